This is an optimization exercise on Yosys and OpenROAD, whose aim is small area, not a production implementation.
Where RTL was checked, it was by simulation tests only, not by an equivalence proof against the original.
Order is by start time. A run may have started before the one above it ended, and the first run may already hold edits.
Not every run is shown, and edits may drop behaviour that the tests do not exercise.
For run 2, only the layout was checked, not whether the RTL still works.
In runs 4 to 8 the design's own scripts or RTL, not TritonCTS, make the clock network.
The clock port is modelled as an ideal driver, which makes a skipped or thinned clock tree look cheaper than it is; a real chip needs a root buffer or a tree.
Power and IR drop assume default switching activity.

## design/flow/config.mk

```make
export PLATFORM = sky130hd
export DESIGN_NAME = cross_bar_top
export DESIGN_NICKNAME = cross_bar_top
export VERILOG_FILES = /design/flow/design.v
export SDC_FILE = /design/flow/constraint.sdc
export NUM_CORES = 4
export LEC_CHECK = 0
export CAP_MARGIN = 20
export CORE_MARGIN = 2
export CORE_UTILIZATION = 40
export SLEW_MARGIN = 20
```

## design/flow/constraint.sdc

```tcl
create_clock -name core_clock -period 7.0 [get_ports {clk_i}]
set_input_delay 1.4000 -clock core_clock [delete_from_list [all_inputs] [get_ports {clk_i}]]
set_output_delay 1.4000 -clock core_clock [all_outputs]
set_load 0.01 [all_outputs]
```

## design/flow/design.v

```verilog
module ch_rr (
  input  logic [4:0] entry_valid_i,
  input  logic [2:0] read_ptr_i,
  output logic [2:0] first_ptr_o
);
  logic [4:0] read_ptr_one_hot;
  logic [2:0] ptr_incr;
  logic [4:0] shift_entry_valid;
  logic [3:0] first_ptr_sum;
  assign read_ptr_one_hot[0] = read_ptr_i[2:0] == 3'd0;
  assign read_ptr_one_hot[1] = read_ptr_i[2:0] == 3'd1;
  assign read_ptr_one_hot[2] = read_ptr_i[2:0] == 3'd2;
  assign read_ptr_one_hot[3] = read_ptr_i[2:0] == 3'd3;
  assign read_ptr_one_hot[4] = read_ptr_i[2:0] == 3'd4;
  assign shift_entry_valid[4:0] = {5{read_ptr_one_hot[0]}} &  entry_valid_i[4:0]
                                | {5{read_ptr_one_hot[1]}} & {entry_valid_i[0],   entry_valid_i[4:1]}
                                | {5{read_ptr_one_hot[2]}} & {entry_valid_i[1:0], entry_valid_i[4:2]}
                                | {5{read_ptr_one_hot[3]}} & {entry_valid_i[2:0], entry_valid_i[4:3]}
                                | {5{read_ptr_one_hot[4]}} & {entry_valid_i[3:0], entry_valid_i[4]  };
  assign ptr_incr[2:0] = shift_entry_valid[0] ? 3'd0
                       : shift_entry_valid[1] ? 3'd1
                       : shift_entry_valid[2] ? 3'd2
                       : shift_entry_valid[3] ? 3'd3
                       : shift_entry_valid[4] ? 3'd4
                       :                        3'd0;
  assign first_ptr_sum[3:0] = {1'b0, read_ptr_i[2:0]} + {1'b0, ptr_incr[2:0]};
  assign first_ptr_o[2:0] = first_ptr_sum[3:0] > 4'd4 ? 3'(first_ptr_sum[3:0] - 4'd5)
                                                      : first_ptr_sum[2:0];
endmodule
module bank_ch_rr(
  input  logic       clk_i,
  input  logic       rstn_i,
  input  logic [2:0] ch_req_valid_i,
  output logic [1:0] ch_req_id_o
);
  logic [1:0] ch_bottom_ptr_incr;
  logic [2:0] ch_grant_sum;
  logic [1:0] ch_grant_id;
  logic [1:0] ch_bottom_ptr_In;
  logic [1:0] ch_bottom_ptr_Q;
  logic [2:0] ch_bottom_ptr_onehot;
  logic [2:0] shift_ch_req_valid;
  assign ch_bottom_ptr_onehot[0] = ch_bottom_ptr_Q == 2'd0;
  assign ch_bottom_ptr_onehot[1] = ch_bottom_ptr_Q == 2'd1;
  assign ch_bottom_ptr_onehot[2] = ch_bottom_ptr_Q == 2'd2;
  assign shift_ch_req_valid[2:0] = {3{ch_bottom_ptr_onehot[0]}} &  ch_req_valid_i[2:0]
                                 | {3{ch_bottom_ptr_onehot[1]}} & {ch_req_valid_i[0]  , ch_req_valid_i[2:1]}
                                 | {3{ch_bottom_ptr_onehot[2]}} & {ch_req_valid_i[1:0], ch_req_valid_i[2]};
  assign ch_bottom_ptr_incr[1:0] = shift_ch_req_valid[0] ? 2'd0
                                 : shift_ch_req_valid[1] ? 2'd1
                                 : shift_ch_req_valid[2] ? 2'd2
                                 :                         2'd0;
  assign ch_grant_sum[2:0] = {1'b0, ch_bottom_ptr_Q[1:0]} + {1'b0, ch_bottom_ptr_incr[1:0]};
  assign ch_grant_id[1:0] = ch_grant_sum[2:0] > 3'd2 ? 2'(ch_grant_sum[2:0] - 3'd3)
                                                     : ch_grant_sum[1:0];
  assign ch_bottom_ptr_In[1:0] = ~|ch_req_valid_i[2:0] ? ch_bottom_ptr_Q[1:0]
                               : ch_grant_id[1:0] == 2'd2 ? 2'd0
                               :                            ch_grant_id[1:0] + 2'd1;
  always_ff @(posedge clk_i or negedge rstn_i) begin
    if (~rstn_i) begin
      ch_bottom_ptr_Q[1:0] <= 2'd0;
    end
    else begin
      ch_bottom_ptr_Q[1:0] <= ch_bottom_ptr_In[1:0];
    end
  end
  assign ch_req_id_o[1:0] = ch_grant_id[1:0];
endmodule
module cross_bar_top #(
  parameter BUFFER_SIZE = 5,
  parameter AW          = 3
) (
  input  logic       clk_i,
  input  logic       rstn_i,
  input  logic       ch0_req_valid_i,
  output logic       ch0_req_allowIn_o,
  input  logic [1:0] ch0_req_addr_i,
  input  logic       ch1_req_valid_i,
  output logic       ch1_req_allowIn_o,
  input  logic [1:0] ch1_req_addr_i,
  input  logic       ch2_req_valid_i,
  output logic       ch2_req_allowIn_o,
  input  logic [1:0] ch2_req_addr_i,
  output logic [3:0] bank_grant_valid_o,
  output logic [7:0] bank_grant_ch_o
);
  logic [1:0] ch0_bank_map;
  logic [1:0] ch1_bank_map;
  logic [1:0] ch2_bank_map;
  logic          ch0_req_push;
  logic          ch0_req_pop;
  logic          ch0_buffer_has_valid_entry;
  logic          ch0_last_entry_already_pop;
  logic [AW-1:0] ch0_write_ptr_In;
  logic [AW-1:0] ch0_write_ptr_Q;
  logic [AW-1:0] ch0_read_ptr_In;
  logic [AW-1:0] ch0_read_ptr_Q;
  logic [AW:0]   ch0_buffer_cnt_In;
  logic [AW:0]   ch0_buffer_cnt_Q;
  logic [4:0]    ch0_bank0_req_array_valid_In;
  logic [4:0]    ch0_bank0_req_array_valid_Q;
  logic [4:0]    ch0_bank0_req_array_invalidate;
  logic [4:0]    ch0_bank1_req_array_valid_In;
  logic [4:0]    ch0_bank1_req_array_valid_Q;
  logic [4:0]    ch0_bank1_req_array_invalidate;
  logic [4:0]    ch0_bank2_req_array_valid_In;
  logic [4:0]    ch0_bank2_req_array_valid_Q;
  logic [4:0]    ch0_bank2_req_array_invalidate;
  logic [4:0]    ch0_bank3_req_array_valid_In;
  logic [4:0]    ch0_bank3_req_array_valid_Q;
  logic [4:0]    ch0_bank3_req_array_invalidate;
  logic          ch0_want_send_to_bank0;
  logic          ch0_want_send_to_bank1;
  logic          ch0_want_send_to_bank2;
  logic          ch0_want_send_to_bank3;
  logic [2:0]    ch0_entryId_want_send_to_bank0;
  logic [2:0]    ch0_entryId_want_send_to_bank1;
  logic [2:0]    ch0_entryId_want_send_to_bank2;
  logic [2:0]    ch0_entryId_want_send_to_bank3;
  logic          ch1_req_push;
  logic          ch1_req_pop;
  logic          ch1_buffer_has_valid_entry;
  logic          ch1_last_entry_already_pop;
  logic [AW-1:0] ch1_write_ptr_In;
  logic [AW-1:0] ch1_write_ptr_Q;
  logic [AW-1:0] ch1_read_ptr_In;
  logic [AW-1:0] ch1_read_ptr_Q;
  logic [AW:0]   ch1_buffer_cnt_In;
  logic [AW:0]   ch1_buffer_cnt_Q;
  logic [4:0]    ch1_bank0_req_array_valid_In;
  logic [4:0]    ch1_bank0_req_array_valid_Q;
  logic [4:0]    ch1_bank0_req_array_invalidate;
  logic [4:0]    ch1_bank1_req_array_valid_In;
  logic [4:0]    ch1_bank1_req_array_valid_Q;
  logic [4:0]    ch1_bank1_req_array_invalidate;
  logic [4:0]    ch1_bank2_req_array_valid_In;
  logic [4:0]    ch1_bank2_req_array_valid_Q;
  logic [4:0]    ch1_bank2_req_array_invalidate;
  logic [4:0]    ch1_bank3_req_array_valid_In;
  logic [4:0]    ch1_bank3_req_array_valid_Q;
  logic [4:0]    ch1_bank3_req_array_invalidate;
  logic          ch1_want_send_to_bank0;
  logic          ch1_want_send_to_bank1;
  logic          ch1_want_send_to_bank2;
  logic          ch1_want_send_to_bank3;
  logic [2:0]    ch1_entryId_want_send_to_bank0;
  logic [2:0]    ch1_entryId_want_send_to_bank1;
  logic [2:0]    ch1_entryId_want_send_to_bank2;
  logic [2:0]    ch1_entryId_want_send_to_bank3;
  logic          ch2_req_push;
  logic          ch2_req_pop;
  logic          ch2_buffer_has_valid_entry;
  logic          ch2_last_entry_already_pop;
  logic [AW-1:0] ch2_write_ptr_In;
  logic [AW-1:0] ch2_write_ptr_Q;
  logic [AW-1:0] ch2_read_ptr_In;
  logic [AW-1:0] ch2_read_ptr_Q;
  logic [AW:0]   ch2_buffer_cnt_In;
  logic [AW:0]   ch2_buffer_cnt_Q;
  logic [4:0]    ch2_bank0_req_array_valid_In;
  logic [4:0]    ch2_bank0_req_array_valid_Q;
  logic [4:0]    ch2_bank0_req_array_invalidate;
  logic [4:0]    ch2_bank1_req_array_valid_In;
  logic [4:0]    ch2_bank1_req_array_valid_Q;
  logic [4:0]    ch2_bank1_req_array_invalidate;
  logic [4:0]    ch2_bank2_req_array_valid_In;
  logic [4:0]    ch2_bank2_req_array_valid_Q;
  logic [4:0]    ch2_bank2_req_array_invalidate;
  logic [4:0]    ch2_bank3_req_array_valid_In;
  logic [4:0]    ch2_bank3_req_array_valid_Q;
  logic [4:0]    ch2_bank3_req_array_invalidate;
  logic          ch2_want_send_to_bank0;
  logic          ch2_want_send_to_bank1;
  logic          ch2_want_send_to_bank2;
  logic          ch2_want_send_to_bank3;
  logic [2:0]    ch2_entryId_want_send_to_bank0;
  logic [2:0]    ch2_entryId_want_send_to_bank1;
  logic [2:0]    ch2_entryId_want_send_to_bank2;
  logic [2:0]    ch2_entryId_want_send_to_bank3;
  logic [2:0] bank0_channel_req_array;
  logic [2:0] bank1_channel_req_array;
  logic [2:0] bank2_channel_req_array;
  logic [2:0] bank3_channel_req_array;
  logic [1:0] bank0_channel_req_id;
  logic [1:0] bank1_channel_req_id;
  logic [1:0] bank2_channel_req_id;
  logic [1:0] bank3_channel_req_id;
  assign ch0_bank_map[1:0] = ch0_req_addr_i[1:0];
  assign ch1_bank_map[1:0] = ch1_req_addr_i[1:0];
  assign ch2_bank_map[1:0] = ch2_req_addr_i[1:0];
  assign ch0_buffer_has_valid_entry = ch0_buffer_cnt_Q != 'd0;
  assign ch0_req_allowIn_o = ch0_buffer_cnt_Q != BUFFER_SIZE;
  assign ch0_req_push = ch0_req_valid_i & ch0_req_allowIn_o;
  assign ch0_last_entry_already_pop = ~(  ch0_bank0_req_array_valid_Q[ch0_read_ptr_Q]  
                                        | ch0_bank1_req_array_valid_Q[ch0_read_ptr_Q]  
                                        | ch0_bank2_req_array_valid_Q[ch0_read_ptr_Q]  
                                        | ch0_bank3_req_array_valid_Q[ch0_read_ptr_Q]  
                                       );
  assign ch0_req_pop = ch0_buffer_has_valid_entry & ch0_last_entry_already_pop;
  assign ch0_write_ptr_In = ch0_write_ptr_Q == BUFFER_SIZE - 1
                          ? 'd0
                          : ch0_write_ptr_Q + 'd1;
  assign ch0_read_ptr_In = ch0_read_ptr_Q == BUFFER_SIZE - 1
                         ? 'd0
                         : ch0_read_ptr_Q + 'd1;
  assign ch0_buffer_cnt_In =  ch0_req_push & ~ch0_req_pop ? ch0_buffer_cnt_Q + 'd1
                           : ~ch0_req_push &  ch0_req_pop ? ch0_buffer_cnt_Q - 'd1
                           :                                ch0_buffer_cnt_Q;
  always_ff @(posedge clk_i or negedge rstn_i) begin
    if (~rstn_i) begin
      ch0_write_ptr_Q <= 'd0;
    end
    else if(ch0_req_push) begin
      ch0_write_ptr_Q <= ch0_write_ptr_In;
    end
  end
  always_ff @(posedge clk_i or negedge rstn_i) begin
    if (~rstn_i) begin
      ch0_read_ptr_Q <= 'd0;
    end
    else if (ch0_req_pop) begin
      ch0_read_ptr_Q <= ch0_read_ptr_In;
    end
  end
  always_ff @(posedge clk_i or negedge rstn_i) begin
    if (~rstn_i) begin
      ch0_buffer_cnt_Q <= 'd0;
    end
    else begin
      ch0_buffer_cnt_Q <= ch0_buffer_cnt_In;
    end
  end
  always_comb begin
    ch0_bank0_req_array_invalidate = '0;
    ch0_bank1_req_array_invalidate = '0;
    ch0_bank2_req_array_invalidate = '0;
    ch0_bank3_req_array_invalidate = '0;
    ch0_bank0_req_array_invalidate[ch0_entryId_want_send_to_bank0] = (bank0_channel_req_id[1:0] == 2'd0)
                                                                   & ch0_want_send_to_bank0;
    ch0_bank1_req_array_invalidate[ch0_entryId_want_send_to_bank1] = (bank1_channel_req_id[1:0] == 2'd0)
                                                                   & ch0_want_send_to_bank1;
    ch0_bank2_req_array_invalidate[ch0_entryId_want_send_to_bank2] = (bank2_channel_req_id[1:0] == 2'd0)
                                                                   & ch0_want_send_to_bank2;
    ch0_bank3_req_array_invalidate[ch0_entryId_want_send_to_bank3] = (bank3_channel_req_id[1:0] == 2'd0)
                                                                   & ch0_want_send_to_bank3;
  end
  always_comb begin
    ch0_bank0_req_array_valid_In[4:0] = ch0_bank0_req_array_valid_Q[4:0] & ~ch0_bank0_req_array_invalidate[4:0];  
    ch0_bank1_req_array_valid_In[4:0] = ch0_bank1_req_array_valid_Q[4:0] & ~ch0_bank1_req_array_invalidate[4:0];  
    ch0_bank2_req_array_valid_In[4:0] = ch0_bank2_req_array_valid_Q[4:0] & ~ch0_bank2_req_array_invalidate[4:0];  
    ch0_bank3_req_array_valid_In[4:0] = ch0_bank3_req_array_valid_Q[4:0] & ~ch0_bank3_req_array_invalidate[4:0];  
    if (ch0_req_push) begin
      ch0_bank0_req_array_valid_In[ch0_write_ptr_Q] = ch0_bank_map[1:0] == 2'd0;
      ch0_bank1_req_array_valid_In[ch0_write_ptr_Q] = ch0_bank_map[1:0] == 2'd1;
      ch0_bank2_req_array_valid_In[ch0_write_ptr_Q] = ch0_bank_map[1:0] == 2'd2;
      ch0_bank3_req_array_valid_In[ch0_write_ptr_Q] = ch0_bank_map[1:0] == 2'd3;
    end
  end
  always_ff @(posedge clk_i or negedge rstn_i) begin
    if (~rstn_i) begin
      ch0_bank0_req_array_valid_Q[4:0] <= 5'd0;
      ch0_bank1_req_array_valid_Q[4:0] <= 5'd0;
      ch0_bank2_req_array_valid_Q[4:0] <= 5'd0;
      ch0_bank3_req_array_valid_Q[4:0] <= 5'd0;
    end
    else begin
      ch0_bank0_req_array_valid_Q[4:0] <= ch0_bank0_req_array_valid_In[4:0];
      ch0_bank1_req_array_valid_Q[4:0] <= ch0_bank1_req_array_valid_In[4:0];
      ch0_bank2_req_array_valid_Q[4:0] <= ch0_bank2_req_array_valid_In[4:0];
      ch0_bank3_req_array_valid_Q[4:0] <= ch0_bank3_req_array_valid_In[4:0];
    end
  end
  assign ch1_buffer_has_valid_entry = ch1_buffer_cnt_Q != 'd0;
  assign ch1_req_allowIn_o = ch1_buffer_cnt_Q != BUFFER_SIZE;
  assign ch1_req_push = ch1_req_valid_i & ch1_req_allowIn_o;
  assign ch1_last_entry_already_pop = ~(  ch1_bank0_req_array_valid_Q[ch1_read_ptr_Q]  
                                        | ch1_bank1_req_array_valid_Q[ch1_read_ptr_Q]  
                                        | ch1_bank2_req_array_valid_Q[ch1_read_ptr_Q]  
                                        | ch1_bank3_req_array_valid_Q[ch1_read_ptr_Q]  
                                       );
  assign ch1_req_pop = ch1_buffer_has_valid_entry & ch1_last_entry_already_pop;
  assign ch1_write_ptr_In = ch1_write_ptr_Q == BUFFER_SIZE - 1
                          ? 'd0
                          : ch1_write_ptr_Q + 'd1;
  assign ch1_read_ptr_In = ch1_read_ptr_Q == BUFFER_SIZE - 1
                         ? 'd0
                         : ch1_read_ptr_Q + 'd1;
  assign ch1_buffer_cnt_In =  ch1_req_push & ~ch1_req_pop ? ch1_buffer_cnt_Q + 'd1
                           : ~ch1_req_push &  ch1_req_pop ? ch1_buffer_cnt_Q - 'd1
                           :                                ch1_buffer_cnt_Q;
  always_ff @(posedge clk_i or negedge rstn_i) begin
    if (~rstn_i) begin
      ch1_write_ptr_Q <= 'd0;
    end
    else if(ch1_req_push) begin
      ch1_write_ptr_Q <= ch1_write_ptr_In;
    end
  end
  always_ff @(posedge clk_i or negedge rstn_i) begin
    if (~rstn_i) begin
      ch1_read_ptr_Q <= 'd0;
    end
    else if (ch1_req_pop) begin
      ch1_read_ptr_Q <= ch1_read_ptr_In;
    end
  end
  always_ff @(posedge clk_i or negedge rstn_i) begin
    if (~rstn_i) begin
      ch1_buffer_cnt_Q <= 'd0;
    end
    else begin
      ch1_buffer_cnt_Q <= ch1_buffer_cnt_In;
    end
  end
  always_comb begin
    ch1_bank0_req_array_invalidate = '0;
    ch1_bank1_req_array_invalidate = '0;
    ch1_bank2_req_array_invalidate = '0;
    ch1_bank3_req_array_invalidate = '0;
    ch1_bank0_req_array_invalidate[ch1_entryId_want_send_to_bank0] = (bank0_channel_req_id[1:0] == 2'd1)
                                                                   & ch1_want_send_to_bank0;
    ch1_bank1_req_array_invalidate[ch1_entryId_want_send_to_bank1] = (bank1_channel_req_id[1:0] == 2'd1)
                                                                   & ch1_want_send_to_bank1;
    ch1_bank2_req_array_invalidate[ch1_entryId_want_send_to_bank2] = (bank2_channel_req_id[1:0] == 2'd1)
                                                                   & ch1_want_send_to_bank2;
    ch1_bank3_req_array_invalidate[ch1_entryId_want_send_to_bank3] = (bank3_channel_req_id[1:0] == 2'd1)
                                                                   & ch1_want_send_to_bank3;
  end
  always_comb begin
    ch1_bank0_req_array_valid_In[4:0] = ch1_bank0_req_array_valid_Q[4:0] & ~ch1_bank0_req_array_invalidate[4:0];  
    ch1_bank1_req_array_valid_In[4:0] = ch1_bank1_req_array_valid_Q[4:0] & ~ch1_bank1_req_array_invalidate[4:0];  
    ch1_bank2_req_array_valid_In[4:0] = ch1_bank2_req_array_valid_Q[4:0] & ~ch1_bank2_req_array_invalidate[4:0];  
    ch1_bank3_req_array_valid_In[4:0] = ch1_bank3_req_array_valid_Q[4:0] & ~ch1_bank3_req_array_invalidate[4:0];  
    if (ch1_req_push) begin
      ch1_bank0_req_array_valid_In[ch1_write_ptr_Q] = ch1_bank_map[1:0] == 2'd0;
      ch1_bank1_req_array_valid_In[ch1_write_ptr_Q] = ch1_bank_map[1:0] == 2'd1;
      ch1_bank2_req_array_valid_In[ch1_write_ptr_Q] = ch1_bank_map[1:0] == 2'd2;
      ch1_bank3_req_array_valid_In[ch1_write_ptr_Q] = ch1_bank_map[1:0] == 2'd3;
    end
  end
  always_ff @(posedge clk_i or negedge rstn_i) begin
    if (~rstn_i) begin
      ch1_bank0_req_array_valid_Q[4:0] <= 5'd0;
      ch1_bank1_req_array_valid_Q[4:0] <= 5'd0;
      ch1_bank2_req_array_valid_Q[4:0] <= 5'd0;
      ch1_bank3_req_array_valid_Q[4:0] <= 5'd0;
    end
    else begin
      ch1_bank0_req_array_valid_Q[4:0] <= ch1_bank0_req_array_valid_In[4:0];
      ch1_bank1_req_array_valid_Q[4:0] <= ch1_bank1_req_array_valid_In[4:0];
      ch1_bank2_req_array_valid_Q[4:0] <= ch1_bank2_req_array_valid_In[4:0];
      ch1_bank3_req_array_valid_Q[4:0] <= ch1_bank3_req_array_valid_In[4:0];
    end
  end
  assign ch2_buffer_has_valid_entry = ch2_buffer_cnt_Q != 'd0;
  assign ch2_req_allowIn_o = ch2_buffer_cnt_Q != BUFFER_SIZE;
  assign ch2_req_push = ch2_req_valid_i & ch2_req_allowIn_o;
  assign ch2_last_entry_already_pop = ~(  ch2_bank0_req_array_valid_Q[ch2_read_ptr_Q]  
                                        | ch2_bank1_req_array_valid_Q[ch2_read_ptr_Q]  
                                        | ch2_bank2_req_array_valid_Q[ch2_read_ptr_Q]  
                                        | ch2_bank3_req_array_valid_Q[ch2_read_ptr_Q]  
                                       );
  assign ch2_req_pop = ch2_buffer_has_valid_entry & ch2_last_entry_already_pop;
  assign ch2_write_ptr_In = ch2_write_ptr_Q == BUFFER_SIZE - 1
                          ? 'd0
                          : ch2_write_ptr_Q + 'd1;
  assign ch2_read_ptr_In = ch2_read_ptr_Q == BUFFER_SIZE - 1
                         ? 'd0
                         : ch2_read_ptr_Q + 'd1;
  assign ch2_buffer_cnt_In =  ch2_req_push & ~ch2_req_pop ? ch2_buffer_cnt_Q + 'd1
                           : ~ch2_req_push &  ch2_req_pop ? ch2_buffer_cnt_Q - 'd1
                           :                                ch2_buffer_cnt_Q;
  always_ff @(posedge clk_i or negedge rstn_i) begin
    if (~rstn_i) begin
      ch2_write_ptr_Q <= 'd0;
    end
    else if(ch2_req_push) begin
      ch2_write_ptr_Q <= ch2_write_ptr_In;
    end
  end
  always_ff @(posedge clk_i or negedge rstn_i) begin
    if (~rstn_i) begin
      ch2_read_ptr_Q <= 'd0;
    end
    else if (ch2_req_pop) begin
      ch2_read_ptr_Q <= ch2_read_ptr_In;
    end
  end
  always_ff @(posedge clk_i or negedge rstn_i) begin
    if (~rstn_i) begin
      ch2_buffer_cnt_Q <= 'd0;
    end
    else begin
      ch2_buffer_cnt_Q <= ch2_buffer_cnt_In;
    end
  end
  always_comb begin
    ch2_bank0_req_array_invalidate = '0;
    ch2_bank1_req_array_invalidate = '0;
    ch2_bank2_req_array_invalidate = '0;
    ch2_bank3_req_array_invalidate = '0;
    ch2_bank0_req_array_invalidate[ch2_entryId_want_send_to_bank0] = (bank0_channel_req_id[1:0] == 2'd2)
                                                                   & ch2_want_send_to_bank0;
    ch2_bank1_req_array_invalidate[ch2_entryId_want_send_to_bank1] = (bank1_channel_req_id[1:0] == 2'd2)
                                                                   & ch2_want_send_to_bank1;
    ch2_bank2_req_array_invalidate[ch2_entryId_want_send_to_bank2] = (bank2_channel_req_id[1:0] == 2'd2)
                                                                   & ch2_want_send_to_bank2;
    ch2_bank3_req_array_invalidate[ch2_entryId_want_send_to_bank3] = (bank3_channel_req_id[1:0] == 2'd2)
                                                                   & ch2_want_send_to_bank3;
  end
  always_comb begin
    ch2_bank0_req_array_valid_In[4:0] = ch2_bank0_req_array_valid_Q[4:0] & ~ch2_bank0_req_array_invalidate[4:0];  
    ch2_bank1_req_array_valid_In[4:0] = ch2_bank1_req_array_valid_Q[4:0] & ~ch2_bank1_req_array_invalidate[4:0];  
    ch2_bank2_req_array_valid_In[4:0] = ch2_bank2_req_array_valid_Q[4:0] & ~ch2_bank2_req_array_invalidate[4:0];  
    ch2_bank3_req_array_valid_In[4:0] = ch2_bank3_req_array_valid_Q[4:0] & ~ch2_bank3_req_array_invalidate[4:0];  
    if (ch2_req_push) begin
      ch2_bank0_req_array_valid_In[ch2_write_ptr_Q] = ch2_bank_map[1:0] == 2'd0;
      ch2_bank1_req_array_valid_In[ch2_write_ptr_Q] = ch2_bank_map[1:0] == 2'd1;
      ch2_bank2_req_array_valid_In[ch2_write_ptr_Q] = ch2_bank_map[1:0] == 2'd2;
      ch2_bank3_req_array_valid_In[ch2_write_ptr_Q] = ch2_bank_map[1:0] == 2'd3;
    end
  end
  always_ff @(posedge clk_i or negedge rstn_i) begin
    if (~rstn_i) begin
      ch2_bank0_req_array_valid_Q[4:0] <= 5'd0;
      ch2_bank1_req_array_valid_Q[4:0] <= 5'd0;
      ch2_bank2_req_array_valid_Q[4:0] <= 5'd0;
      ch2_bank3_req_array_valid_Q[4:0] <= 5'd0;
    end
    else begin
      ch2_bank0_req_array_valid_Q[4:0] <= ch2_bank0_req_array_valid_In[4:0];
      ch2_bank1_req_array_valid_Q[4:0] <= ch2_bank1_req_array_valid_In[4:0];
      ch2_bank2_req_array_valid_Q[4:0] <= ch2_bank2_req_array_valid_In[4:0];
      ch2_bank3_req_array_valid_Q[4:0] <= ch2_bank3_req_array_valid_In[4:0];
    end
  end
  assign ch0_want_send_to_bank0 = |ch0_bank0_req_array_valid_Q[4:0];
  assign ch0_want_send_to_bank1 = |ch0_bank1_req_array_valid_Q[4:0];
  assign ch0_want_send_to_bank2 = |ch0_bank2_req_array_valid_Q[4:0];
  assign ch0_want_send_to_bank3 = |ch0_bank3_req_array_valid_Q[4:0];
  ch_rr
  ch0_bank0_rr(
    .entry_valid_i (ch0_bank0_req_array_valid_Q[4:0]),
    .read_ptr_i    (ch0_read_ptr_Q                  ),
    .first_ptr_o   (ch0_entryId_want_send_to_bank0  )
  );
  ch_rr
  ch0_bank1_rr(
    .entry_valid_i (ch0_bank1_req_array_valid_Q[4:0]),
    .read_ptr_i    (ch0_read_ptr_Q                  ),
    .first_ptr_o   (ch0_entryId_want_send_to_bank1  )
  );
  ch_rr
  ch0_bank2_rr(
    .entry_valid_i (ch0_bank2_req_array_valid_Q[4:0]),
    .read_ptr_i    (ch0_read_ptr_Q                  ),
    .first_ptr_o   (ch0_entryId_want_send_to_bank2  )
  );
  ch_rr
  ch0_bank3_rr(
    .entry_valid_i (ch0_bank3_req_array_valid_Q[4:0]),
    .read_ptr_i    (ch0_read_ptr_Q                  ),
    .first_ptr_o   (ch0_entryId_want_send_to_bank3  )
  );
  assign ch1_want_send_to_bank0 = |ch1_bank0_req_array_valid_Q[4:0];
  assign ch1_want_send_to_bank1 = |ch1_bank1_req_array_valid_Q[4:0];
  assign ch1_want_send_to_bank2 = |ch1_bank2_req_array_valid_Q[4:0];
  assign ch1_want_send_to_bank3 = |ch1_bank3_req_array_valid_Q[4:0];
  ch_rr
  ch1_bank0_rr(
    .entry_valid_i (ch1_bank0_req_array_valid_Q[4:0]),
    .read_ptr_i    (ch1_read_ptr_Q                  ),
    .first_ptr_o   (ch1_entryId_want_send_to_bank0  )
  );
  ch_rr
  ch1_bank1_rr(
    .entry_valid_i (ch1_bank1_req_array_valid_Q[4:0]),
    .read_ptr_i    (ch1_read_ptr_Q                  ),
    .first_ptr_o   (ch1_entryId_want_send_to_bank1  )
  );
  ch_rr
  ch1_bank2_rr(
    .entry_valid_i (ch1_bank2_req_array_valid_Q[4:0]),
    .read_ptr_i    (ch1_read_ptr_Q                  ),
    .first_ptr_o   (ch1_entryId_want_send_to_bank2  )
  );
  ch_rr
  ch1_bank3_rr(
    .entry_valid_i (ch1_bank3_req_array_valid_Q[4:0]),
    .read_ptr_i    (ch1_read_ptr_Q                  ),
    .first_ptr_o   (ch1_entryId_want_send_to_bank3  )
  );
  assign ch2_want_send_to_bank0 = |ch2_bank0_req_array_valid_Q[4:0];
  assign ch2_want_send_to_bank1 = |ch2_bank1_req_array_valid_Q[4:0];
  assign ch2_want_send_to_bank2 = |ch2_bank2_req_array_valid_Q[4:0];
  assign ch2_want_send_to_bank3 = |ch2_bank3_req_array_valid_Q[4:0];
  ch_rr
  ch2_bank0_rr(
    .entry_valid_i (ch2_bank0_req_array_valid_Q[4:0]),
    .read_ptr_i    (ch2_read_ptr_Q                  ),
    .first_ptr_o   (ch2_entryId_want_send_to_bank0  )
  );
  ch_rr
  ch2_bank1_rr(
    .entry_valid_i (ch2_bank1_req_array_valid_Q[4:0]),
    .read_ptr_i    (ch2_read_ptr_Q                  ),
    .first_ptr_o   (ch2_entryId_want_send_to_bank1  )
  );
  ch_rr
  ch2_bank2_rr(
    .entry_valid_i (ch2_bank2_req_array_valid_Q[4:0]),
    .read_ptr_i    (ch2_read_ptr_Q                  ),
    .first_ptr_o   (ch2_entryId_want_send_to_bank2  )
  );
  ch_rr
  ch2_bank3_rr(
    .entry_valid_i (ch2_bank3_req_array_valid_Q[4:0]),
    .read_ptr_i    (ch2_read_ptr_Q                  ),
    .first_ptr_o   (ch2_entryId_want_send_to_bank3  )
  );
  assign bank0_channel_req_array[2:0] = {ch2_want_send_to_bank0, 
                                         ch1_want_send_to_bank0,
                                         ch0_want_send_to_bank0};
  assign bank1_channel_req_array[2:0] = {ch2_want_send_to_bank1, 
                                         ch1_want_send_to_bank1,
                                         ch0_want_send_to_bank1};
  assign bank2_channel_req_array[2:0] = {ch2_want_send_to_bank2, 
                                         ch1_want_send_to_bank2,
                                         ch0_want_send_to_bank2};
  assign bank3_channel_req_array[2:0] = {ch2_want_send_to_bank3, 
                                         ch1_want_send_to_bank3,
                                         ch0_want_send_to_bank3};
  bank_ch_rr
  bank0_ch_rr(
    .clk_i          (clk_i                  ),
    .rstn_i         (rstn_i                 ),
    .ch_req_valid_i (bank0_channel_req_array),
    .ch_req_id_o    (bank0_channel_req_id   )
  );
  bank_ch_rr
  bank1_ch_rr(
    .clk_i          (clk_i                  ),
    .rstn_i         (rstn_i                 ),
    .ch_req_valid_i (bank1_channel_req_array),
    .ch_req_id_o    (bank1_channel_req_id   )
  );
  bank_ch_rr
  bank2_ch_rr(
    .clk_i          (clk_i                  ),
    .rstn_i         (rstn_i                 ),
    .ch_req_valid_i (bank2_channel_req_array),
    .ch_req_id_o    (bank2_channel_req_id   )
  );
  bank_ch_rr
  bank3_ch_rr(
    .clk_i          (clk_i                  ),
    .rstn_i         (rstn_i                 ),
    .ch_req_valid_i (bank3_channel_req_array),
    .ch_req_id_o    (bank3_channel_req_id   )
  );
  assign bank_grant_valid_o[3:0] = {|bank3_channel_req_array[2:0],
                                    |bank2_channel_req_array[2:0],
                                    |bank1_channel_req_array[2:0],
                                    |bank0_channel_req_array[2:0]};
  assign bank_grant_ch_o[7:0] = {bank3_channel_req_id[1:0],
                                 bank2_channel_req_id[1:0],
                                 bank1_channel_req_id[1:0],
                                 bank0_channel_req_id[1:0]};
endmodule
```

## design/flow/run.sh

```bash
#!/bin/bash
# synth_recipe.tcl (not shown) runs the flow's synth.tcl, then flattens the netlist and writes it again
# the make line also repeats each setting of config.mk as NAME=value (left out here)
make -C /OpenROAD-flow-scripts/flow DESIGN_CONFIG=/design/flow/config.mk WORK_HOME=/design/flow/orfs CLKGATE_MAP_FILE= SYNTH_SCRIPT=/design/flow/synth_recipe.tcl finish
```

==> impl_results.md, run 1 <==
* Area grow syn2layout at 5.33%
* Clock transition at path regs at 0.08 ns
* CTS H-tree lvls at 3
* Initial antenna violation count at 1
* Final Hold Fails at 0
* Crit Path Class: flop to flop
* Routed met2 length at ~15 mm
* Routed via count at 12100
* Synth top cells by count: 160 x nand2_1, 112 x nor2_1, 107 x ha_1, 98 x clkbuf_1, 98 x dfrtp_1
* Hold buffers post-CTS at 0
* Mean Syn Cell Area at 7.83 µm²
* Hold crit path type: flop to flop
* Wl on met1 at 16.1 mm
* Clock skew at 0.0148 ns
* Largest area contributor in the netlist: dfrtp_1
* RePlAce Congestion at 0.876
* Max Cap Viol at 0
* Initial Utilization at roughly two fifths
* Outcome: finished clean
* Post_cts resized at 0
* Adder-cell share of the synthesized area at around 14%
* Actual slew at the worst max-slew pin at 0.919 ns
* Simple-gate area share of the yosys netlist at 21.3%
* Largest family of logic cells by synthesized area: compound AO/OA/AOI/OAI gates
* Post-Syn Nets at between 1500 and 2000
* CTS root buf: clkbuf_16
* Maximum clock frequency at 163 MHz
* Port bufs at 25
* XOR/XNOR Fraction of Synth Area at 3.77%
* Min-Delay Path Depth at 1
* Post-synthesis compound-gate area fraction at 30.3%
* Crit path buffers/inverters at 3
* Core area at 30400 µm²
* Die height at approximately 180 µm
* CP startpoint kind: flop
* Vias/cell at 6.34
* Cell count along the critical path at 17
* Critical Path Sink: ch0_bank0_req_array_valid_Q[4]
* R2R Path Start: ch0_read_ptr_Q[1]
* Post-Synthesis Cells at 1573
* Num rows at 64
* Register area share after synthesis at 19.9%
* R2R Path End: ch0_bank0_req_array_valid_Q[4]
* Worst endpoint required time at 7.27 ns
* Hpwl dp at 24.3 mm
* WL met3 at approximately 1.7 mm
* CP Max Fanout at 14
* CP max stage cell: a2111oi_0
* Initial drt markers at 1337
* Setup bufs post-CTS at 0
* EDFF count, synth at 0
* Die boundary width at about 180 µm
* Period minus WS final at 6.13 ns
* Die ar. at 32200 µm²
* Crit path from: ch0_read_ptr_Q[1]
* Fin crit share at 87.6%
* R2r setup slk at 0.87 ns
* Async S/R FF share, synth at 100%
* Synth top area cells: dfrtp_1 20%, ha_1 11%, nand2_1 4.9%
* GRT Util Overall at 20.4%
* Top_reg_cell synth: dfrtp_1
* Most numerous cell in the Yosys netlist: nand2_1
* R2R depth at 17
* Pin count of the biggest net entering global routing at 63
* Final wirelength at 33.7 mm
* Layout cell share with drive strength beyond 1 at under 10%
* First-pass DRT Iterations at 10
* Fillers at 3032
* Yosys top cell area share at 19.9%
* Final #Nets at 1638
* CTS tree: done
* DR top layer: met4
* Slew Limit Fails at 0
* Antenna cells at 0
* Worst path cell trace: inv_1, ha_1, and2_0, or2_2, a2111oi_0, fa_1, inv_1, ha_1, inv_1, a221oi_1, mux2_2, ha_1, a311oi_1, nor2_1, a222oi_1, o211ai_1, o21ai_0
* Clock latency on the worst-skew pair at 0.36 ns
* Area of the multi-input gates at ~9100 µm²
* Max Root-Sink Buffers at 2
* Top Ports at 26
* Post-synth cell types at 81
* RSZ-0062 raised after global routing: false
* Sink Count at 98
* Avg WL per Cell at 17.7 µm
* Reg area at 2450 µm²
* Worst slew margin at 38.6%
* Multiplexer share of the synthesized area at 4.43%
* CP arrival at 6.40 ns
* Synth warn at 2
* Setup crit end kind: flop
* Crit-path max cell delay at 0.74 ns
* Fin Setup TNS at 0 ns
* Seq cells post-synth at 98
* Detailed-route DRC error count at 0
* Endpoints failing setup at 0
* GRT overflow at 0
* Family with the most delay on the worst path: compound AO/OA/AOI/OAI gates
* TritonCTS Buffers at 9
* Vias in the first global route at 11100
* Post-Syn Area at 12300 µm²
* First-pass GRT wire length at 56.2 mm
* Antenna Nets Post-Route at 0
cell type report:
type | count | share of cell area [%]
Multi-Input combinational cell | 1274 | 70.0
Sequential cell | 98 | 18.9
Tap cell | 396 | 3.82
Timing Repair Buffer | 35 | 2.49
Inverter | 83 | 2.40
Clock buffer | 11 | 1.95
Clock inverter | 5 | 0.463
per-layer routing:
metal / up-vias / global-route usage (%)
met5: - / 0
met2: 374 / 33.5
met1: 5760 / 28.9
met3: 42 / 2.11
li1: 5878 / -
met4: 0 / 4.62
metrics by stage:
step / instances / utilization (%) / worst slack, ns / instance area (µm²) / hold WS, ns
after global routing: 1902 / 42.7 / 0.290 / 13000 / 0.513
after global placement: 1886 / 41.6 / 1.04 / 12700 / 0.478
after detailed placement: 1886 / 41.6 / 0.939 / 12700 / 0.489
final: 1902 / 42.7 / 0.871 / 13000 / 0.499
after floorplan: 1573 / - / 1.37 / 12300 / 0.465
after CTS: 1902 / 42.7 / 0.874 / 13000 / 0.503
cell families (layout without fill, tap and decap cells):
kind of cell	count (synthesis)	in the layout
buffers and inverters	201	134
AO/OA/AOI/OAI	525	525
adder cells (fa/ha/maj)	126	126
flip-flops	98	98
AND/OR/NAND/NOR	521	521
XOR/XNOR	53	53
multiplexers	49	49
worst min path at each step:
| stage | from | endpoint |
|---|---|---|
| 2_1_floorplan | ch0_buffer_cnt_Q[3] | ch0_buffer_cnt_Q[3] |
| 3_3_place_gp | ch1_buffer_cnt_Q[3] | ch1_buffer_cnt_Q[3] |
| 3_5_place_dp | ch2_buffer_cnt_Q[3] | ch2_buffer_cnt_Q[3] |
| 4_1_cts | ch0_buffer_cnt_Q[3] | ch0_buffer_cnt_Q[3] |
| 5_1_grt | ch0_buffer_cnt_Q[3] | ch0_buffer_cnt_Q[3] |
| 6_report | ch0_buffer_cnt_Q[3] | ch0_buffer_cnt_Q[3] |
layout by cell type, fill, tap and decap left out, types with 10 or more instances in the layout:
cell             netlist  routed
nor2b_1               19      19
nor2_1               112     112
o211ai_1              33      33
and3_1                22      22
a211oi_1              16      16
xnor2_1               36      36
buf_4                  0      11
a22oi_1               30      30
a221oi_1              25      25
fa_1                  19      19
a222oi_1              56      56
nand2_1              160     160
o21ai_0               89      89
ha_1                 107     107
or4_1                 10      10
a311oi_1              10      10
a31oi_1               29      29
nor4_1                23      23
inv_1                 83      83
o22ai_1               27      27
mux2i_1               14      14
a21o_1                21      21
a21oi_1               85      85
nand2b_1              25      25
a2111oi_0             11      11
o31ai_1               14      14
dfrtp_1               98      98
mux2_2                33      33
nor3b_1               16      16
nor3_1                32      32
clkdlybuf4s50_1        0      24
xor2_1                17      17
nand3_1               37      37
registers in the layout, summed over array words and instances (netlist names), 3 cells and up:
register / count
ch0_write_ptr_Q: 3
ch1_bank2_req_array_valid_Q: 5
ch1_bank0_req_array_valid_Q: 5
ch2_bank0_req_array_valid_Q: 5
ch1_write_ptr_Q: 3
ch2_bank3_req_array_valid_Q: 5
ch2_write_ptr_Q: 3
ch2_buffer_cnt_Q: 4
ch1_bank3_req_array_valid_Q: 5
ch2_bank1_req_array_valid_Q: 5
ch1_read_ptr_Q: 3
ch0_bank0_req_array_valid_Q: 5
ch2_bank2_req_array_valid_Q: 5
ch0_buffer_cnt_Q: 4
ch0_bank3_req_array_valid_Q: 5
ch1_buffer_cnt_Q: 4
ch0_bank2_req_array_valid_Q: 5
ch2_read_ptr_Q: 3
ch0_bank1_req_array_valid_Q: 5
ch1_bank1_req_array_valid_Q: 5
ch0_read_ptr_Q: 3
Power of run 1 is not shown: default switching activity piles up to over one toggle a cycle in this logic, so the estimate is an artifact.
==> run 2, diff against run 1 <==
==> design/flow/design.v (replaced) <==
module cross_bar_top #(
  parameter BUFFER_SIZE = 5,
  parameter AW          = 3
) (
  input  logic       clk_i,
  input  logic       rstn_i,
  input  logic       ch0_req_valid_i,
  output logic       ch0_req_allowIn_o,
  input  logic [1:0] ch0_req_addr_i,
  input  logic       ch1_req_valid_i,
  output logic       ch1_req_allowIn_o,
  input  logic [1:0] ch1_req_addr_i,
  input  logic       ch2_req_valid_i,
  output logic       ch2_req_allowIn_o,
  input  logic [1:0] ch2_req_addr_i,
  output logic [3:0] bank_grant_valid_o,
  output logic [7:0] bank_grant_ch_o
);
  logic [2:0]  req_valid;
  logic [5:0]  req_addr;
  logic [2:0]  allow;
  logic [11:0] want;      
  logic [11:0] gnt;       
  assign req_valid = {ch2_req_valid_i, ch1_req_valid_i, ch0_req_valid_i};
  assign req_addr  = {ch2_req_addr_i, ch1_req_addr_i, ch0_req_addr_i};
  assign ch0_req_allowIn_o = allow[0];
  assign ch1_req_allowIn_o = allow[1];
  assign ch2_req_allowIn_o = allow[2];
  for (genvar c = 0; c < 3; c++) begin : g_ch
    logic [1:0] addr;
    logic [3:0] cgnt, cwant;
    assign addr = req_addr[2*c +: 2];
    assign cgnt = gnt[4*c +: 4];
    assign want[4*c +: 4] = cwant;
      logic [4:0] x_q, y_q, z_q;
      logic [4:0] x_d, y_d, z_d;
      logic [4:0] occ;
      logic [4:0] tail;        
      logic [4:0] srv;         
      logic [5:0] xn, yn, zn;  
      logic       ret, push;
      assign occ           = x_q | y_q;
      assign tail          = ~occ & {occ[3:0], 1'b1};
      assign allow[c] = ~occ[4];
      assign push          = req_valid[c] & ~occ[4];
      assign ret           = y_q[0] & ~x_q[0];
      logic [3:0] d [5];
      logic [3:0] t [5];
      assign t[0] = cgnt;
      for (genvar i = 0; i < 5; i++) begin : g_dec
        assign d[i][0] = x_q[i] & ~y_q[i] & ~z_q[i];
        assign d[i][1] = x_q[i] & ~y_q[i] &  z_q[i];
        assign d[i][2] = x_q[i] &  y_q[i] & ~z_q[i];
        assign d[i][3] = x_q[i] &  y_q[i] &  z_q[i];
        assign srv[i]  = |(t[i] & d[i]);
        if (i < 4) begin : g_t
          assign t[i+1] = t[i] & ~d[i];
        end
      end
      assign cwant = d[0] | d[1] | d[2] | d[3] | d[4];
      assign xn = {1'b0, x_q & ~srv | {5{push}} & tail};
      assign yn = {1'b0, y_q | srv | {5{push & addr[1]}} & tail};
      assign zn = {addr[0], x_q & z_q | ~x_q & {5{addr[0]}}};
      assign x_d = ret ? xn[5:1] : xn[4:0];
      assign y_d = ret ? yn[5:1] : yn[4:0];
      assign z_d = ret ? zn[5:1] : zn[4:0];
      always_ff @(posedge clk_i or negedge rstn_i) begin
        if (~rstn_i) begin
          x_q <= '0;
          y_q <= '0;
        end
        else begin
          x_q <= x_d;
          y_q <= y_d;
        end
      end
      always_ff @(posedge clk_i) begin
        z_q <= z_d;
      end
  end
  for (genvar b = 0; b < 4; b++) begin : g_bank
    logic [1:0] ptr_q, ptr_d;
    logic [2:0] r, g;
    logic       p0, p1, p2, gv;
    assign r  = {want[8+b], want[4+b], want[b]};
    assign p1 = ptr_q[0];
    assign p2 = ptr_q[1];
    assign p0 = ~p1 & ~p2;
    assign g[0] = r[0] & ~(r[2] & ~p0) & ~(r[1] & p1);
    assign g[1] = r[1] & ~(r[0] & ~p1) & ~(r[2] & p2);
    assign g[2] = r[2] & ~(r[1] & ~p2) & ~(r[0] & p0);
    assign gv   = |r;
    assign gnt[b]   = g[0];
    assign gnt[4+b] = g[1];
    assign gnt[8+b] = g[2];
    assign ptr_d = gv ? {g[1], g[0]} : ptr_q;
    always_ff @(posedge clk_i or negedge rstn_i) begin
      if (~rstn_i) ptr_q <= 2'd0;
      else         ptr_q <= ptr_d;
    end
    assign bank_grant_valid_o[b]     = gv;
    assign bank_grant_ch_o[2*b +: 2] = {g[2], g[1]};
  end
endmodule
==> design/flow/flow/run.sh (new file) <==
#!/bin/bash
# Own layout flow: the standard ORFS flow (standard.sh), with
#  - an area-oriented ABC mapping script (flow/abc.script) in synthesis,
#  - port buffers of the smallest buffer cell,
#  - clock tree synthesis without dummy loads.
# Every tool's output goes to ORFS's own logs under orfs/logs/, and make's
# output to flow_make.log.
set -euo pipefail
here=$(pwd)
rm -rf "$here/scripts_mod"
cp -r "$FLOW_HOME/scripts" "$here/scripts_mod"
cp "$here/flow/abc.script" "$here/scripts_mod/abc_area.script"
cp "$here/flow/abc.script" "$here/scripts_mod/abc_speed.script"
bash standard.sh \
  "SCRIPTS_DIR=$here/scripts_mod" \
  "BUFFER_PORTS_ARGS=-buffer_cell sky130_fd_sc_hd__buf_1" \
  "CTS_ARGS=-sink_clustering_enable -repair_clock_nets -dont_use_dummy_load" \
  finish > "$here/flow_make.log" 2>&1
==> design/flow/flow/abc.script (new file) <==
strash
dc2
dch -f
amap
topo
==> design/flow/standard.sh (new file) <==
#!/bin/bash
# synth_recipe.tcl (not shown) runs the flow's synth.tcl, then flattens the netlist and writes it again
# the make line also repeats each setting of config.mk as NAME=value (left out here)
make -C /OpenROAD-flow-scripts/flow DESIGN_CONFIG=/design/flow/config.mk WORK_HOME=/design/flow/orfs CLKGATE_MAP_FILE= SYNTH_SCRIPT=/design/flow/synth_recipe.tcl "${@:-finish}"
--- a/design/flow/config.mk
+++ b/design/flow/config.mk
@@ -5,6 +5,7 @@
 export SDC_FILE = /design/flow/constraint.sdc
 export NUM_CORES = 4
 export LEC_CHECK = 0
+export ABC_AREA = 1
 export CAP_MARGIN = 20
 export CORE_MARGIN = 2
 export CORE_UTILIZATION = 40
removed: design/flow/run.sh
==> impl_results.md, run 2 <==
* Fin crit share at 56.9% (-31 points)
* Yosys top cell area share at 27.1% (+7.2 points)
* GRT Util Overall at 20.4% (+0.024 points)
* Actual slew at the worst max-slew pin at 0.938 ns (+0.0188 ns)
* Num rows at 34 (-47%)
* Pin count of the biggest net entering global routing at 39 (-38%)
* Antenna Nets Post-Route at 0 (unchanged)
* Port bufs at 25 (unchanged)
* EDFF count, synth at 3 (+3)
* Max Cap Viol at 0 (unchanged)
* Crit path buffers/inverters at 2 (-1)
* First-pass DRT Iterations at 5 (-5)
* Final wirelength at 9.48 mm (-72%)
* First-pass GRT wire length at 16.3 mm (-71%)
* Area grow syn2layout at 6.39%
* Fin cells at 616 (-68%)
* Initial Utilization at 40.8% (+0.28 points)
* Die boundary width at 97.6 µm (-46%)
* Fin Setup TNS at 0 ns (unchanged)
* Synth warn at 7 (+5)
* CP Max Fanout at 5 (-9)
* Crit-path max cell delay at 0.59 ns (-0.15 ns)
* Family with the most delay on the worst path: simple AND/OR/NAND/NOR gates
* CP arrival at 2.58 ns (-3.82 ns)
* Max Root-Sink Buffers at 2 (unchanged)
* Final #Nets at 521 (-68%)
* Commonest non-fill, non-tap cell in the layout: clkinv_1
* Hold crit path type: flop to flop
* Async S/R FF share, synth at 71.7% (-28 points)
* Endpoints failing setup at 0 (unchanged)
* Clock skew at 0.00563 ns (-0.00917 ns)
* Clock latency on the worst-skew pair at 0.31 ns (-0.05 ns)
* Adder-cell share of the synthesized area at 0% (-14 points)
* Synth top area cells: dfrtp_1 27%, clkinv_1 8.6%, nor2_1 7.8%
* Top Ports at 26 (unchanged)
* Hold buffers post-CTS at 0 (unchanged)
* Placed Cells incl. Taps at 611 (-68%)
* Seq cells post-synth at 53 (-46%)
* Most frequent cells in the layout: 80 x clkinv_1, 73 x nor2_1, 49 x nor3_1, 38 x dfrtp_1
* Antenna cells at 0 (unchanged)
* RePlAce Congestion at 0.885 (+1.1%)
* Final Hold Fails at 0 (unchanged)
* Most numerous cell in the Yosys netlist: clkinv_1
* Core area at 8590 µm² (-72%)
* Fillers at 897 (-70%)
* CP max stage cell: nor3_1
* Crit Path Class: flop to primary output
* Routed via count at 3597 (-70%)
* Initial drt markers at 203 (-85%)
* RSZ-0062 raised after global routing: false
* Synth top cells by count: 80 x clkinv_1, 73 x nor2_1, 49 x nor3_1, 38 x dfrtp_1
* Initial antenna violation count at 0 (-1)
* Detailed-route DRC error count at 0 (unchanged)
* Maximum clock frequency at 251 MHz (+54%)
* Sink Count at 53 (-46%)
* Post-Synthesis Cells at 488 (-69%)
* Post-Syn Nets at 499 (-71%)
* Vias in the first global route at 3450 (-69%)
* Largest family of logic cells by synthesized area: simple AND/OR/NAND/NOR gates
* GRT overflow at 0 (unchanged)
* Mean Syn Cell Area at 7.18 µm² (-8.4%)
* CTS H-tree lvls at 2 (-1)
* Top_reg_cell synth: dfrtp_1
* Simple-gate area share of the yosys netlist at 31.0% (+9.7 points)
* Hpwl dp at 7.53 mm (-69%)
* Layout cell share with drive strength beyond 1 at 1.57% (-3.6 points)
* Post-synth cell types at 35 (-57%)
* Post_cts resized at 0 (unchanged)
* Cell mode on critical path: nor2_1
* Worst slew margin at 37.5% (-1.1 points)
* CTS tree: done
* Die height at 97.6 µm (-46%)
* Post-synthesis compound-gate area fraction at 21.3% (-9.0 points)
* Avg WL per Cell at 15.4 µm (-13%)
* Outcome: finished clean
* Largest area contributor in the netlist: dfrtp_1
* Register area share after synthesis at 36.6% (+17 points)
* XOR/XNOR Fraction of Synth Area at 0% (-3.8 points)
* Worst endpoint required time at 5.60 ns (-1.67 ns)
* Setup crit end kind: primary output
* CTS root buf: clkbuf_8
* Top flop regs: g_ch.x_q: 15 flops, g_ch.y_q: 15 flops, g_ch.z_q: 12 flops
* Multiplexer share of the synthesized area at 0% (-4.4 points)
* Die ar. at 9520 µm² (-70%)
* Vias/cell at 5.84 (-7.9%)
* Clock transition at path regs at 0.09 ns (about the same)
* Post-Syn Area at 3500 µm² (-72%)
* Slew Limit Fails at 0 (unchanged)
* Fin Hold WS at 0.542 ns (+0.0421 ns)
* Worst path cell trace: clkinv_1, or2_0, nor2_1, nor4_1, nor2_1, nor3_1, buf_1
* Setup bufs post-CTS at 0 (unchanged)
* TritonCTS Buffers at 5 (-4)
* CP startpoint kind: flop
* Period minus WS final at 3.98 ns (-2.14 ns)
run 2: cell count changes in the layout (fill, tap and decap cells not counted), sizes merged, moves of 56 or more:
cell    before  now
nand2      160   36
ha         107    0
o21ai       92   24
inv         85    0
a222oi      56    0
dfrtp       98   38
a21oi       85    9
clkinv       1   80
run 2: cell families (layout without fill, tap and decap cells):
logic type             after synthesis  after routing
buffers and inverters               92            112
DFF                                 53             53
AOI/OAI and AO/OA                  113            113
and+or+nand+nor                    230            230
run 2: routing by layer:
| metal | global-route usage (%) | share of wire [%] |
|---|---|---|
| met3 | 3.09 | 5.6 |
| met5 | 0 | 0 |
| met2 | 33.3 | 46 |
| met4 | 5.77 | 1.4 |
| met1 | 28.3 | 47 |
run 2: stage by stage:
stage               cell area [µm²]  worst slack, ns  util (%)
floorplan                      3500             3.86         -
global placement               3660             3.40      42.6
global route                   3730             2.76      43.4
CTS                            3730             3.05      43.4
finish                         3730             3.02      43.4
detailed placement             3660             3.40      42.6
run 2: cell type report:
class | instances | area [µm²] | share of cell area, %
inverter | 80 | 300 | 8.06
multi-input combinational | 343 | 1830 | 49.1
clock buffer | 5 | 68.8 | 1.85
tap | 108 | 135 | 3.63
timing repair buffer | 27 | 110 | 2.95
sequential | 53 | 1280 | 34.4
run 2: worst min-delay path: cells and delay by family, from the launching register on:
kind | cells | cell delay (ns)
flip-flops | 1 | 0.38
buffers and inverters | 1 | 0.05
AO/OA/AOI/OAI | 1 | 0.07
run 2: final timing paths:
path                       slack, ns  cells past startpoint               start                 end
setup / recovery                3.02                      7      g_ch[2].x_q[4]  bank_grant_ch_o[0]
hold / removal                  0.54                      2  g_bank[3].ptr_q[1]  g_bank[3].ptr_q[1]
setup reg to reg                3.76                     12      g_ch[2].x_q[0]      g_ch[0].x_q[0]
hold reg to reg                 0.54                      2  g_bank[3].ptr_q[1]  g_bank[3].ptr_q[1]
max in group asynchronous       5.20                      1              rstn_i      g_ch[2].y_q[2]
min in group asynchronous       1.23                      1              rstn_i      g_ch[0].y_q[1]
Power of run 2 is not shown: the default activity estimate is doubtful for this run.
==> run 3, diff against run 2 <==
--- a/design/flow/design.v
+++ b/design/flow/design.v
@@ -35,15 +35,12 @@
       logic [4:0] x_q, y_q, z_q;
       logic [4:0] x_d, y_d, z_d;
       logic [4:0] occ;
-      logic [4:0] tail;        
       logic [4:0] srv;         
       logic [5:0] xn, yn, zn;  
-      logic       ret, push;
-      assign occ           = x_q | y_q;
-      assign tail          = ~occ & {occ[3:0], 1'b1};
-      assign allow[c] = ~occ[4];
-      assign push          = req_valid[c] & ~occ[4];
-      assign ret           = y_q[0] & ~x_q[0];
+      logic       push;
+      assign occ      = x_q | y_q;
+      assign allow[c] = ~occ[0];
+      assign push     = req_valid[c] & ~occ[0];
       logic [3:0] d [5];
       logic [3:0] t [5];
       assign t[0] = cgnt;
@@ -58,12 +55,12 @@
         end
       end
       assign cwant = d[0] | d[1] | d[2] | d[3] | d[4];
-      assign xn = {1'b0, x_q & ~srv | {5{push}} & tail};
-      assign yn = {1'b0, y_q | srv | {5{push & addr[1]}} & tail};
-      assign zn = {addr[0], x_q & z_q | ~x_q & {5{addr[0]}}};
-      assign x_d = ret ? xn[5:1] : xn[4:0];
-      assign y_d = ret ? yn[5:1] : yn[4:0];
-      assign z_d = ret ? zn[5:1] : zn[4:0];
+      assign xn = {1'b1,    x_q & ~srv};
+      assign yn = {addr[1], srv | y_q & (x_q | {occ[3:0], 1'b0})};
+      assign zn = {addr[0], z_q};
+      assign x_d = push ? xn[5:1] : xn[4:0];
+      assign y_d = push ? yn[5:1] : yn[4:0];
+      assign z_d = push ? zn[5:1] : zn[4:0];
       always_ff @(posedge clk_i or negedge rstn_i) begin
         if (~rstn_i) begin
           x_q <= '0;
==> design/flow/flow/abc.script (replaced) <==
strash
ifraig
dc2
dch -f
amap
topo
==> impl_results.md, run 3 <==
* Outcome: finished clean
* Seq cells post-synth at 53 (unchanged)
* Endpoints failing setup at 0 (unchanged)
* CTS H-tree lvls at 2 (unchanged)
* Max Root-Sink Buffers at 2 (unchanged)
* Post-Syn Area at 3230 µm² (-7.7%)
* R2R depth at 11 (-1)
* Synth top cells by count: 79 x clkinv_1, 45 x nor3_1, 38 x dfrtp_1, 35 x nand2_1, 32 x nor2_1
* CP startpoint kind: flop
* CP Max Fanout at 5 (unchanged)
* R2r setup slk at 3.72 ns (-0.04 ns)
* RSZ-0062 raised after global routing: false
* Fin crit share at 56.4% (-0.53 points)
* CTS tree: done
* Min-Delay Path Depth at 0 (-2)
* Crit Path Class: flop to primary output
* Worst endpoint required time at 5.60 ns (about the same)
* Largest area contributor in the netlist: dfrtp_1
* Hold_sp: g_ch[1].z_q[2]
* Max Cap Viol at 0 (unchanged)
* Final Cell Area at 3430 µm² (-7.9%)
* Placed Cells incl. Taps at 524 (-14%)
* WL met3 at 401 µm (-24%)
* Slew Limit Fails at 0 (unchanged)
* Mean Syn Cell Area at 7.90 µm² (+10%)
* Core area at 7770 µm² (-9.6%)
* Area grow syn2layout at 6.23%
* Routed via count at 3011 (-16%)
* Antenna Nets Post-Route at 0 (unchanged)
* Actual slew at the worst max-slew pin at 0.892 ns (-0.0452 ns)
* Die height at 93.9 µm (-3.8%)
* Hold buffers post-CTS at 0 (unchanged)
* Top_reg_cell synth: dfrtp_1
* Post_cts resized at 0 (unchanged)
* Wl on met1 at 3.75 mm (-16%)
* Setup bufs post-CTS at 0 (unchanged)
* Initial antenna violation count at 0 (unchanged)
* Most frequent cells in the layout: 79 x clkinv_1, 45 x nor3_1, 38 x dfrtp_1, 35 x nand2_1, 32 x nor2_1
* Family with the most delay on the worst path: simple AND/OR/NAND/NOR gates
* Antenna cells at 0 (unchanged)
* RePlAce Congestion at 0.958 (+8.2%)
* Post-Syn Nets at 420 (-16%)
* Async S/R FF share, synth at 71.7% (unchanged)
* Finished Core Util at 44.2% (+0.83 points)
* Most numerous cell in the Yosys netlist: clkinv_1
* Top flop regs: g_ch.x_q: 15 flops, g_ch.y_q: 15 flops, g_ch.z_q: 15 flops
* Post-synth cell types at 36 (+2.9%)
* Period minus WS final at 3.95 ns (-0.0370 ns)
* Clock latency on the worst-skew pair at 0.30 ns (about the same)
* Hold crit path type: flop to flop
* CP arrival at 2.55 ns (-0.03 ns)
* Die boundary width at 93.9 µm (-3.8%)
* Top Ports at 26 (unchanged)
* Routed met2 length at 3.44 mm (-21%)
* Worst hold path endpoint: g_ch[1].z_q[1]
* Crit path buffers/inverters at 2 (unchanged)
* Pin count of the biggest net entering global routing at 39 (unchanged)
* Maximum clock frequency at 253 MHz (+0.94%)
* Register area share after synthesis at 43.4% (+6.8 points)
* Switch Pwr at approximately 0.82 mW
* Hpwl dp at 5.98 mm (-21%)
* CTS root buf: clkbuf_8
* Max VDD drop at 0.188 mV
* Power share of the combinational group at 56.2%
* Port bufs at 25 (unchanged)
* Clock transition at path regs at 0.10 ns (about the same)
* First-pass GRT wire length at 13.0 mm (-20%)
* Post-Synthesis Cells at 409 (-16%)
* R2R Path Start: g_ch[2].z_q[3]
* Avg WL per Cell at 14.5 µm (-5.8%)
* Setup crit end kind: primary output
* Worst slew margin at 40.5% (+3.0 points)
* TritonCTS Buffers at 5 (unchanged)
* Crit-path max cell delay at 0.60 ns (about the same)
* Sink Count at 53 (unchanged)
* First-pass DRT Iterations at 4 (-1)
* Final #Nets at 440 (-16%)
* CP max stage cell: nor3_1
* Synth top area cells: dfrtp_1 29%, edfxtp_1 14%, clkinv_1 9.2%
* Vias/cell at 5.69 (-2.5%)
* DR top layer: met4
* Fin Setup TNS at 0 ns (unchanged)
* Initial Utilization at 41.6% (+0.84 points)
* Flop pwr share at 34.0%
* GRT Util Overall at 18.4% (-2.0 points)
* Commonest non-fill, non-tap cell in the layout: clkinv_1
* Fillers at 814 (-9.3%)
* Cell internal pwr at 0.810 mW
* Num rows at 32 (-5.9%)
* Layout cell share with drive strength beyond 1 at 1.41% (-0.17 points)
* Initial drt markers at 138 (-32%)
* Clock power frac at between 9 and 10%
* R2R Path End: g_ch[1].y_q[3]
* Vias in the first global route at 2831 (-18%)
* Die ar. at 8810 µm² (-7.4%)
* Detailed-route DRC error count at 0 (unchanged)
* Yosys top cell area share at 29.4% (+2.3 points)
* Switching fraction of total power at between 50% and 60%
* Fin cells at 529 (-14%)
* GRT overflow at 0 (unchanged)
* Final Hold Fails at 0 (unchanged)
* Synth warn at 7 (unchanged)
* Final wirelength at 7.68 mm (-19%)
* EDFF count, synth at 15 (+12)
* Post-place instance area at 3360 µm² (-8.0%)
* Pwr dens at 474 nW/µm²
* Worst path cell trace: clkinv_1, nand3_1, o31ai_1, nor4_1, nor2_1, nor3_1, buf_1
* Pleak at 1.24 nW
* Clock skew at 0.0155 ns (+0.00989 ns)
-- run 3: cell count changes in the layout (fill, tap and decap cells not counted), moves of 5 or more --
cell	delta
dfxtp_1	-12
o22ai_1	-17
nand4_1	-7
or3_1	-6
nand3_1	+5
edfxtp_1	+12
nor2_1	-41
o21a_1	-7
-- run 3: per-layer routing --
layer / up-vias / track usage, %
met1: 1423 / 26.2
met3: 8 / 3.05
met4: 0 / 5.19
met5: - / 0
met2: 70 / 28.9
li1: 1510 / -
-- run 3: per-stage QoR --
stage / power (mW) / hold WS [ns] / worst slack [ns]
3_3_place_gp: 1.45 / 0.440 / 3.51
5_1_grt: 1.79 / 0.493 / 2.85
4_1_cts: 1.63 / 0.476 / 3.04
3_5_place_dp: 1.46 / 0.452 / 3.41
2_1_floorplan: 1.28 / 0.435 / 3.82
6_report: 1.63 / 0.478 / 3.05
-- run 3: cell families (layout without fill, tap and decap cells) --
group                  after synthesis  in the layout  synth area share (%)
DFF                                 53             53                  43.4
buffers and inverters               91            109                  12.0
AOI/OAI and AO/OA                   89             89                  18.4
and+or+nand+nor                    176            176                  26.3
-- run 3: worst max path at each step --
stage,start,to,slack [ns],depth (start not counted)
CTS,g_ch[2].y_q[2],bank_grant_ch_o[2],3.04,7
global placement,g_ch[2].y_q[2],bank_grant_ch_o[2],3.51,7
floorplan,g_ch[2].y_q[2],bank_grant_ch_o[2],3.82,7
detailed placement,g_ch[2].y_q[2],bank_grant_ch_o[2],3.41,7
finish,g_ch[2].y_q[2],bank_grant_ch_o[2],3.05,7
global route,g_ch[2].y_q[2],bank_grant_ch_o[2],2.85,7
-- run 3: layout make-up --
cell class	count	area, µm²	area share (%)
Multi-Input combinational cell	265	1440	42.1
Tap cell	102	128	3.72
Clock buffer	5	68.8	2.00
Timing Repair Buffer	25	95.1	2.77
Sequential cell	53	1400	40.8
Inverter	79	297	8.64
-- run 3: power by group through the flow --
| stage | Clock, mW | Combinational [mW] | Sequential (mW) |
|---|---|---|---|
| floorplan | 0 | 0.749 | 0.531 |
| global placement | 0 | 0.899 | 0.553 |
| detailed placement | 0 | 0.903 | 0.558 |
| CTS | 0.169 | 0.909 | 0.551 |
| global route | 0.181 | 1.04 | 0.571 |
| finish | 0.161 | 0.914 | 0.552 |
==> run 4, diff against run 3 <==
==> design/flow/flow/run.sh (replaced) <==
#!/bin/bash
# Own layout flow: the standard ORFS flow (standard.sh) with
#  - an area-oriented ABC mapping script (flow/abc.script) in synthesis,
#  - port buffers of the smallest buffer cell,
#  - a one-level clock tree (flow/mancts.tcl) in place of TritonCTS: the
#    clock port drives three clkbuf_8, each driving one cluster of registers.
# ORFS writes each tool's output to its own log under orfs/logs/; make's
# output goes to flow_make.log.
set -euo pipefail
here=$(pwd)
rm -rf "$here/scripts_mod"
cp -r "$FLOW_HOME/scripts" "$here/scripts_mod"
cp "$here/flow/abc.script" "$here/scripts_mod/abc_area.script"
cp "$here/flow/abc.script" "$here/scripts_mod/abc_speed.script"
cp "$here/flow/mancts.tcl" "$here/scripts_mod/mancts.tcl"
python3 - "$here/scripts_mod/cts.tcl" <<'PY'
import sys
p = sys.argv[1]
s = open(p).read()
old = "log_cmd clock_tree_synthesis {*}$cts_args\n"
assert s.count(old) == 1
new = ("source $::env(SCRIPTS_DIR)/mancts.tcl\n"
       "man_cts 3 sky130_fd_sc_hd__clkbuf_8\n"
       "set_propagated_clock [all_clocks]\n")
open(p, "w").write(s.replace(old, new))
PY
bash standard.sh \
  "SCRIPTS_DIR=$here/scripts_mod" \
  "BUFFER_PORTS_ARGS=-buffer_cell sky130_fd_sc_hd__buf_1" \
  finish > "$here/flow_make.log" 2>&1
==> design/flow/flow/abc.script (replaced) <==
strash
ifraig
&get -n
&deepsyn -T 90 -S 7
&put
dch -f
amap
topo
==> design/flow/flow/mancts.tcl (new file) <==
# Simple clock tree: the clock port drives K buffers directly, each buffer
# drives the registers of one cluster (k-means on register locations).
proc man_cts {k bufname} {
  set block [ord::get_db_block]
  set clknet [$block findNet clk_i]
  set master [[ord::get_db] findMaster $bufname]
  set sinks {}
  foreach it [$clknet getITerms] {
    set i [$it getInst]
    set bb [$i getBBox]
    lappend sinks [list $it [expr ([$bb xMin]+[$bb xMax])/2] [expr ([$bb yMin]+[$bb yMax])/2]]
  }
  set n [llength $sinks]
  # initial centres: spread along sorted x+y order
  set sorted [lsort -real -index 1 $sinks]
  set cs {}
  for {set c 0} {$c < $k} {incr c} {
    set s [lindex $sorted [expr int(($c + 0.5) * $n / $k)]]
    lappend cs [list [lindex $s 1] [lindex $s 2]]
  }
  for {set iter 0} {$iter < 50} {incr iter} {
    set asg {}
    foreach s $sinks {
      set best 0; set bd 1e18
      for {set c 0} {$c < $k} {incr c} {
        set dx [expr [lindex $s 1] - [lindex [lindex $cs $c] 0]]
        set dy [expr [lindex $s 2] - [lindex [lindex $cs $c] 1]]
        set d [expr abs($dx) + abs($dy)]
        if {$d < $bd} {set bd $d; set best $c}
      }
      lappend asg $best
    }
    set ncs {}
    for {set c 0} {$c < $k} {incr c} {
      set sx 0; set sy 0; set m 0
      foreach s $sinks a $asg { if {$a == $c} { set sx [expr $sx + [lindex $s 1]]; set sy [expr $sy + [lindex $s 2]]; incr m } }
      if {$m > 0} { lappend ncs [list [expr $sx / $m] [expr $sy / $m]] } else { lappend ncs [lindex $cs $c] }
    }
    set cs $ncs
  }
  for {set c 0} {$c < $k} {incr c} {
    set inst [odb::dbInst_create $block $master clkbuf_leaf_$c]
    set net [odb::dbNet_create $block clknet_leaf_$c]
    $net setSigType CLOCK
    [$inst findITerm A] connect $clknet
    [$inst findITerm X] connect $net
    foreach s $sinks a $asg {
      if {$a == $c} { set it [lindex $s 0]; $it disconnect; $it connect $net }
    }
    $inst setLocation [expr int([lindex [lindex $cs $c] 0])] [expr int([lindex [lindex $cs $c] 1])]
    $inst setPlacementStatus PLACED
    puts "clock buffer $c: [llength [lsearch -all $asg $c]] sinks"
  }
}
==> impl_results.md, run 4 <==
* Outcome: finished clean
* M3 GR Usage at 1.53% (-1.5 points)
* Most numerous cell in the Yosys netlist: clkinv_1
* Routed via count at 2906 (-3.5%)
* Area grow syn2layout at 5.68%
* Cell mode on critical path: nor2_1
* Largest area contributor in the netlist: dfrtp_1
* Async S/R FF share, synth at 71.7% (unchanged)
* First-pass DRT Iterations at 4 (unchanged)
* Final wirelength at 7.40 mm (-3.6%)
* Final #Nets at 437 (-0.68%)
* Pin count of the biggest net entering global routing at 39 (unchanged)
* Slew Limit Fails at 0 (unchanged)
* Die boundary width at 93.3 µm (-0.59%)
* Initial drt markers at 148 (+7.2%)
* CP max stage cell: dfrtp_1
* Register area share after synthesis at 43.9% (+0.54 points)
* Post_cts resized at 0 (unchanged)
* Yosys top cell area share at 29.8% (+0.37 points)
* Antenna cells at 0 (unchanged)
* Hold crit path type: flop to flop
* Die height at 93.3 µm (-0.59%)
* Clock skew at 0.0196 ns (+0.00411 ns)
* Crit-path max cell delay at 0.40 ns (-0.20 ns)
* Actual slew at the worst max-slew pin at 0.894 ns (+0.00167 ns)
* M1 GR Usage at 25.2% (-0.99 points)
* Top Ports at 26 (unchanged)
* Synth warn at 7 (unchanged)
* RSZ-0062 raised after global routing: false
* Post-place instance area at 3330 µm² (-0.97%)
* CP arrival at 2.83 ns (+0.28 ns)
* Worst path cell trace: clkinv_1, nor3_1, clkinv_1, nand2_1, nor4_1, nor2_1, nor2_1, a21oi_1, nor2_1, nor3_1, clkinv_1, nand2_1, nor2_1, buf_1
* Top flop regs: g_ch.x_q: 15 flops, g_ch.y_q: 15 flops, g_ch.z_q: 15 flops
* Reg area at 1400 µm² (unchanged)
* Busiest grt layer: met2
* Core area at 7730 µm² (-0.52%)
* Fin crit share at 60.4% (+4.0 points)
* Fin Setup TNS at 0 ns (unchanged)
* Initial Utilization at 41.3% (-0.30 points)
* Synth top cells by count: 76 x clkinv_1, 50 x nor2_1, 41 x nor3_1, 38 x dfrtp_1, 33 x nand3_1
* Min-Delay Path Depth at 0 (unchanged)
* Num rows at 32 (unchanged)
* Period minus WS final at 4.23 ns (+0.279 ns)
* Cell count along the critical path at 14 (+7)
* Post-synth cell types at 31 (-14%)
* Die ar. at 8710 µm² (-1.2%)
* Maximum clock frequency at 237 MHz (-6.6%)
* Antenna Nets Post-Route at 0 (unchanged)
* Setup crit end kind: primary output
* Commonest non-fill, non-tap cell in the layout: clkinv_1
* CP startpoint kind: flop
* Clock transition at path regs at 0.12 ns (+0.02 ns)
* Setup bufs post-CTS at 0 (unchanged)
* Worst endpoint required time at 5.60 ns (about the same)
* Seq cells post-synth at 53 (unchanged)
* Endpoints failing setup at 0 (unchanged)
* Post-Syn Area at 3190 µm² (-1.2%)
* Post-Syn Nets at 418 (-0.48%)
* GR Util met2 at 30.0% (+1.0 points)
* GRT overflow at 0 (unchanged)
* Crit Path Class: flop to primary output
* Post-Synthesis Cells at 407 (-0.49%)
* Vias/cell at 5.52 (-2.9%)
* Final Hold Fails at 0 (unchanged)
* Layout cell share with drive strength beyond 1 at 1.18% (-0.23 points)
* Fillers at 791 (-2.8%)
* Avg WL per Cell at 14.1 µm (-3.0%)
* Synth top area cells: dfrtp_1 30%, edfxtp_1 14%, clkinv_1 8.9%
* Max Cap Viol at 0 (unchanged)
* CP Max Fanout at 6 (+1)
* RePlAce Congestion at 0.935 (-2.4%)
* Final Cell Area at 3370 µm² (-1.7%)
* Area of the multi-input gates at 1420 µm² (-2.0%)
* GRT Util Overall at 17.6% (-0.77 points)
* Hpwl dp at 5.99 mm (about the same)
* Initial antenna violation count at 0 (unchanged)
* Worst slew margin at 40.4% (-0.11 points)
* Port bufs at 25 (unchanged)
* Hold buffers post-CTS at 0 (unchanged)
* Family with the most delay on the worst path: simple AND/OR/NAND/NOR gates
* Crit path buffers/inverters at 4 (+2)
* First-pass GRT wire length at 12.9 mm (-1.4%)
* Most frequent cells in the layout: 76 x clkinv_1, 50 x nor2_1, 41 x nor3_1, 38 x dfrtp_1, 33 x nand3_1
* Detailed-route DRC error count at 0 (unchanged)
* R2R depth at 20 (+9)
* Clock latency on the worst-skew pair at 0.17 ns (-0.13 ns)
* Mean Syn Cell Area at 7.84 µm² (-0.75%)
* EDFF count, synth at 15 (unchanged)
* Top_reg_cell synth: dfrtp_1
* Vias in the first global route at 2802 (-1.0%)
run 4: changes by cell type after synthesis, moves of 5 or more:
cell	before	now
o22ai_1	19	14
nand3_1	28	33
a21oi_1	11	17
nor2_1	32	50
nor4_1	9	1
nand2_1	35	30
a31oi_1	7	12
run 4: cell type report:
type                       count  share of cell area [%]
tap                          102                    3.78
sequential                    53                    41.5
multi-input combinational    266                    42.0
buffer                         3                    1.22
timing repair buffer          26                    3.04
inverter                      76                    8.46
run 4: worst register-to-register path: cells and delay by family, from the launching register on:
| kind | cells | cell delay (ns) |
|---|---|---|
| AO/OA/AOI/OAI | 4 | 0.70 |
| buffers and inverters | 3 | 0.55 |
| AND/OR/NAND/NOR | 13 | 1.90 |
| flip-flops | 1 | 0.40 |
run 4: final timing paths:
| path | endpoint | startpoint | slack [ns] |
|---|---|---|---|
| min | g_ch[1].z_q[0] | g_ch[1].z_q[1] | 0.52 |
| max reg2reg | g_ch[2].x_q[3] | g_ch[2].x_q[1] | 3.38 |
| min in group asynchronous | g_ch[1].x_q[0] | rstn_i | 1.33 |
| max in group asynchronous | g_ch[0].y_q[1] | rstn_i | 5.09 |
| min reg2reg | g_ch[1].z_q[0] | g_ch[1].z_q[1] | 0.52 |
| max | bank_grant_ch_o[1] | g_ch[2].x_q[1] | 2.77 |
run 4: logic make-up (layout without fill, tap and decap cells):
group,Yosys count,in the layout,share of synthesized area (%)
AOI/OAI and AO/OA,95,95,19.9
buffers and inverters,88,105,11.8
DFF,53,53,43.9
and+or+nand+nor,171,171,24.4
run 4: layer usage:
metal,share of wire [%],routed length [µm],vias to the layer above
met5,0,0,-
met4,1.2,91,0
met3,5.0,372,8
met2,45,3320,78
met1,49,3610,1336
li1,-,-,1484
run 4: metrics by stage:
step / hold slack (ns) / cells / setup slack (ns) / util (%)
after global placement: 0.482 / 523 / 2.97 / 43.1
after CTS: 0.514 / 526 / 2.78 / 43.7
after detailed placement: 0.489 / 523 / 3.00 / 43.1
final: 0.516 / 526 / 2.77 / 43.7
after floorplan: 0.458 / 407 / 3.44 / -
after global routing: 0.534 / 526 / 2.42 / 43.7
Power of run 4 is not shown: the default activity estimate is doubtful for this run.
==> run 5, diff against run 4 <==
--- a/design/flow/flow/run.sh
+++ b/design/flow/flow/run.sh
@@ -3,7 +3,7 @@
 #  - an area-oriented ABC mapping script (flow/abc.script) in synthesis,
 #  - port buffers of the smallest buffer cell,
 #  - a one-level clock tree (flow/mancts.tcl) in place of TritonCTS: the
-#    clock port drives three clkbuf_8, each driving one cluster of registers.
+#    clock port drives four clkbuf_8, each driving one cluster of registers.
 # ORFS writes each tool's output to its own log under orfs/logs/; make's
 # output goes to flow_make.log.
 set -euo pipefail
@@ -20,7 +20,7 @@
 old = "log_cmd clock_tree_synthesis {*}$cts_args\n"
 assert s.count(old) == 1
 new = ("source $::env(SCRIPTS_DIR)/mancts.tcl\n"
-       "man_cts 3 sky130_fd_sc_hd__clkbuf_8\n"
+       "man_cts 4 sky130_fd_sc_hd__clkbuf_8\n"
        "set_propagated_clock [all_clocks]\n")
 open(p, "w").write(s.replace(old, new))
 PY
==> design/flow/flow/mancts.tcl (replaced) <==
# A one-level clock tree in place of TritonCTS: the clock port drives K
# buffers directly, and each buffer drives one cluster of registers. The
# clusters come from k-means on the register locations, with each cluster
# holding at most ceil(N/K) registers so that the buffers are evenly loaded.
proc man_cts {k bufname} {
  set block [ord::get_db_block]
  set clknet [$block findNet clk_i]
  set master [[ord::get_db] findMaster $bufname]
  set sinks {}
  foreach it [$clknet getITerms] {
    set bb [[$it getInst] getBBox]
    lappend sinks [list $it [expr {([$bb xMin] + [$bb xMax]) / 2}] [expr {([$bb yMin] + [$bb yMax]) / 2}]]
  }
  set n [llength $sinks]
  set cap [expr {($n + $k - 1) / $k}]
  set sorted [lsort -integer -index 1 $sinks]
  set cs {}
  for {set c 0} {$c < $k} {incr c} {
    set s [lindex $sorted [expr {int(($c + 0.5) * $n / $k)}]]
    lappend cs [list [lindex $s 1] [lindex $s 2]]
  }
  for {set iter 0} {$iter < 30} {incr iter} {
    # capacity-limited assignment, closest pairs first
    set pairs {}
    for {set j 0} {$j < $n} {incr j} {
      set s [lindex $sinks $j]
      for {set c 0} {$c < $k} {incr c} {
        set d [expr {abs([lindex $s 1] - [lindex $cs $c 0]) + abs([lindex $s 2] - [lindex $cs $c 1])}]
        lappend pairs [list $d $j $c]
      }
    }
    set pairs [lsort -real -index 0 $pairs]
    set asg [lrepeat $n -1]
    set cnt [lrepeat $k 0]
    foreach p $pairs {
      lassign $p d j c
      if {[lindex $asg $j] >= 0 || [lindex $cnt $c] >= $cap} { continue }
      lset asg $j $c
      lset cnt $c [expr {[lindex $cnt $c] + 1}]
    }
    set ncs {}
    for {set c 0} {$c < $k} {incr c} {
      set sx 0; set sy 0; set m 0
      foreach s $sinks a $asg {
        if {$a == $c} { incr sx [lindex $s 1]; incr sy [lindex $s 2]; incr m }
      }
      if {$m > 0} { lappend ncs [list [expr {$sx / $m}] [expr {$sy / $m}]] } else { lappend ncs [lindex $cs $c] }
    }
    set cs $ncs
  }
  for {set c 0} {$c < $k} {incr c} {
    set inst [odb::dbInst_create $block $master clkbuf_leaf_$c]
    set net [odb::dbNet_create $block clknet_leaf_$c]
    $net setSigType CLOCK
    [$inst findITerm A] connect $clknet
    [$inst findITerm X] connect $net
    foreach s $sinks a $asg {
      if {$a == $c} {
        set it [lindex $s 0]
        $it disconnect
        $it connect $net
      }
    }
    $inst setLocation [lindex $cs $c 0] [lindex $cs $c 1]
    $inst setPlacementStatus PLACED
    puts "clock buffer $c: [llength [lsearch -all $asg $c]] sinks"
  }
}
==> impl_results.md, run 5 <==
* Outcome: finished clean
* Final wirelength at 7.51 mm (+1.4%)
* Register area share after synthesis at 43.9% (unchanged)
* Worst endpoint required time at 5.60 ns (about the same)
* Initial antenna violation count at 0 (unchanged)
* Fin Setup TNS at 0 ns (unchanged)
* Die height at 93.3 µm (unchanged)
* Final setup margin at 2.79 ns (+0.0114 ns)
* Clock latency on the worst-skew pair at 0.15 ns (-0.02 ns)
* Period minus WS final at 4.21 ns (-0.0114 ns)
* Detailed-route DRC error count at 0 (unchanged)
* CP Max Fanout at 6 (unchanged)
* Setup bufs post-CTS at 0 (unchanged)
* Final #Nets at 438 (+0.23%)
* CP startpoint kind: flop
* Die ar. at 8710 µm² (unchanged)
* Post-Syn Nets at 418 (unchanged)
* Family with the most delay on the worst path: simple AND/OR/NAND/NOR gates
* Max Cap Viol at 0 (unchanged)
* Post-synth cell types at 31 (unchanged)
* Num rows at 32 (unchanged)
* DR top layer: met4
* Routed via count at 2895 (-0.38%)
* Top_reg_cell synth: dfrtp_1
* Crit Path Class: flop to primary output
* Slew Limit Fails at 0 (unchanged)
* Clock skew at 0.0148 ns (-0.00481 ns)
* EDFF count, synth at 15 (unchanged)
* Mean Syn Cell Area at 7.84 µm² (unchanged)
* Hpwl dp at 5.99 mm (unchanged)
* Post-Synthesis Cells at 407 (unchanged)
* Antenna cells at 0 (unchanged)
* Post-place instance area at 3330 µm² (unchanged)
* Core area at 7730 µm² (unchanged)
* Most numerous cell in the Yosys netlist: clkinv_1
* CP max stage cell: dfrtp_1
* Fillers at 791 (unchanged)
* Place WS at 3.00 ns (unchanged)
* Final Hold Fails at 0 (unchanged)
* Endpoints failing setup at 0 (unchanged)
* Pin count of the biggest net entering global routing at 39 (unchanged)
* Synth top cells by count: 76 x clkinv_1, 50 x nor2_1, 41 x nor3_1, 38 x dfrtp_1, 33 x nand3_1
* Initial drt markers at 135 (-8.8%)
* Async S/R FF share, synth at 71.7% (unchanged)
* First-pass DRT Iterations at 4 (unchanged)
* GRT Util Overall at 17.9% (+0.29 points)
* Most frequent cells in the layout: 76 x clkinv_1, 50 x nor2_1, 41 x nor3_1, 38 x dfrtp_1, 33 x nand3_1
* Finished Core Util at 43.8% (+0.18 points)
* Post_cts resized at 0 (unchanged)
* Clock transition at path regs at 0.09 ns (-0.03 ns)
* Commonest non-fill, non-tap cell in the layout: clkinv_1
* Actual slew at the worst max-slew pin at 0.889 ns (-0.00479 ns)
* Final Cell Area at 3390 µm² (+0.41%)
* RSZ-0062 raised after global routing: false
* Top flop regs: g_ch.x_q: 15 flops, g_ch.y_q: 15 flops, g_ch.z_q: 15 flops
* RePlAce Congestion at 0.935 (unchanged)
* Hold buffers post-CTS at 0 (unchanged)
* Fin crit share at 60.2% (-0.16 points)
* First-pass GRT wire length at 13.1 mm (+1.5%)
* Crit path buffers/inverters at 4 (unchanged)
* Synth top area cells: dfrtp_1 30%, edfxtp_1 14%, clkinv_1 8.9%
* Cell mode on critical path: nor2_1
* Largest area contributor in the netlist: dfrtp_1
* Crit-path max cell delay at 0.39 ns (about the same)
* Yosys top cell area share at 29.8% (unchanged)
* CP arrival at 2.81 ns (-0.02 ns)
* Wl on met1 at 3.63 mm (+0.36%)
* Hold crit path type: flop to flop
* WL met3 at 375 µm (+0.81%)
* Top Ports at 26 (unchanged)
* Routed met2 length at 3.39 mm (+2.0%)
* GRT overflow at 0 (unchanged)
* Port bufs at 25 (unchanged)
* Seq cells post-synth at 53 (unchanged)
* Post-Syn Area at 3190 µm² (unchanged)
* Vias/cell at 5.49 (-0.57%)
* Worst path cell trace: clkinv_1, nor3_1, clkinv_1, nand2_1, nor4_1, nor2_1, nor2_1, a21oi_1, nor2_1, nor3_1, clkinv_1, nand2_1, nor2_1, buf_1
* Worst slew margin at 40.7% (+0.32 points)
* Antenna Nets Post-Route at 0 (unchanged)
* Area grow syn2layout at 6.12%
* Die boundary width at 93.3 µm (unchanged)
* Layout cell share with drive strength beyond 1 at 1.41% (+0.23 points)
* Maximum clock frequency at 237 MHz (+0.27%)
* Avg WL per Cell at 14.2 µm (+1.2%)
* Synth warn at 7 (unchanged)
* Setup crit end kind: primary output
* Initial Utilization at 41.3% (unchanged)
* Vias in the first global route at 2849 (+1.7%)
[run 5: worst register-to-register path, stage by stage (launching register included)]
cell and delay, ns:
dfrtp_1 0.39, clkinv_1 0.15, nor3_1 0.35, clkinv_1 0.15, nand2_1 0.09, nor4_1 0.09
nor2_1 0.16, nor2_1 0.06, a21oi_1 0.15, nor2_1 0.14, nor3_1 0.31, clkinv_1 0.25
nand2_1 0.15, nor2_1 0.06, nand2_1 0.16, nor3_1 0.09, a221oi_1 0.27, o21ai_0 0.17
nor2_1 0.16, nand2_1 0.08, o31ai_1 0.10
[run 5: kinds of logic (layout without fill, tap and decap cells)]
group | count (synthesis) | in the layout | synth area share, %
AO/OA/AOI/OAI | 95 | 95 | 19.9
flip-flops | 53 | 53 | 43.9
AND/OR/NAND/NOR | 171 | 171 | 24.4
buffers and inverters | 88 | 106 | 11.8
[run 5: through the flow]
step,hold slack (ns),instances
final,0.512,527
after global routing,0.530,527
after CTS,0.510,527
after detailed placement,0.489,523
after global placement,0.482,523
after floorplan,0.458,407
[run 5: final timing paths]
check | start | endpoint | slack [ns] | depth (start not counted)
max | g_ch[2].x_q[1] | bank_grant_ch_o[1] | 2.79 | 14
min | g_ch[1].z_q[1] | g_ch[1].z_q[0] | 0.51 | 0
max reg2reg | g_ch[2].x_q[1] | g_ch[2].x_q[3] | 3.37 | 20
min reg2reg | g_ch[1].z_q[1] | g_ch[1].z_q[0] | 0.51 | 0
max in group asynchronous | rstn_i | g_bank[2].ptr_q[1] | 5.07 | 1
min in group asynchronous | rstn_i | g_ch[1].x_q[1] | 1.36 | 1
[run 5: final cells by class]
type                       count  area [µm²]  area share [%]
buffer                         4        55.1            1.63
inverter                      76         285            8.42
multi-input combinational    266        1420            41.8
sequential                    53        1400            41.4
tap                          102         128            3.77
timing repair buffer          26         103            3.03
[run 5: per-layer routing]
layer	global-route usage (%)	vias to the layer above
met5	0	-
li1	-	1487
met4	3.43	0
met3	1.93	8
met2	30.0	61
met1	25.4	1339
Power of run 5 is not shown: the default activity estimate is doubtful for this run.
==> run 6, diff against run 5 <==
--- a/design/flow/flow/run.sh
+++ b/design/flow/flow/run.sh
@@ -3,7 +3,7 @@
 #  - an area-oriented ABC mapping script (flow/abc.script) in synthesis,
 #  - port buffers of the smallest buffer cell,
 #  - a one-level clock tree (flow/mancts.tcl) in place of TritonCTS: the
-#    clock port drives four clkbuf_8, each driving one cluster of registers.
+#    clock port drives three clkbuf_8, each driving one cluster of registers.
 # ORFS writes each tool's output to its own log under orfs/logs/; make's
 # output goes to flow_make.log.
 set -euo pipefail
@@ -20,7 +20,7 @@
 old = "log_cmd clock_tree_synthesis {*}$cts_args\n"
 assert s.count(old) == 1
 new = ("source $::env(SCRIPTS_DIR)/mancts.tcl\n"
-       "man_cts 4 sky130_fd_sc_hd__clkbuf_8\n"
+       "man_cts 3 sky130_fd_sc_hd__clkbuf_8\n"
        "set_propagated_clock [all_clocks]\n")
 open(p, "w").write(s.replace(old, new))
 PY
==> impl_results.md, run 6 <==
* Setup bufs post-CTS at 0 (unchanged)
* Max Cap Viol at 0 (unchanged)
* Clock transition at path regs at 0.12 ns (+0.03 ns)
* Clock skew at 0.00791 ns (-0.00690 ns)
* Mean Syn Cell Area at 7.84 µm² (unchanged)
* RePlAce Congestion at 0.935 (unchanged)
* Hpwl dp at 5.99 mm (unchanged)
* Top_reg_cell synth: dfrtp_1
* EDFF count, synth at 15 (unchanged)
* Detailed-route DRC error count at 0 (unchanged)
* Pin count of the biggest net entering global routing at 39 (unchanged)
* CP Max Fanout at 6 (unchanged)
* Post-Synthesis Cells at 407 (unchanged)
* Commonest non-fill, non-tap cell in the layout: clkinv_1
* Crit Path Class: flop to primary output
* Hold buffers post-CTS at 0 (unchanged)
* Worst slew margin at 40.6% (-0.078 points)
* Die boundary width at 93.3 µm (unchanged)
* Vias/cell at 5.53 (+0.74%)
* First-pass GRT wire length at 13.0 mm (about the same)
* CP startpoint kind: flop
* Initial antenna violation count at 0 (unchanged)
* Port bufs at 25 (unchanged)
* Synth top cells by count: 76 x clkinv_1, 50 x nor2_1, 41 x nor3_1, 38 x dfrtp_1, 33 x nand3_1
* Async S/R FF share, synth at 71.7% (unchanged)
* Area grow syn2layout at 5.68%
* Avg WL per Cell at 14.3 µm (+0.12%)
* Antenna cells at 0 (unchanged)
* Seq cells post-synth at 53 (unchanged)
* Final #Nets at 437 (-0.23%)
* Largest area contributor in the netlist: dfrtp_1
* Final Hold Fails at 0 (unchanged)
* Die ar. at 8710 µm² (unchanged)
* Initial drt markers at 150 (+11%)
* Clock latency on the worst-skew pair at 0.17 ns (+0.02 ns)
* Final Cell Area at 3370 µm² (-0.41%)
* Most frequent cells in the layout: 76 x clkinv_1, 50 x nor2_1, 41 x nor3_1, 38 x dfrtp_1, 33 x nand3_1
* Post-Syn Nets at 418 (unchanged)
* Yosys top cell area share at 29.8% (unchanged)
* Fin crit share at 60.3% (+0.13 points)
* Most numerous cell in the Yosys netlist: clkinv_1
* RSZ-0062 raised after global routing: false
* Vias in the first global route at 2799 (-1.8%)
* Maximum clock frequency at 237 MHz (-0.22%)
* Num rows at 32 (unchanged)
* Synth warn at 7 (unchanged)
* Synth top area cells: dfrtp_1 30%, edfxtp_1 14%, clkinv_1 8.9%
* Initial Utilization at 41.3% (unchanged)
* Post-Syn Area at 3190 µm² (unchanged)
* Period minus WS final at 4.22 ns (+0.00927 ns)
* Fin Setup TNS at 0 ns (unchanged)
* Post_cts resized at 0 (unchanged)
* Worst endpoint required time at 5.60 ns (about the same)
* Register area share after synthesis at 43.9% (unchanged)
* GRT Util Overall at 17.9% (unchanged)
* Layout cell share with drive strength beyond 1 at 1.18% (-0.23 points)
* Slew Limit Fails at 0 (unchanged)
* Top Ports at 26 (unchanged)
* First-pass DRT Iterations at 4 (unchanged)
* Setup crit end kind: primary output
* Actual slew at the worst max-slew pin at 0.890 ns (+0.00117 ns)
* Post-place instance area at 3330 µm² (unchanged)
* Top flop regs: g_ch.x_q: 15 flops, g_ch.y_q: 15 flops, g_ch.z_q: 15 flops
* Routed via count at 2911 (+0.55%)
* Outcome: finished clean
* GRT overflow at 0 (unchanged)
* CP arrival at 2.82 ns (about the same)
* Antenna Nets Post-Route at 0 (unchanged)
* Core area at 7730 µm² (unchanged)
* Post-synth cell types at 31 (unchanged)
* Final wirelength at 7.50 mm (about the same)
* Hold crit path type: flop to flop
* Endpoints failing setup at 0 (unchanged)
* Die height at 93.3 µm (unchanged)
==> run 6: through the flow <==
stage	hold slack (ns)	setup slack (ns)	util, %	std cells
2_1_floorplan	0.458	3.44	-	407
3_3_place_gp	0.482	2.97	43.1	523
3_5_place_dp	0.489	3.00	43.1	523
4_1_cts	0.516	2.77	43.7	526
5_1_grt	0.536	2.41	43.7	526
6_report	0.511	2.78	43.7	526
==> run 6: critical path, stage by stage, from the launching register on <==
cell and delay, ns:
dfrtp_1 0.40, clkinv_1 0.14, nor3_1 0.35, clkinv_1 0.15, nand2_1 0.09, nor4_1 0.09, nor2_1 0.16, nor2_1 0.05
a21oi_1 0.15, nor2_1 0.13, nor3_1 0.31, clkinv_1 0.26, nand2_1 0.15, nor2_1 0.06, buf_1 0.16
==> run 6: cell families (layout without fill, tap and decap cells) <==
kind of cell	count (synthesis)	in the layout	share of synthesized area, %
simple gates	171	171	24.4
compound gates	95	95	19.9
buf+inv	88	105	11.8
flops	53	53	43.9
==> run 6: path summary, 6_finish.rpt <==
path                                start                  to  slack (ns)  cells past startpoint
max                        g_ch[2].x_q[1]  bank_grant_ch_o[1]        2.78                     14
min reg2reg                g_ch[1].z_q[1]      g_ch[1].z_q[0]        0.51                      0
max reg2reg                g_ch[2].x_q[1]      g_ch[2].x_q[3]        3.39                     20
min in group asynchronous          rstn_i      g_ch[1].x_q[0]        1.34                      1
min                        g_ch[1].z_q[1]      g_ch[1].z_q[0]        0.51                      0
max in group asynchronous          rstn_i  g_bank[0].ptr_q[1]        5.10                      1
==> run 6: area by class of cell <==
type	count	area [µm²]
buffer	3	41.3
inverter	76	285
multi-input combinational	266	1420
sequential	53	1400
tap	102	128
timing repair buffer	26	103
fill	794	4350
==> run 6: metal layers <==
metal / up-vias / routed length [µm] / global-route usage, % / part of all wire, %
li1: 1485 / - / - / -
met1: 1342 / 3590 / 26.1 / 48
met2: 72 / 3340 / 29.7 / 45
met3: 12 / 424 / 1.45 / 5.7
met4: 0 / 142 / 3.19 / 1.9
met5: - / 0 / 0 / 0
Power of run 6 is not shown: the default activity estimate is doubtful for this run.
==> run 7, diff against run 6 <==
--- a/design/flow/config.mk
+++ b/design/flow/config.mk
@@ -8,5 +8,5 @@
 export ABC_AREA = 1
 export CAP_MARGIN = 20
 export CORE_MARGIN = 2
-export CORE_UTILIZATION = 40
+export CORE_UTILIZATION = 65
 export SLEW_MARGIN = 20
==> impl_results.md, run 7 <==
* Min-Delay Path Depth at 0 (unchanged)
* Hold_sp: g_ch[1].z_q[2]
* Detailed-route DRC error count at 0 (unchanged)
* Clock skew at 0.0282 ns (+0.0203 ns)
* Die boundary width at 74.1 µm (-21%)
* Mean Syn Cell Area at 7.84 µm² (unchanged)
* R2r setup slk at 3.03 ns (-0.36 ns)
* Synth top area cells: dfrtp_1 30%, edfxtp_1 14%, clkinv_1 8.9%
* Area grow syn2layout at 4.08%
* Fin crit share at 64.3% (+3.9 points)
* Yosys top cell area share at 29.8% (unchanged)
* Hpwl dp at 5.85 mm (-2.3%)
* Hold buffers post-CTS at 0 (unchanged)
* Core area at 4720 µm² (-39%)
* Hold crit path type: flop to flop
* Setup bufs post-CTS at 0 (unchanged)
* Vias in the first global route at 2680 (-4.3%)
* Final Hold Fails at 0 (unchanged)
* Register area share after synthesis at 43.9% (unchanged)
* Post-synth cell types at 31 (unchanged)
* Outcome: finished clean
* Crit Path Class: flop to primary output
* Crit path from: g_ch[2].x_q[1]
* Synth warn at 7 (unchanged)
* Worst path cell trace: clkinv_1, nor3_1, clkinv_1, nand2_1, nor4_1, nor2_1, nor2_1, a21oi_1, nor2_1, nor3_1, clkinv_1, nand2_1, nor2_1, buf_1
* First-pass DRT Iterations at 5 (+1)
* Routed met2 length at 3.45 mm (+3.3%)
* Routed via count at 2965 (+1.9%)
* Place WS at 2.77 ns (-0.224 ns)
* Max Cap Viol at 0 (unchanged)
* Clock transition at path regs at 0.13 ns (about the same)
* Antenna cells at 0 (unchanged)
* Most numerous cell in the Yosys netlist: clkinv_1
* DR top layer: met4
* Clock latency on the worst-skew pair at 0.18 ns (about the same)
* Most frequent cells in the layout: 76 x clkinv_1, 50 x nor2_1, 41 x nor3_1, 38 x dfrtp_1, 33 x nand3_1
* Top_reg_cell synth: dfrtp_1
* RSZ-0062 raised after global routing: false
* Die height at 74.1 µm (-21%)
* Slew Limit Fails at 0 (unchanged)
* Post-Synthesis Cells at 407 (unchanged)
* CP startpoint kind: flop
* Cell mode on critical path: nor2_1
* Final #Nets at 436 (-0.23%)
* Async S/R FF share, synth at 71.7% (unchanged)
* Post-Syn Area at 3190 µm² (unchanged)
* Crit-path max cell delay at 0.41 ns (about the same)
* CP Max Fanout at 6 (unchanged)
* Final setup margin at 2.50 ns (-0.276 ns)
* Avg WL per Cell at 15.1 µm (+5.6%)
* Vias/cell at 6.05 (+9.3%)
* Final wirelength at 7.38 mm (-1.7%)
* Fin Setup TNS at 0 ns (unchanged)
* Post_cts resized at 0 (unchanged)
* Actual slew at the worst max-slew pin at 0.892 ns (+0.00136 ns)
* Num rows at 25 (-22%)
* Seq cells post-synth at 53 (unchanged)
* Antenna Nets Post-Route at 0 (unchanged)
* Period minus WS final at 4.50 ns (+0.276 ns)
* Initial antenna violation count at 0 (unchanged)
* CP arrival at 3.10 ns (+0.28 ns)
* Finished Core Util at 70.3% (+27 points)
* RePlAce Congestion at 0.928 (-0.74%)
* Top flop regs: g_ch.x_q: 15 flops, g_ch.y_q: 15 flops, g_ch.z_q: 15 flops
* Synth top cells by count: 76 x clkinv_1, 50 x nor2_1, 41 x nor3_1, 38 x dfrtp_1, 33 x nand3_1
* Initial Utilization at 67.6% (+26 points)
* Setup crit end kind: primary output
* Top Ports at 26 (unchanged)
* EDFF count, synth at 15 (unchanged)
* Largest area contributor in the netlist: dfrtp_1
* Maximum clock frequency at 222 MHz (-6.1%)
* WL met3 at 393 µm (-7.3%)
* Wl on met1 at 3.40 mm (-5.3%)
* R2R Path Start: g_ch[2].x_q[1]
* CP max stage cell: dfrtp_1
* Worst slew margin at 40.5% (-0.091 points)
* Worst hold path endpoint: g_ch[1].z_q[1]
* Worst endpoint required time at 5.60 ns (about the same)
* R2R Path End: g_ch[2].y_q[2]
* First-pass GRT wire length at 12.3 mm (-6.0%)
* Commonest non-fill, non-tap cell in the layout: clkinv_1
* Initial drt markers at 246 (+64%)
* Post-Syn Nets at 418 (unchanged)
* GRT overflow at 0 (unchanged)
* Pin count of the biggest net entering global routing at 39 (unchanged)
* Port bufs at 25 (unchanged)
* Endpoints failing setup at 0 (unchanged)
* Die ar. at 5490 µm² (-37%)
* GRT Util Overall at 27.9% (+10 points)
* Layout cell share with drive strength beyond 1 at 0.946% (-0.23 points)
* R2R depth at 19 (-5.0%)
[run 7: cell counts after synthesis]
Identical to the previous run, type by type.
[run 7: per-layer routing]
| layer | vias to the layer above | global-route usage, % |
|---|---|---|
| met1 | 1361 | 40.4 |
| met3 | 15 | 1.76 |
| li1 | 1488 | - |
| met2 | 101 | 47.4 |
| met5 | - | 0 |
| met4 | 0 | 4.85 |
[run 7: how the worst max path moves through the flow]
stage                                     to  slack (ns)  depth (start not counted)
after floorplan           bank_grant_ch_o[1]        3.44                         14
after CTS                 bank_grant_ch_o[1]        2.56                         14
after global routing      bank_grant_ch_o[1]        2.16                         14
after global placement    bank_grant_ch_o[1]        2.86                         14
final                     bank_grant_ch_o[1]        2.50                         14
after detailed placement  bank_grant_ch_o[1]        2.77                         14
[run 7: kinds of logic (layout without fill, tap and decap cells)]
family	count (synthesis)	in the layout	synth area share, %
simple gates	171	171	24.4
compound gates	95	95	19.9
buf+inv	88	104	11.8
flops	53	53	43.9
[run 7: cell type report]
| type | count | area (µm²) |
|---|---|---|
| plain buffers | 3 | 41.3 |
| fillers | 415 | 1400 |
| inverters | 76 | 285 |
| multi-input cells | 266 | 1420 |
| flip-flops and latches | 53 | 1400 |
| well taps | 67 | 83.8 |
| repair buffers | 25 | 95.1 |
[run 7: metrics by stage]
stage,cells,cell area [µm²],hold WS (ns)
floorplan,407,3190,0.458
global placement,487,3280,0.466
detailed placement,487,3280,0.474
CTS,490,3320,0.501
global route,490,3320,0.532
finish,490,3320,0.500
[run 7: critical path, delay by kind of cell, from the launching register on]
family	cells	cell delay (ns)
AND/OR/NAND/NOR	9	1.57
AO/OA/AOI/OAI	1	0.14
flip-flops	1	0.41
buffers and inverters	4	0.81
Power of run 7 is not shown: the default activity estimate is doubtful for this run.
==> run 8, diff against run 7 <==
--- a/design/flow/config.mk
+++ b/design/flow/config.mk
@@ -6,7 +6,7 @@
 export NUM_CORES = 4
 export LEC_CHECK = 0
 export ABC_AREA = 1
-export CAP_MARGIN = 20
+export CAP_MARGIN = 0
 export CORE_MARGIN = 2
-export CORE_UTILIZATION = 65
-export SLEW_MARGIN = 20
+export CORE_UTILIZATION = 40
+export SLEW_MARGIN = 0
==> impl_results.md, run 8 <==
* Most numerous cell in the Yosys netlist: clkinv_1
* Fin crit share at 60.4% (-3.9 points)
* Clock transition at path regs at 0.12 ns (about the same)
* Top flop regs: g_ch.x_q: 15 flops, g_ch.y_q: 15 flops, g_ch.z_q: 15 flops
* Clock latency on the worst-skew pair at 0.17 ns (about the same)
* CP startpoint kind: flop
* Period minus WS final at 4.23 ns (-0.272 ns)
* Outcome: finished clean
* Setup bufs post-CTS at 0 (unchanged)
* Yosys top cell area share at 29.8% (unchanged)
* R2R depth at 20 (+1)
* Vias in the first global route at 2799 (+4.4%)
* Routed via count at 2908 (-1.9%)
* Clock skew at 0.00799 ns (-0.0202 ns)
* Synth warn at 7 (unchanged)
* Avg WL per Cell at 14.2 µm (-5.5%)
* Initial Utilization at 41.3% (-26 points)
* GRT overflow at 0 (unchanged)
* Crit Path Class: flop to primary output
* Hold crit path type: flop to flop
* R2r setup slk at 3.39 ns (+0.36 ns)
* Antenna Nets Post-Route at 0 (unchanged)
* Hold buffers post-CTS at 0 (unchanged)
* Die height at 93.3 µm (+26%)
* Min-Delay Path Depth at 0 (unchanged)
* Initial drt markers at 150 (-39%)
* Setup crit end kind: primary output
* Final Hold Fails at 0 (unchanged)
* Vias/cell at 5.53 (-8.6%)
* R2R Path End: g_ch[2].x_q[3]
* Post_cts resized at 0 (unchanged)
* Core area at 7730 µm² (+64%)
* Worst slew margin at 33.9% (-6.6 points)
* GRT Util Overall at 17.9% (-10 points)
* Worst hold path endpoint: g_ch[1].z_q[0]
* Final wirelength at 7.49 mm (+1.5%)
* Antenna cells at 0 (unchanged)
* Detailed-route DRC error count at 0 (unchanged)
* Most frequent cells in the layout: 76 x clkinv_1, 50 x nor2_1, 41 x nor3_1, 38 x dfrtp_1, 33 x nand3_1
* Layout cell share with drive strength beyond 1 at 1.18% (+0.23 points)
* Post-Syn Area at 3190 µm² (unchanged)
* Fin Setup TNS at 0 ns (unchanged)
* Wl on met1 at 3.59 mm (+5.6%)
* CP Max Fanout at 6 (unchanged)
* WL met3 at 425 µm (+8.1%)
* Post-Syn Nets at 418 (unchanged)
* Top Ports at 26 (unchanged)
* Register area share after synthesis at 43.9% (unchanged)
* Routed met2 length at 3.33 mm (-3.6%)
* Endpoints failing setup at 0 (unchanged)
* Largest area contributor in the netlist: dfrtp_1
* Top_reg_cell synth: dfrtp_1
* Die ar. at 8710 µm² (+59%)
* Hold_sp: g_ch[1].z_q[1]
* Commonest non-fill, non-tap cell in the layout: clkinv_1
* First-pass GRT wire length at 13.0 mm (+6.4%)
* RePlAce Congestion at 0.935 (+0.74%)
* Port bufs at 25 (unchanged)
* Num rows at 32 (+28%)
* Seq cells post-synth at 53 (unchanged)
* R2R Path Start: g_ch[2].x_q[1]
* Post-Synthesis Cells at 407 (unchanged)
* Slew Limit Fails at 0 (unchanged)
* Hpwl dp at 5.99 mm (+2.3%)
* Worst endpoint required time at 5.60 ns (about the same)
* Actual slew at the worst max-slew pin at 0.991 ns (+0.0992 ns)
* Area grow syn2layout at 5.68%
* Async S/R FF share, synth at 71.7% (unchanged)
* Synth top cells by count: 76 x clkinv_1, 50 x nor2_1, 41 x nor3_1, 38 x dfrtp_1, 33 x nand3_1
* Die boundary width at 93.3 µm (+26%)
* Mean Syn Cell Area at 7.84 µm² (unchanged)
* DR top layer: met4
* Maximum clock frequency at 237 MHz (+6.4%)
* RSZ-0062 raised after global routing: false
* Post-synth cell types at 31 (unchanged)
* Initial antenna violation count at 0 (unchanged)
* First-pass DRT Iterations at 4 (-1)
* Final #Nets at 437 (+0.23%)
* Synth top area cells: dfrtp_1 30%, edfxtp_1 14%, clkinv_1 8.9%
* CP arrival at 2.83 ns (-0.27 ns)
* Pin count of the biggest net entering global routing at 39 (unchanged)
* EDFF count, synth at 15 (unchanged)
* Max Cap Viol at 0 (unchanged)
## run 8: cell counts after synthesis
No cell type changed its count.
## run 8: logic make-up after synthesis
family	Yosys count	synth area share, %
AOI/OAI and AO/OA	95	19.9
buffers and inverters	88	11.8
DFF	53	43.9
and+or+nand+nor	171	24.4
## run 8: critical path, cell delays in order (launching register included)
cell and delay (ns):
dfrtp_1 0.40, clkinv_1 0.14, nor3_1 0.35, clkinv_1 0.15, nand2_1 0.09, nor4_1 0.09
nor2_1 0.16, nor2_1 0.05, a21oi_1 0.15, nor2_1 0.13, nor3_1 0.31, clkinv_1 0.26
nand2_1 0.15, nor2_1 0.06, buf_1 0.16
## run 8: through the flow
stage | util (%) | setup WS (ns) | cells | instance area [µm²] | hold WS, ns
floorplan | - | 3.44 | 407 | 3190 | 0.458
global placement | 43.1 | 2.97 | 523 | 3330 | 0.482
detailed placement | 43.1 | 3.00 | 523 | 3330 | 0.489
CTS | 43.7 | 2.77 | 526 | 3370 | 0.516
global route | 43.7 | 2.41 | 526 | 3370 | 0.536
finish | 43.7 | 2.77 | 526 | 3370 | 0.511
## run 8: cell type report
| cell class | count | area (µm²) |
|---|---|---|
| buffer | 3 | 41.3 |
| fill | 794 | 4350 |
| tap | 102 | 128 |
| sequential | 53 | 1400 |
| timing repair buffer | 26 | 103 |
| multi-input combinational | 266 | 1420 |
| inverter | 76 | 285 |
## run 8: routing by layer
| metal | GRT usage [%] | vias up |
|---|---|---|
| met5 | 0 | - |
| met4 | 3.19 | 0 |
| met3 | 1.45 | 12 |
| met2 | 29.7 | 68 |
| met1 | 26.1 | 1342 |
| li1 | - | 1486 |
## run 8: worst max-delay path by stage
| stage | start | to | cells after the start |
|---|---|---|---|
| after floorplan | g_ch[2].x_q[1] | bank_grant_ch_o[1] | 14 |
| after global routing | g_ch[2].x_q[1] | bank_grant_ch_o[1] | 14 |
| after global placement | g_ch[2].x_q[2] | bank_grant_ch_o[7] | 12 |
| after CTS | g_ch[2].x_q[0] | bank_grant_ch_o[7] | 12 |
| after detailed placement | g_ch[2].x_q[0] | bank_grant_ch_o[7] | 12 |
| final | g_ch[2].x_q[1] | bank_grant_ch_o[1] | 14 |
Power of run 8 is not shown: the default activity estimate is doubtful for this run.

## port drivers added, routing unchanged
The results above use ideal ports. As a check the final layouts listed here were re-extracted and re-timed, cells and wires unchanged.
Step 1: set_driving_cell puts a clkbuf_16 on clk_i and a buf_2 on each other input, an assumption about the parent block.
Step 2 moves the port delays by t, midway between the first and last clock arrival at a register: inputs arrive t later, outputs are due t later. That takes back most of the time a late clock gives input paths.
Three values: no drivers, after step 1, after step 2; two values: the first two.
| run | shift t [ns] | setup slack, ns | worst setup path at the end | latest minus earliest clock arrival (ns) | pins driven straight from the clock port |
|---|---|---|---|---|---|
| run 1 | 0.404 | 0.871 / 0.871 / 0.871 | register to register | 0.018 / 0.018 | 1 |
| run 2 | 0.334 | 3.016 / 2.987 / 3.320 | register to output | 0.006 / 0.005 | 1 |
| run 3 | 0.321 | 3.053 / 3.024 / 3.345 | register to output | 0.015 / 0.015 | 1 |
| run 4 | 0.210 | 2.774 / 2.726 / 2.935 | register to output | 0.020 / 0.019 | 3 |
| run 5 | 0.207 | 2.786 / 2.725 / 2.931 | register to output | 0.014 / 0.015 | 4 |
| run 6 | 0.222 | 2.777 / 2.720 / 2.942 | register to output | 0.008 / 0.008 | 3 |
| run 7 | 0.210 | 2.501 / 2.454 / 2.664 | register to output | 0.029 / 0.028 | 3 |
| run 8 | 0.222 | 2.773 / 2.716 / 2.938 | register to output | 0.008 / 0.008 | 3 |
After both steps every run listed still meets setup and hold.
